Source: an optimization exercise on an open RTL-to-GDS flow (aim: small area). Production flows keep margins and buffers that such runs may drop. In this exercise RTL edits were held to simulation tests only and were not proved equivalent to the original. The runs stand in the order in which they began. Some may have run side by side, so a run need not build on the results above it, and the first need not be the original design. Not every run is shown, and edits may drop behaviour that the tests do not exercise. Power figures rest on the tool's default switching activity, not on a simulated workload.

--- flow/config.mk ---
export PLATFORM = sky130hd
export DESIGN_NAME = cic_decimator
export DESIGN_NICKNAME = cic_decimator
export VERILOG_FILES = /design/flow/design.v
export SDC_FILE = /design/flow/constraint.sdc
export NUM_CORES = 8
export LEC_CHECK = 0
export CAP_MARGIN = 20
export CORE_MARGIN = 2
export CORE_UTILIZATION = 40
export SLEW_MARGIN = 20
--- flow/constraint.sdc ---
create_clock -name core_clock -period 7.5 [get_ports {i_clock}]
set_input_delay 1.5000 -clock core_clock [delete_from_list [all_inputs] [get_ports {i_clock}]]
set_output_delay 1.5000 -clock core_clock [all_outputs]
set_load 0.01 [all_outputs]
--- flow/design.v ---
`timescale 10ps / 10ps
`default_nettype none
module cic_decim_integrator #(
    parameter integer WIDTH = 16
) (
    input  wire logic [WIDTH-1:0] i_inph_data,
    input  wire logic [WIDTH-1:0] i_quad_data,
    input  wire logic             i_valid,
    output      logic [WIDTH-1:0] o_inph_data,
    output      logic [WIDTH-1:0] o_quad_data,
    output      logic             o_valid,
    input  wire logic             i_clock,
    input  wire logic             i_reset
);
logic [WIDTH-1:0] inph_accum;
logic [WIDTH-1:0] quad_accum;
always @(posedge i_clock) begin
    if (i_reset == 1'b1) begin
        inph_accum <= '0;
        quad_accum <= '0;
    end else if (i_valid == 1'b1) begin
        inph_accum <= inph_accum + i_inph_data;
        quad_accum <= quad_accum + i_quad_data;
    end
    o_valid <= i_valid;
end
assign o_inph_data = inph_accum;
assign o_quad_data = quad_accum;
endmodule
`default_nettype wire
`timescale 10ps / 10ps
`default_nettype none
module cic_decim_comb #(
    parameter integer WIDTH = 16,
    parameter integer DELAY = 2
) (
    input  wire logic [WIDTH-1:0] i_inph_data,
    input  wire logic [WIDTH-1:0] i_quad_data,
    input  wire logic             i_valid,
    output      logic [WIDTH-1:0] o_inph_data,
    output      logic [WIDTH-1:0] o_quad_data,
    output      logic             o_valid,
    input  wire logic             i_clock,
    input  wire logic             i_reset
);
logic [DELAY*WIDTH-1:0] inph_delays;
logic [DELAY*WIDTH-1:0] quad_delays;
generate
if (DELAY == 1) begin
    always @(posedge i_clock) begin
        if (i_reset == 1'b1) begin
            inph_delays <= { (DELAY*WIDTH){1'b0} };
            quad_delays <= { (DELAY*WIDTH){1'b0} };
            o_inph_data <= { (WIDTH){1'b0} };
            o_quad_data <= { (WIDTH){1'b0} };
        end else if (i_valid == 1'b1) begin
            inph_delays <= i_inph_data;
            quad_delays <= i_quad_data;
            o_inph_data <= i_inph_data - inph_delays;
            o_quad_data <= i_quad_data - quad_delays;
        end
        o_valid <= i_valid;
    end
end
if (DELAY > 1) begin
    always @(posedge i_clock) begin
        if (i_reset == 1'b1) begin
            inph_delays <= { (DELAY*WIDTH){1'b0} };
            quad_delays <= { (DELAY*WIDTH){1'b0} };
            o_inph_data <= { (WIDTH){1'b0} };
            o_quad_data <= { (WIDTH){1'b0} };
        end else if (i_valid == 1'b1) begin
            inph_delays[WIDTH-1:0] <= i_inph_data;
            quad_delays[WIDTH-1:0] <= i_quad_data;
            for (integer d = 1; d < DELAY; d++) begin
                inph_delays[(d+1)*WIDTH-1-:WIDTH] <= inph_delays[d*WIDTH-1-:WIDTH];
                quad_delays[(d+1)*WIDTH-1-:WIDTH] <= quad_delays[d*WIDTH-1-:WIDTH];
            end
            o_inph_data <= i_inph_data - inph_delays[DELAY*WIDTH-1-:WIDTH];
            o_quad_data <= i_quad_data - quad_delays[DELAY*WIDTH-1-:WIDTH];
        end
        o_valid <= i_valid;
    end
end
endgenerate
endmodule
`default_nettype wire
`timescale 10ps / 10ps
`default_nettype none
module cic_decim_stages #(
    parameter integer WIDTH = 16,
    parameter integer FACTOR = 313,
    parameter integer DELAY = 2,
    parameter integer STAGES = 5
) (
    input  wire logic [WIDTH-1:0] i_inph_data,
    input  wire logic [WIDTH-1:0] i_quad_data,
    input  wire logic             i_valid,
    output      logic [WIDTH-1:0] o_inph_data,
    output      logic [WIDTH-1:0] o_quad_data,
    output      logic             o_valid,
    input  wire logic             i_clock,
    input  wire logic             i_reset
);
wire [(STAGES+1)*WIDTH-1:0] inph_integ_data;
wire [(STAGES+1)*WIDTH-1:0] quad_integ_data;
wire [STAGES:0]             integ_valids;
logic [WIDTH-1:0] sample_inph;
logic [WIDTH-1:0] sample_quad;
logic             sample_valid;
genvar stage;
generate
assign inph_integ_data[WIDTH-1:0] = i_inph_data;
assign quad_integ_data[WIDTH-1:0] = i_quad_data;
assign integ_valids[0] = i_valid;
for(stage = 0; stage < STAGES; stage++) begin
    cic_decim_integrator #(
        .WIDTH(WIDTH))
    cic_integrator_inst (
        .i_inph_data(inph_integ_data[(stage+1)*WIDTH-1-:WIDTH]),
        .i_quad_data(quad_integ_data[(stage+1)*WIDTH-1-:WIDTH]),
        .i_valid    (integ_valids[stage]                      ),
        .o_inph_data(inph_integ_data[(stage+2)*WIDTH-1-:WIDTH]),
        .o_quad_data(quad_integ_data[(stage+2)*WIDTH-1-:WIDTH]),
        .o_valid    (integ_valids[stage+1]                    ),
        .i_clock    (i_clock                                  ),
        .i_reset    (i_reset                                  ));
end
endgenerate
logic [$clog2(FACTOR)-1:0] upsample_counter;
always_ff @(posedge i_clock) begin
    if(i_reset == 1'b1) begin
        upsample_counter <= '0;
        sample_inph <= '0;
        sample_quad <= '0;
        sample_valid <= 1'b0;
    end else begin
        if (integ_valids[STAGES] == 1'b1) begin
            if (upsample_counter == FACTOR-1) begin
                upsample_counter <= '0;
                sample_inph <= inph_integ_data[(STAGES+1)*WIDTH-1-:WIDTH];
                sample_quad <= quad_integ_data[(STAGES+1)*WIDTH-1-:WIDTH];
                sample_valid <= 1'b1;
            end else begin
                upsample_counter <= upsample_counter + 1;
                sample_valid <= 1'b0;
            end
        end else begin
            sample_valid <= 1'b0;
        end
    end
end
wire [(STAGES+1)*WIDTH-1:0] inph_comb_data;
wire [(STAGES+1)*WIDTH-1:0] quad_comb_data;
wire [STAGES:0]             comb_valids;
generate
assign inph_comb_data[WIDTH-1:0] = sample_inph;
assign quad_comb_data[WIDTH-1:0] = sample_quad;
assign comb_valids[0] = sample_valid;
for(stage = 0; stage < STAGES; stage++) begin
    cic_decim_comb #(
        .WIDTH(WIDTH),
        .DELAY(DELAY))
    cic_comb_inst (
        .i_inph_data(inph_comb_data[(stage+1)*WIDTH-1-:WIDTH]),
        .i_quad_data(quad_comb_data[(stage+1)*WIDTH-1-:WIDTH]),
        .i_valid    (comb_valids[stage]                    ),
        .o_inph_data(inph_comb_data[(stage+2)*WIDTH-1-:WIDTH]),
        .o_quad_data(quad_comb_data[(stage+2)*WIDTH-1-:WIDTH]),
        .o_valid    (comb_valids[stage+1]                    ),
        .i_clock    (i_clock                                 ),
        .i_reset    (i_reset                                 ));
end
endgenerate
assign o_inph_data = inph_comb_data[(STAGES+1)*WIDTH-1-:WIDTH];
assign o_quad_data = quad_comb_data[(STAGES+1)*WIDTH-1-:WIDTH];
assign o_valid = comb_valids[STAGES];
endmodule
`default_nettype wire
`timescale 10ps / 10ps
`default_nettype none
module cic_decim_compfir #(
    parameter integer WIDTH = 16
) (
    input  wire logic [WIDTH-1:0] i_inph,
    input  wire logic [WIDTH-1:0] i_quad,
    input  wire logic             i_valid,
    output      logic             o_ready,
    output      logic [WIDTH-1:0] o_inph,
    output      logic [WIDTH-1:0] o_quad,
    output      logic             o_inph_pos_oflow,
    output      logic             o_inph_neg_oflow,
    output      logic             o_quad_pos_oflow,
    output      logic             o_quad_neg_oflow,
    output      logic             o_valid,
    input  wire logic             i_clock,
    input  wire logic             i_reset
);
localparam integer F_HALF_ORDER = 16;
logic [$clog2(F_HALF_ORDER)-1:0] ready_count;
logic                                    accum_start;
logic                                    accum_finish;
always_ff @(posedge i_clock) begin
    if (i_reset == 1'b1) begin
        ready_count <= { $clog2(F_HALF_ORDER){ 1'b0 } };
        o_ready <= 1'b0;
        accum_start <= 1'b0;
        accum_finish <= 1'b0;
    end else if ((i_valid & o_ready) == 1'b1) begin
        ready_count <= F_HALF_ORDER-1;
        o_ready <= 1'b0;
        accum_start <= 1'b1;
        accum_finish <= 1'b0;
    end else if (ready_count > 0) begin
        ready_count <= ready_count - 1;
        o_ready <= ready_count == { { ($clog2(F_HALF_ORDER)-1){ 1'b0 } }, 1'b1 };
        accum_start <= 1'b0;
        accum_finish <= ready_count == { { ($clog2(F_HALF_ORDER)-1){ 1'b0 } }, 1'b1 };
    end else begin
        accum_finish <= 1'b0;
        o_ready <= ready_count == { { $clog2(F_HALF_ORDER){ 1'b0 } } };
    end
end
logic signed [17:0] inph_coeff_entry_reg0;
logic signed [17:0] quad_coeff_entry_reg0;
logic signed [17:0] coeff_entry_reg0;
logic               accum_start_reg0;
logic               accum_finish_reg0;
always_ff @ (posedge i_clock) begin
    case (ready_count)
    15: begin
        coeff_entry_reg0 <= 18'sb000000000010100011;
    end
    14: begin
        coeff_entry_reg0 <= 18'sb111111110110001011;
    end
    13: begin
        coeff_entry_reg0 <= 18'sb111111111100100001;
    end
    12: begin
        coeff_entry_reg0 <= 18'sb000000100110001111;
    end
    11: begin
        coeff_entry_reg0 <= 18'sb111111010111111100;
    end
    10: begin
        coeff_entry_reg0 <= 18'sb111111001101101010;
    end
    9: begin
        coeff_entry_reg0 <= 18'sb000010011001101100;
    end
    8: begin
        coeff_entry_reg0 <= 18'sb111110111110010111;
    end
    7: begin
        coeff_entry_reg0 <= 18'sb111100010001101010;
    end
    6: begin
        coeff_entry_reg0 <= 18'sb000101110110110110;
    end
    5: begin
        coeff_entry_reg0 <= 18'sb000000110101100011;
    end
    4: begin
        coeff_entry_reg0 <= 18'sb110101000011010110;
    end
    3: begin
        coeff_entry_reg0 <= 18'sb001000100100010111;
    end
    2: begin
        coeff_entry_reg0 <= 18'sb001010011011110000;
    end
    1: begin
        coeff_entry_reg0 <= 18'sb101010100011100100;
    end
    default: begin
        coeff_entry_reg0 <= 18'sb111110000001110101;
    end
    endcase
    accum_start_reg0 <= accum_start;
    accum_finish_reg0 <= accum_finish;
end
assign inph_coeff_entry_reg0 = coeff_entry_reg0;
assign quad_coeff_entry_reg0 = coeff_entry_reg0;
localparam integer F_LENGTH = 2 * F_HALF_ORDER + 1;
logic signed [F_LENGTH*WIDTH-1:0] inph_tdl;
logic signed [F_LENGTH*WIDTH-1:0] quad_tdl;
logic signed [WIDTH-1:0]          lhs_inph_reg0;
logic signed [WIDTH-1:0]          lhs_quad_reg0;
logic signed [WIDTH-1:0]          rhs_inph_reg0;
logic signed [WIDTH-1:0]          rhs_quad_reg0;
logic signed [WIDTH-1:0]          mid_inph_reg0;
logic signed [WIDTH-1:0]          mid_quad_reg0;
always_ff @(posedge i_clock) begin
    if (i_reset == 1'b1) begin
        inph_tdl <= { (F_LENGTH*WIDTH){ 1'b0 } };
        quad_tdl <= { (F_LENGTH*WIDTH){ 1'b0 } };
    end else if ((i_valid & o_ready) == 1'b1) begin
        inph_tdl[WIDTH-1-:WIDTH] <= i_inph;
        quad_tdl[WIDTH-1-:WIDTH] <= i_quad;
        for(integer TDL_IDX = 1; TDL_IDX < F_LENGTH; TDL_IDX++) begin
            inph_tdl[(TDL_IDX+1)*WIDTH-1-:WIDTH] <= inph_tdl[TDL_IDX*WIDTH-1-:WIDTH];
            quad_tdl[(TDL_IDX+1)*WIDTH-1-:WIDTH] <= quad_tdl[TDL_IDX*WIDTH-1-:WIDTH];
        end
        mid_inph_reg0 <= inph_tdl[(F_HALF_ORDER)*WIDTH-1-:WIDTH];
        mid_quad_reg0 <= quad_tdl[(F_HALF_ORDER)*WIDTH-1-:WIDTH];
    end
    case (ready_count)
    15: begin
        lhs_inph_reg0 <= inph_tdl[(0+1)*WIDTH-1-:WIDTH];
        lhs_quad_reg0 <= quad_tdl[(0+1)*WIDTH-1-:WIDTH];
        rhs_inph_reg0 <= inph_tdl[(32+1)*WIDTH-1-:WIDTH];
        rhs_quad_reg0 <= quad_tdl[(32+1)*WIDTH-1-:WIDTH];
    end
    14: begin
        lhs_inph_reg0 <= inph_tdl[(1+1)*WIDTH-1-:WIDTH];
        lhs_quad_reg0 <= quad_tdl[(1+1)*WIDTH-1-:WIDTH];
        rhs_inph_reg0 <= inph_tdl[(31+1)*WIDTH-1-:WIDTH];
        rhs_quad_reg0 <= quad_tdl[(31+1)*WIDTH-1-:WIDTH];
    end
    13: begin
        lhs_inph_reg0 <= inph_tdl[(2+1)*WIDTH-1-:WIDTH];
        lhs_quad_reg0 <= quad_tdl[(2+1)*WIDTH-1-:WIDTH];
        rhs_inph_reg0 <= inph_tdl[(30+1)*WIDTH-1-:WIDTH];
        rhs_quad_reg0 <= quad_tdl[(30+1)*WIDTH-1-:WIDTH];
    end
    12: begin
        lhs_inph_reg0 <= inph_tdl[(3+1)*WIDTH-1-:WIDTH];
        lhs_quad_reg0 <= quad_tdl[(3+1)*WIDTH-1-:WIDTH];
        rhs_inph_reg0 <= inph_tdl[(29+1)*WIDTH-1-:WIDTH];
        rhs_quad_reg0 <= quad_tdl[(29+1)*WIDTH-1-:WIDTH];
    end
    11: begin
        lhs_inph_reg0 <= inph_tdl[(4+1)*WIDTH-1-:WIDTH];
        lhs_quad_reg0 <= quad_tdl[(4+1)*WIDTH-1-:WIDTH];
        rhs_inph_reg0 <= inph_tdl[(28+1)*WIDTH-1-:WIDTH];
        rhs_quad_reg0 <= quad_tdl[(28+1)*WIDTH-1-:WIDTH];
    end
    10: begin
        lhs_inph_reg0 <= inph_tdl[(5+1)*WIDTH-1-:WIDTH];
        lhs_quad_reg0 <= quad_tdl[(5+1)*WIDTH-1-:WIDTH];
        rhs_inph_reg0 <= inph_tdl[(27+1)*WIDTH-1-:WIDTH];
        rhs_quad_reg0 <= quad_tdl[(27+1)*WIDTH-1-:WIDTH];
    end
    9: begin
        lhs_inph_reg0 <= inph_tdl[(6+1)*WIDTH-1-:WIDTH];
        lhs_quad_reg0 <= quad_tdl[(6+1)*WIDTH-1-:WIDTH];
        rhs_inph_reg0 <= inph_tdl[(26+1)*WIDTH-1-:WIDTH];
        rhs_quad_reg0 <= quad_tdl[(26+1)*WIDTH-1-:WIDTH];
    end
    8: begin
        lhs_inph_reg0 <= inph_tdl[(7+1)*WIDTH-1-:WIDTH];
        lhs_quad_reg0 <= quad_tdl[(7+1)*WIDTH-1-:WIDTH];
        rhs_inph_reg0 <= inph_tdl[(25+1)*WIDTH-1-:WIDTH];
        rhs_quad_reg0 <= quad_tdl[(25+1)*WIDTH-1-:WIDTH];
    end
    7: begin
        lhs_inph_reg0 <= inph_tdl[(8+1)*WIDTH-1-:WIDTH];
        lhs_quad_reg0 <= quad_tdl[(8+1)*WIDTH-1-:WIDTH];
        rhs_inph_reg0 <= inph_tdl[(24+1)*WIDTH-1-:WIDTH];
        rhs_quad_reg0 <= quad_tdl[(24+1)*WIDTH-1-:WIDTH];
    end
    6: begin
        lhs_inph_reg0 <= inph_tdl[(9+1)*WIDTH-1-:WIDTH];
        lhs_quad_reg0 <= quad_tdl[(9+1)*WIDTH-1-:WIDTH];
        rhs_inph_reg0 <= inph_tdl[(23+1)*WIDTH-1-:WIDTH];
        rhs_quad_reg0 <= quad_tdl[(23+1)*WIDTH-1-:WIDTH];
    end
    5: begin
        lhs_inph_reg0 <= inph_tdl[(10+1)*WIDTH-1-:WIDTH];
        lhs_quad_reg0 <= quad_tdl[(10+1)*WIDTH-1-:WIDTH];
        rhs_inph_reg0 <= inph_tdl[(22+1)*WIDTH-1-:WIDTH];
        rhs_quad_reg0 <= quad_tdl[(22+1)*WIDTH-1-:WIDTH];
    end
    4: begin
        lhs_inph_reg0 <= inph_tdl[(11+1)*WIDTH-1-:WIDTH];
        lhs_quad_reg0 <= quad_tdl[(11+1)*WIDTH-1-:WIDTH];
        rhs_inph_reg0 <= inph_tdl[(21+1)*WIDTH-1-:WIDTH];
        rhs_quad_reg0 <= quad_tdl[(21+1)*WIDTH-1-:WIDTH];
    end
    3: begin
        lhs_inph_reg0 <= inph_tdl[(12+1)*WIDTH-1-:WIDTH];
        lhs_quad_reg0 <= quad_tdl[(12+1)*WIDTH-1-:WIDTH];
        rhs_inph_reg0 <= inph_tdl[(20+1)*WIDTH-1-:WIDTH];
        rhs_quad_reg0 <= quad_tdl[(20+1)*WIDTH-1-:WIDTH];
    end
    2: begin
        lhs_inph_reg0 <= inph_tdl[(13+1)*WIDTH-1-:WIDTH];
        lhs_quad_reg0 <= quad_tdl[(13+1)*WIDTH-1-:WIDTH];
        rhs_inph_reg0 <= inph_tdl[(19+1)*WIDTH-1-:WIDTH];
        rhs_quad_reg0 <= quad_tdl[(19+1)*WIDTH-1-:WIDTH];
    end
    1: begin
        lhs_inph_reg0 <= inph_tdl[(14+1)*WIDTH-1-:WIDTH];
        lhs_quad_reg0 <= quad_tdl[(14+1)*WIDTH-1-:WIDTH];
        rhs_inph_reg0 <= inph_tdl[(18+1)*WIDTH-1-:WIDTH];
        rhs_quad_reg0 <= quad_tdl[(18+1)*WIDTH-1-:WIDTH];
    end
    0: begin
        lhs_inph_reg0 <= inph_tdl[(15+1)*WIDTH-1-:WIDTH];
        lhs_quad_reg0 <= quad_tdl[(15+1)*WIDTH-1-:WIDTH];
        rhs_inph_reg0 <= inph_tdl[(17+1)*WIDTH-1-:WIDTH];
        rhs_quad_reg0 <= quad_tdl[(17+1)*WIDTH-1-:WIDTH];
    end
    endcase
end
logic signed [WIDTH:0]   inph_preadder_reg1;
logic signed [WIDTH:0]   quad_preadder_reg1;
logic signed [17:0]      inph_coeff_entry_reg1;
logic signed [17:0]      quad_coeff_entry_reg1;
logic signed [WIDTH-1:0] mid_inph_reg1;
logic signed [WIDTH-1:0] mid_quad_reg1;
logic                    accum_start_reg1;
logic                    accum_finish_reg1;
always_ff @(posedge i_clock) begin
    inph_preadder_reg1 <= { lhs_inph_reg0[WIDTH-1], lhs_inph_reg0 } + { rhs_inph_reg0[WIDTH-1], rhs_inph_reg0 };
    quad_preadder_reg1 <= { lhs_quad_reg0[WIDTH-1], lhs_quad_reg0 } + { rhs_quad_reg0[WIDTH-1], rhs_quad_reg0 };
    inph_coeff_entry_reg1 <= inph_coeff_entry_reg0;
    quad_coeff_entry_reg1 <= quad_coeff_entry_reg0;
    accum_start_reg1 <= accum_start_reg0;
    accum_finish_reg1 <= accum_finish_reg0;
    if (accum_finish_reg0 == 1'b1) begin
        mid_inph_reg1 <= mid_inph_reg0;
        mid_quad_reg1 <= mid_quad_reg0;
    end
end
logic signed [WIDTH+18:0] inph_product_reg2;
logic signed [WIDTH+18:0] quad_product_reg2;
logic                     accum_start_reg2;
logic                     accum_finish_reg2;
always_ff @(posedge i_clock) begin
    inph_product_reg2 <= $signed(inph_preadder_reg1) * $signed(inph_coeff_entry_reg1);
    quad_product_reg2 <= $signed(quad_preadder_reg1) * $signed(quad_coeff_entry_reg1);
    accum_start_reg2 <= accum_start_reg1;
    accum_finish_reg2 <= accum_finish_reg1;
end
localparam integer MAX_FILTER_GAIN = 20;
logic signed [WIDTH+18+MAX_FILTER_GAIN:0] inph_accum_reg3;
logic signed [WIDTH+18+MAX_FILTER_GAIN:0] quad_accum_reg3;
logic                                     accum_finish_reg3;
always_ff @(posedge i_clock) begin
    if (accum_start_reg2 == 1'b1) begin
        inph_accum_reg3 <= inph_product_reg2;
        quad_accum_reg3 <= quad_product_reg2;
    end else begin
        inph_accum_reg3 <= inph_product_reg2 + inph_accum_reg3;
        quad_accum_reg3 <= quad_product_reg2 + quad_accum_reg3;
    end
    accum_finish_reg3 <= accum_finish_reg2;
end
logic signed [WIDTH+18+MAX_FILTER_GAIN:0] inph_result_reg4;
logic signed [WIDTH+18+MAX_FILTER_GAIN:0] quad_result_reg4;
logic                                     valid_reg4;
always_ff @(posedge i_clock) begin
    if (accum_finish_reg3 == 1'b1) begin
        inph_result_reg4 <= inph_accum_reg3 + {
            { (MAX_FILTER_GAIN + 3){ mid_inph_reg1[WIDTH-1] } },
            mid_inph_reg1,
            17'b0
        };
        quad_result_reg4 <= quad_accum_reg3 + {
            { (MAX_FILTER_GAIN + 3){ mid_quad_reg1[WIDTH-1] } },
            mid_quad_reg1,
            17'b0
        };
    end
    if (i_reset == 1'b1) begin
        valid_reg4 <= 1'b0;
    end else begin
        valid_reg4 <= accum_finish_reg3;
    end
end
localparam integer LOG2_DC_GAIN = 15;
logic signed [WIDTH+18+MAX_FILTER_GAIN-LOG2_DC_GAIN+1:0] inph_rounded_result_reg5;
logic signed [WIDTH+18+MAX_FILTER_GAIN-LOG2_DC_GAIN+1:0] quad_rounded_result_reg5;
logic                                                    valid_reg5;
always_ff @(posedge i_clock) begin
    if (inph_result_reg4[LOG2_DC_GAIN-1:0] == { 1'b1, { (LOG2_DC_GAIN-1){ 1'b0 } } }) begin
        if (inph_result_reg4[LOG2_DC_GAIN] == 1'b1) begin
            inph_rounded_result_reg5 <= {
                inph_result_reg4[WIDTH+18+MAX_FILTER_GAIN],
                inph_result_reg4[WIDTH+18+MAX_FILTER_GAIN:LOG2_DC_GAIN]
            };
        end else begin
            inph_rounded_result_reg5 <= {
                inph_result_reg4[WIDTH+18+MAX_FILTER_GAIN],
                inph_result_reg4[WIDTH+18+MAX_FILTER_GAIN:LOG2_DC_GAIN]
            } + 1'b1;
        end
    end else begin
        inph_rounded_result_reg5 <= {
            inph_result_reg4[WIDTH+18+MAX_FILTER_GAIN],
            inph_result_reg4[WIDTH+18+MAX_FILTER_GAIN:LOG2_DC_GAIN]
        } + inph_result_reg4[LOG2_DC_GAIN-1];
    end
    if (quad_result_reg4[LOG2_DC_GAIN-1:0] == { 1'b1, { (LOG2_DC_GAIN-1){ 1'b0 } } }) begin
        if (quad_result_reg4[LOG2_DC_GAIN] == 1'b1) begin
            quad_rounded_result_reg5 <= {
                quad_result_reg4[WIDTH+18+MAX_FILTER_GAIN],
                quad_result_reg4[WIDTH+18+MAX_FILTER_GAIN:LOG2_DC_GAIN]
            };
        end else begin
            quad_rounded_result_reg5 <= {
                quad_result_reg4[WIDTH+18+MAX_FILTER_GAIN],
                quad_result_reg4[WIDTH+18+MAX_FILTER_GAIN:LOG2_DC_GAIN]
            } + 1'b1;
        end
    end else begin
        quad_rounded_result_reg5 <= {
            quad_result_reg4[WIDTH+18+MAX_FILTER_GAIN],
            quad_result_reg4[WIDTH+18+MAX_FILTER_GAIN:LOG2_DC_GAIN]
        } + quad_result_reg4[LOG2_DC_GAIN-1];
    end
    if (i_reset == 1'b1) begin
        valid_reg5 <= 1'b0;
    end else begin
        valid_reg5 <= valid_reg4;
    end
end
always_ff @(posedge i_clock) begin
    if (i_reset == 1'b1) begin
        o_inph <= { WIDTH{1'b0} };
        o_quad <= { WIDTH{1'b0} };
        o_inph_pos_oflow <= 1'b0;
        o_inph_neg_oflow <= 1'b0;
        o_quad_pos_oflow <= 1'b0;
        o_quad_neg_oflow <= 1'b0;
        o_valid <= 1'b0;
    end else begin
        if (((&inph_rounded_result_reg5[WIDTH+18+MAX_FILTER_GAIN-16+1:WIDTH-1]) != 1'b1)
                && ((|inph_rounded_result_reg5[WIDTH+18+MAX_FILTER_GAIN-16+1:WIDTH-1]) != 1'b0)) begin
            if (inph_rounded_result_reg5[WIDTH+18+MAX_FILTER_GAIN-16+1] == 1'b0) begin
                o_inph_pos_oflow <= 1'b1;
                o_inph_neg_oflow <= 1'b0;
                o_inph <= { 1'b0, { (WIDTH-1){ 1'b1 } } };
            end else begin
                o_inph_pos_oflow <= 1'b0;
                o_inph_neg_oflow <= 1'b1;
                o_inph <= { 1'b1, { (WIDTH-1){ 1'b0 } } };
            end
        end else begin
            o_inph_pos_oflow <= 1'b0;
            o_inph_neg_oflow <= 1'b0;
            o_inph <= inph_rounded_result_reg5[WIDTH-1:0];
        end
        if (((&quad_rounded_result_reg5[WIDTH+18+MAX_FILTER_GAIN-16+1:WIDTH-1]) != 1'b1)
                && ((|quad_rounded_result_reg5[WIDTH+18+MAX_FILTER_GAIN-16+1:WIDTH-1]) != 1'b0)) begin
            if (quad_rounded_result_reg5[WIDTH+18+MAX_FILTER_GAIN-16+1] == 1'b0) begin
                o_quad_pos_oflow <= 1'b1;
                o_quad_neg_oflow <= 1'b0;
                o_quad <= { 1'b0, { (WIDTH-1){ 1'b1 } } };
            end else begin
                o_quad_pos_oflow <= 1'b0;
                o_quad_neg_oflow <= 1'b1;
                o_quad <= { 1'b1, { (WIDTH-1){ 1'b0 } } };
            end
        end else begin
            o_quad_pos_oflow <= 1'b0;
            o_quad_neg_oflow <= 1'b0;
            o_quad <= quad_rounded_result_reg5[WIDTH-1:0];
        end
        o_valid <= valid_reg5;
    end
end
endmodule
`default_nettype wire
`timescale 10ps / 10ps
`default_nettype none
module cic_decimator #(
    parameter integer WIDTH = 16
) (
    input  wire logic [WIDTH-1:0] i_inph,
    input  wire logic [WIDTH-1:0] i_quad,
    input  wire logic             i_valid,
    output      logic             o_ready,
    output      logic [WIDTH-1:0] o_inph,
    output      logic [WIDTH-1:0] o_quad,
    output      logic             o_valid,
    output      logic             o_inph_pos_oflow,
    output      logic             o_inph_neg_oflow,
    output      logic             o_quad_pos_oflow,
    output      logic             o_quad_neg_oflow,
    output      logic             o_cic_inph_pos_oflow,
    output      logic             o_cic_inph_neg_oflow,
    output      logic             o_cic_quad_pos_oflow,
    output      logic             o_cic_quad_neg_oflow,
    input  wire logic             i_clock,
    input  wire logic             i_reset
);
assign o_ready = 1'b1;
logic [50+WIDTH-1:0] cic_inph;
logic [50+WIDTH-1:0] cic_quad;
logic [50+WIDTH-1:0] comp_inph;
logic [50+WIDTH-1:0] comp_quad;
logic                comp_valid;
assign cic_inph = { { 50{ i_inph[WIDTH-1] } }, i_inph };
assign cic_quad = { { 50{ i_quad[WIDTH-1] } }, i_quad };
cic_decim_stages #(
    .FACTOR(       313),
    .DELAY (         2),
    .STAGES(         5),
    .WIDTH (WIDTH + 50))
cic_decim_stages_inst (
    .i_inph_data(cic_inph  ),
    .i_quad_data(cic_quad  ),
    .i_valid    (i_valid   ),
    .o_inph_data(comp_inph ),
    .o_quad_data(comp_quad ),
    .o_valid    (comp_valid),
    .i_clock    (i_clock   ),
    .i_reset    (i_reset   ));
logic [4+WIDTH-1:0] comp_rounded_inph;
logic [4+WIDTH-1:0] comp_rounded_quad;
logic               comp_rounded_valid;
always_ff @(posedge i_clock) begin
    if (i_reset == 1'b1) begin
        comp_rounded_valid <= 1'b0;
    end else begin
        comp_rounded_valid <= comp_valid;
    end
    comp_rounded_inph <= (comp_inph[WIDTH+50-1-:WIDTH+4+1] + 1'b1) >>> 1;
    comp_rounded_quad <= (comp_quad[WIDTH+50-1-:WIDTH+4+1] + 1'b1) >>> 1;
end
logic [WIDTH-1:0] comp_saturated_inph;
logic [WIDTH-1:0] comp_saturated_quad;
logic             comp_saturated_valid;
logic             comp_saturated_ready;
always_ff @(posedge i_clock) begin
    if (i_reset == 1'b1) begin
        comp_saturated_valid <= 1'b0;
    end else begin
        comp_saturated_valid <= comp_valid;
    end
    if (((&comp_rounded_inph[4+WIDTH-1:WIDTH-1]) != 1'b1)
            && ((|comp_rounded_inph[4+WIDTH-1:WIDTH-1]) != 1'b0)) begin
        if (comp_rounded_inph[4+WIDTH-1] == 1'b0) begin
            o_cic_inph_pos_oflow <= 1'b1;
            o_cic_inph_neg_oflow <= 1'b0;
            comp_saturated_inph <= { 1'b0, { (WIDTH-1){ 1'b1 } } };
        end else begin
            o_cic_inph_pos_oflow <= 1'b0;
            o_cic_inph_neg_oflow <= 1'b1;
            comp_saturated_inph <= { 1'b1, { (WIDTH-1){ 1'b0 } } };
        end
    end else begin
        o_cic_inph_pos_oflow <= 1'b0;
        o_cic_inph_neg_oflow <= 1'b0;
        comp_saturated_inph <= comp_rounded_inph[WIDTH-1:0];
    end
    if (((&comp_rounded_quad[4+WIDTH-1:WIDTH-1]) != 1'b1)
            && ((|comp_rounded_quad[4+WIDTH-1:WIDTH-1]) != 1'b0)) begin
        if (comp_rounded_quad[4+WIDTH-1] == 1'b0) begin
            o_cic_quad_pos_oflow <= 1'b1;
            o_cic_quad_neg_oflow <= 1'b0;
            comp_saturated_quad <= { 1'b0, { (WIDTH-1){ 1'b1 } } };
        end else begin
            o_cic_quad_pos_oflow <= 1'b0;
            o_cic_quad_neg_oflow <= 1'b1;
            comp_saturated_quad <= { 1'b1, { (WIDTH-1){ 1'b0 } } };
        end
    end else begin
        o_cic_quad_pos_oflow <= 1'b0;
        o_cic_quad_neg_oflow <= 1'b0;
        comp_saturated_quad <= comp_rounded_quad[WIDTH-1:0];
    end
end
cic_decim_compfir #(
    .WIDTH(WIDTH))
cic_decim_compfir_inst (
    .i_inph          (comp_saturated_inph ),
    .i_quad          (comp_saturated_quad ),
    .i_valid         (comp_saturated_valid),
    .o_ready         (comp_saturated_ready),
    .o_inph          (o_inph              ),
    .o_quad          (o_quad              ),
    .o_inph_pos_oflow(o_inph_pos_oflow    ),
    .o_inph_neg_oflow(o_inph_neg_oflow    ),
    .o_quad_pos_oflow(o_quad_pos_oflow    ),
    .o_quad_neg_oflow(o_quad_neg_oflow    ),
    .o_valid         (o_valid             ),
    .i_clock         (i_clock             ),
    .i_reset         (i_reset             ));
endmodule
`default_nettype wire
--- flow/run.sh ---
#!/bin/bash
# synth_recipe.tcl (not shown) runs the flow's synth.tcl, then flattens the netlist and writes it again
# the make line also repeats each setting of config.mk as NAME=value (left out here)
make -C /OpenROAD-flow-scripts/flow DESIGN_CONFIG=/design/flow/config.mk WORK_HOME=/design/flow/orfs CLKGATE_MAP_FILE= SYNTH_SCRIPT=/design/flow/synth_recipe.tcl finish
==> summary.txt, run 1 <==
Synthesis
  • Post-Syn Area: 0.258 sq mm
  • Number of synthesized flops with an enable pin: 174
  • Yosys cell types: 130
  • Register area share after synthesis: 35.2%
  • Syn Nets: 32899
  • Ys flop type: dfxtp_1
  • Yosys reg bits: 4456
  • Syn avg cell area: 8.47 sq um
  • Yosys synthesis warning count: 5
  • Syn Inst Count: 30516
  • Async SR Flop Fraction: 0%

STA
  • Setup_tns: 0 ns
  • Max_slew headroom: 10.5%
  • Setup Skew: 0.0640 ns
  • Fmax: 0.142 GHz
  • Period Utilization, post-route: 94.1%
  • Fin. Hold Viols: 0
  • Fin crit period: 7.05 ns
  • Least-Margin Pin Slew: 1.34 ns
  • RSZ-0062 raised after global routing: no
  • Final setup viols: 0
  • Pins Over Slew Limit: 0

Layout
  • Final-stage net count: 32043
  • Share of cells above drive strength 1: 4.45%
  • Filler instances: 63574
  • Area Growth Syn to Fin: 9.89%
  • Finished Cell Area: 0.284 sq mm
  • Biggest regs: cic_decim_stages_inst.genblk2.cic_comb_inst.inph_delays x660, cic_decim_stages_inst.genblk2.cic_comb_inst.quad_delays x660

Clock tree
  • CTS Buf Count: 522
  • Post-CTS Setup Repair Bufs: 0
  • CTS Root Cell: clkbuf_16
  • Clock Sinks: 4456
  • TritonCTS clock tree: yes
  • Clk latency of the worst-skew pair: 1.06 ns
  • Reg clk slew, reported paths: 0.06 ns
  • H-tree levels: 6
  • Clk buf depth: 4

Setup path
  • CP Launch Type: register
  • CP arrival: 8.04 ns
  • Crit path required time: 8.49 ns
  • CP endpoint kind: register
  • WS Path Type: register to register
  • Critical Path Fanout Max: 18

Route
  • Post-DRT Antenna Nets: 0
  • Post-route DRC: 0
  • DR pass1 iterations: 9
  • Drt initial violations: 14184
  • Vias/cell: 5.33
  • Wire per inst: 16.9 microns
  • Via count: 206358
  • Drt total wl: 654 mm

Global routing
  • First-pass GRT wire length: 1060 mm
  • Grt ovf: 0
  • Antenna violations before repair: 28
  • Largest net degree at the start of global routing: 240
  • Vias in the first global route: 196729
  • Gr usage total: 19.2%

Die
  • Die Area: 0.653 sq mm
  • Placeable Area: 0.644 sq mm
  • I/O pins: 77
  • Die width: 808 microns
  • Initial Utilization: 40.1%
  • Die Y: 808 microns
  • Num rows: 295

Place
  • DP Area: 0.266 sq mm
  • RePlAce Congestion: 0.869
  • Dpl hpwl: 466 mm
  • IO Port Bufs: 75

Outcome
  • Status: timing/DRC/antenna clean

Job
  • Max Cap Viol: 0

Hold path
  • HP Class: register to register
worst max-delay path, cell delays in order, from the launching register on:
cell      delay (ns)
dfxtp_1         0.90
nand2_1         0.20
fa_1            0.56
fa_1            0.49
fa_1            0.54
inv_1           0.05
fa_1            0.49
fa_1            0.49
inv_1           0.05
fa_1            0.51
inv_1           0.05
ha_1            0.35
a21o_1          0.20
a21o_1          0.16
a21oi_1         0.20
o31ai_1         0.08
a21oi_1         0.34
o311a_1         0.28
a21oi_1         0.13
o311ai_0        0.46
nand2b_1        0.11
a21oi_1         0.18
xnor2_1         0.13
per-stage QoR:
step                hold slack [ns]  cells  utilization, %  worst slack (ns)
global placement              0.311  37748            41.3             0.305
CTS                           0.324  38687            44.1             0.324
finish                        0.325  38699            44.1             0.445
global route                  0.327  38689            44.1            0.0104
detailed placement            0.312  37749            41.3             0.407
floorplan                     0.310  30516               -              1.08
placed cells by master, fill, tap and decap left out, drive strengths merged, types with 227 or more instances in the layout:
cell / synthesis / routed
a21o: 1079 / 1079
a21oi: 2883 / 2883
and2: 410 / 410
and3: 227 / 227
clkbuf: 1540 / 728
dfxtp: 4282 / 4282
fa: 646 / 646
ha: 1702 / 1702
inv: 1703 / 1742
mux2i: 2044 / 2044
nand2: 3975 / 3975
nand3: 444 / 444
nand4: 297 / 297
nor2: 3283 / 3283
nor2b: 231 / 231
nor3: 244 / 244
o21ai: 1070 / 1070
xnor2: 929 / 929
xor2: 527 / 527
worst paths after layout:
kind	startpoint	endpoint	slack, ns	depth (start not counted)
max	cic_decim_compfir_inst.inph_preadder_reg1[2]	cic_decim_compfir_inst.inph_product_reg2[31]	0.45	22
min	cic_decim_compfir_inst.coeff_entry_reg0[3]	cic_decim_compfir_inst.inph_coeff_entry_reg1[3]	0.32	0
max reg2reg	cic_decim_compfir_inst.inph_preadder_reg1[2]	cic_decim_compfir_inst.inph_product_reg2[31]	0.45	22
min reg2reg	cic_decim_compfir_inst.coeff_entry_reg0[3]	cic_decim_compfir_inst.inph_coeff_entry_reg1[3]	0.32	0
routing by layer:
layer	part of all wire, %	GRT usage, %
met1	47	26.2
met2	47	32.7
met3	4.1	2.02
met4	2.2	4.25
met5	0.0095	0
kinds of logic (layout without fill, tap and decap cells):
kind of cell,after synthesis,count (layout),share of synthesized area (%)
simple gates,9709,9709,16.3
compound gates,7104,7104,17.4
flops,4456,4456,35.2
buf+inv,3378,2936,4.92
fa+ha+maj,2348,2348,13.2
mux,2064,2064,8.00
xor+xnor,1456,1456,4.93
other cells,1,13,0.00145
final cells by class:
type / count / area, sq um / area share (%)
Sequential cell: 4456 / 91000 / 32.0
Multi-Input combinational cell: 22682 / 155000 / 54.5
Tap cell: 8613 / 10800 / 3.79
Timing Repair Buffer: 291 / 2830 / 0.997
Antenna cell: 12 / 30.0 / 0.0106
Clock buffer: 728 / 15000 / 5.27
Inverter: 1707 / 6410 / 2.26
Clock inverter: 210 / 3110 / 1.10
Yosys cell counts, types with 646 or more instances:
master    number  area (sq um)
nor2_1      3282         12300
inv_1       1700          6380
a21oi_1     2881         14400
o21ai_0      925          4630
dfxtp_1     4282         85700
mux2i_1     2044         20500
a21o_1      1079          8100
ha_1        1702         21300
xnor2_1      929          8140
nand2_1     3972         14900
fa_1         646         12900
clkbuf_1    1538          5770
timing repair:
action / CTS / global route
setup endpoints to repair: 0 / 4
hold buffers: 0 / 0
gates resized for setup: 0 / 1
endpoints found under the hold margin: 0 / 0
Power of run 1 is not shown: the default activity estimate is doubtful for this run.
==> run 2: changes to the inputs <==
==> flow/design.v (replaced) <==
`timescale 10ps / 10ps
`default_nettype none
module cic_decim_integrator #(
    parameter integer W  = 63,
    parameter integer NC = 4,
    parameter integer CW = 16
) (
    input  wire logic [W-1:0]  i_data,
    input  wire logic [NC-1:0] i_gate,
    output      logic [W-1:0]  o_data,
    input  wire logic          i_clock,
    input  wire logic          i_reset
);
logic [W-1:0]  acc;
logic [W-1:0]  opnd;
logic [W-1:0]  sum;
logic [W:0]    cy;
logic [NC-1:0] cout;
logic [NC-2:0] creg;
always_comb begin
    for (integer i = 0; i < W; i++) begin
        opnd[i] = i_data[i] & i_gate[(i / CW < NC) ? i / CW : NC - 1];
    end
    cy[0] = 1'b0;
    for (integer i = 0; i < W; i++) begin
        sum[i] = acc[i] ^ opnd[i] ^ cy[i];
        if (((i + 1) % CW == 0) && ((i + 1) / CW < NC)) begin
            cout[(i + 1) / CW - 1] = (acc[i] & opnd[i]) | (cy[i] & (acc[i] ^ opnd[i]));
            cy[i + 1] = creg[(i + 1) / CW - 1];
        end else begin
            cy[i + 1] = (acc[i] & opnd[i]) | (cy[i] & (acc[i] ^ opnd[i]));
        end
    end
    cout[NC-1] = cy[W];
end
always_ff @(posedge i_clock) begin
    if (i_reset == 1'b1) begin
        acc  <= '0;
        creg <= '0;
    end else begin
        acc  <= sum;
        creg <= cout[NC-2:0];
    end
end
assign o_data = acc;
endmodule
`default_nettype wire
`timescale 10ps / 10ps
`default_nettype none
module cic_decim_comb #(
    parameter integer W  = 63,
    parameter integer NC = 4,
    parameter integer CW = 16
) (
    input  wire logic [W-1:0]  i_data,     
    input  wire logic [NC-1:0] i_load,     
    input  wire logic          i_sload,    
    input  wire logic          i_clear,    
    input  wire logic          i_pass,     
    input  wire logic [5:0]    i_phase,
    output      logic [15:0]   o_data,
    output      logic          o_pos_oflow,
    output      logic          o_neg_oflow,
    input  wire logic          i_clock,
    input  wire logic          i_reset
);
localparam integer NR = 9;
logic [W-1:0]    x_reg;
logic [W-1:0]    q_reg;
logic [NR*W-1:0] ring;
always_ff @(posedge i_clock) begin
    for (integer i = 0; i < W; i++) begin
        if (i_reset == 1'b1)
            x_reg[i] <= 1'b0;
        else if (i_load[(i / CW < NC) ? i / CW : NC - 1] == 1'b1)
            x_reg[i] <= i_data[i];
    end
end
logic [W-1:0] nq;
logic [W:0]   yc;
logic [2:0]   yc_reg;
logic         yc3_reg;
logic [7:0]   ylo_reg;
logic [7:0]   ylo_nxt;
logic [8:0]   yhi;
logic         yc3_nxt;
logic [2:0]   yc_nxt;
assign nq = ~q_reg;
always_comb begin
    yc = '0;
    yc[0] = 1'b1;
    for (integer i = 0; i < 16; i++)
        yc[i+1] = (x_reg[i] & nq[i]) | (yc[i] & (x_reg[i] | nq[i]));
    yc_nxt[0] = yc[16];
    yc[16] = yc_reg[0];
    for (integer i = 16; i < 32; i++)
        yc[i+1] = (x_reg[i] & nq[i]) | (yc[i] & (x_reg[i] | nq[i]));
    yc_nxt[1] = yc[32];
    yc[32] = yc_reg[1];
    for (integer i = 32; i < 46; i++)
        yc[i+1] = (x_reg[i] & nq[i]) | (yc[i] & (x_reg[i] | nq[i]));
    yc_nxt[2] = yc[46];
    yc[46] = yc_reg[2];
    for (integer i = 46; i < 54; i++) begin
        ylo_nxt[i-46] = x_reg[i] ^ nq[i] ^ yc[i];
        yc[i+1] = (x_reg[i] & nq[i]) | (yc[i] & (x_reg[i] | nq[i]));
    end
    yc3_nxt = yc[54];
    yc[54] = yc3_reg;
    for (integer i = 54; i < 63; i++) begin
        yhi[i-54] = x_reg[i] ^ nq[i] ^ yc[i];
        yc[i+1] = (x_reg[i] & nq[i]) | (yc[i] & (x_reg[i] | nq[i]));
    end
end
always_ff @(posedge i_clock) begin
    yc_reg  <= yc_nxt;
    yc3_reg <= yc3_nxt;
    ylo_reg <= ylo_nxt;
end
logic [16:0] rnd;
logic        ovf;
assign rnd = { yhi, ylo_reg };
assign ovf = rnd[16] ^ rnd[15];
always_ff @(posedge i_clock) begin
    if (i_reset == 1'b1) begin
        o_data      <= '0;
        o_pos_oflow <= 1'b0;
        o_neg_oflow <= 1'b0;
    end else if (i_sload == 1'b1) begin
        o_data      <= ovf ? { rnd[16], { 15{ ~rnd[16] } } } : rnd[15:0];
        o_pos_oflow <= ovf & ~rnd[16];
        o_neg_oflow <= ovf & rnd[16];
    end
end
logic first;
logic early;
logic ba, bb, bc, bd, be;
logic u, v1, v, w, t, q;
logic cu_r, c1_r, c2_r, c3_r, c4_r, c5_r;
logic cu, c1, c2, c3, c4, c5;
logic u_r, vd1_r, vd2_r;
logic u2, v4, kbit;
assign first = (i_phase == 6'd0);
assign early = (i_phase[5:1] == 5'd0);
assign ba = ring[0*W];
assign bb = ring[2*W];
assign bc = ring[4*W];
assign bd = ring[6*W];
assign be = ring[8*W];
assign kbit = (i_phase >= 6'd45);
assign cu = first ? 1'b1 : cu_r;
assign u  = bc ^ ~bb ^ cu;
assign u2 = first ? 1'b0 : u_r;
assign c1 = first ? 1'b1 : c1_r;
assign v1 = ba ^ ~bd ^ c1;
assign c2 = first ? 1'b0 : c2_r;
assign v  = v1 ^ u2 ^ c2;
assign v4 = early ? 1'b0 : vd2_r;
assign c3 = first ? 1'b0 : c3_r;
assign w  = v ^ v4 ^ c3;
assign c4 = first ? 1'b0 : c4_r;
assign t  = be ^ w ^ c4;
assign c5 = first ? 1'b0 : c5_r;
assign q  = t ^ kbit ^ c5;
always_ff @(posedge i_clock) begin
    cu_r  <= (bc & ~bb) | (cu & (bc | ~bb));
    c1_r  <= (ba & ~bd) | (c1 & (ba | ~bd));
    c2_r  <= (v1 & u2) | (c2 & (v1 | u2));
    c3_r  <= (v & v4) | (c3 & (v | v4));
    c4_r  <= (be & w) | (c4 & (be | w));
    c5_r  <= (t & kbit) | (c5 & (t | kbit));
    u_r   <= u;
    vd1_r <= v;
    vd2_r <= vd1_r;
end
always_ff @(posedge i_clock) begin
    if (i_reset == 1'b1)
        q_reg <= { { (W-45){ 1'b1 } }, 45'b0 };    
    else if (i_pass == 1'b1)
        q_reg <= { q, q_reg[W-1:1] };
end
logic [NR-1:0] rin;
always_comb begin
    for (integer m = 0; m < NR; m++) begin
        if (i_clear == 1'b1)
            rin[m] = 1'b0;
        else if (i_pass == 1'b1)
            rin[m] = (m == 0) ? x_reg[i_phase] : ring[(m-1)*W];
        else
            rin[m] = ring[m*W];
    end
end
always_ff @(posedge i_clock) begin
    for (integer m = 0; m < NR; m++)
        ring[m*W +: W] <= { rin[m], ring[m*W+1 +: W-1] };
end
endmodule
`default_nettype wire
`timescale 10ps / 10ps
`default_nettype none
module cic_decim_stages #(
    parameter integer FACTOR = 313,
    parameter integer W      = 63,
    parameter integer NC     = 4,
    parameter integer CW     = 16
) (
    input  wire logic [15:0] i_inph,
    input  wire logic [15:0] i_quad,
    input  wire logic        i_valid,
    output      logic [15:0] o_inph,       
    output      logic [15:0] o_quad,
    output      logic        o_inph_pos_oflow,
    output      logic        o_inph_neg_oflow,
    output      logic        o_quad_pos_oflow,
    output      logic        o_quad_neg_oflow,
    output      logic        o_valid,      
    output      logic        o_new,        
    output      logic        o_clear,      
    input  wire logic        i_clock,
    input  wire logic        i_reset
);
logic [NC+3:0]               valids;
logic [$clog2(FACTOR)-1:0]   upsample_counter;
logic                        sample_valid;
logic [5:1]                  comb_valids;
logic                        trig;
assign trig = ~i_reset & valids[5] & (upsample_counter == FACTOR-1);
always_ff @(posedge i_clock) begin
    valids[NC+3:1] <= valids[NC+2:0];
    comb_valids <= { comb_valids[4:1], sample_valid };
end
assign valids[0] = i_valid;
always_ff @(posedge i_clock) begin
    if (i_reset == 1'b1) begin
        upsample_counter <= '0;
        sample_valid <= 1'b0;
        o_valid <= 1'b0;
    end else begin
        if (valids[5] == 1'b1) begin
            if (upsample_counter == FACTOR-1)
                upsample_counter <= '0;
            else
                upsample_counter <= upsample_counter + 1;
        end
        sample_valid <= trig;
        o_valid <= comb_valids[5];
    end
end
logic [7:1] trig_d;
always_ff @(posedge i_clock) begin
    if (i_reset == 1'b1)
        trig_d <= '0;
    else
        trig_d <= { trig_d[6:1], trig };
end
assign o_new = trig_d[7];
logic [5:0] phase;
logic       clear;
logic       pend;
logic       pass;
always_ff @(posedge i_clock) begin
    if (i_reset == 1'b1) begin
        phase <= 6'd0;
        clear <= 1'b1;
        pend <= 1'b0;
        pass <= 1'b0;
    end else begin
        phase <= (phase == 6'd62) ? 6'd0 : phase + 6'd1;
        if (phase == 6'd62)
            clear <= 1'b0;
        if (trig_d[7] == 1'b1)
            pend <= 1'b1;
        else if ((pend & ~clear) && (phase == 6'd62))
            pend <= 1'b0;
        if (phase == 6'd62)
            pass <= pend & ~clear;
    end
end
assign o_clear = clear;
logic [NC-1:1] inph_sign_d;
logic [NC-1:1] quad_sign_d;
always_ff @(posedge i_clock) begin
    inph_sign_d <= { inph_sign_d[NC-2:1], i_inph[15] & i_valid & ~i_reset };
    quad_sign_d <= { quad_sign_d[NC-2:1], i_quad[15] & i_valid & ~i_reset };
end
logic [W-1:0] inph_in;
logic [W-1:0] quad_in;
logic [NC-1:0] gate1;
always_comb begin
    for (integer i = 0; i < W; i++) begin
        if (i < 16) begin
            inph_in[i] = i_inph[i];
            quad_in[i] = i_quad[i];
        end else if (i < CW) begin
            inph_in[i] = i_inph[15];
            quad_in[i] = i_quad[15];
        end else begin
            inph_in[i] = inph_sign_d[(i / CW < NC) ? i / CW : NC - 1];
            quad_in[i] = quad_sign_d[(i / CW < NC) ? i / CW : NC - 1];
        end
    end
    gate1 = { { (NC-1){ 1'b1 } }, i_valid };
end
logic [W-1:0] inph_int [0:5];
logic [W-1:0] quad_int [0:5];
assign inph_int[0] = inph_in;
assign quad_int[0] = quad_in;
genvar st;
generate
for (st = 0; st < 5; st++) begin : g_int
    logic [NC-1:0] gate;
    assign gate = (st == 0) ? gate1 : valids[st+NC-1:st];
    cic_decim_integrator #(.W(W), .NC(NC), .CW(CW)) inph_inst (
        .i_data (inph_int[st]  ),
        .i_gate (gate          ),
        .o_data (inph_int[st+1]),
        .i_clock(i_clock       ),
        .i_reset(i_reset       ));
    cic_decim_integrator #(.W(W), .NC(NC), .CW(CW)) quad_inst (
        .i_data (quad_int[st]  ),
        .i_gate (gate          ),
        .o_data (quad_int[st+1]),
        .i_clock(i_clock       ),
        .i_reset(i_reset       ));
end
endgenerate
logic [NC-1:0] load;
assign load = { trig_d[NC-1:1], trig };
cic_decim_comb #(.W(W), .NC(NC), .CW(CW)) inph_comb (
    .i_data     (inph_int[5]     ),
    .i_load     (load            ),
    .i_sload    (trig_d[7]       ),
    .i_clear    (clear           ),
    .i_pass     (pass            ),
    .i_phase    (phase           ),
    .o_data     (o_inph          ),
    .o_pos_oflow(o_inph_pos_oflow),
    .o_neg_oflow(o_inph_neg_oflow),
    .i_clock    (i_clock         ),
    .i_reset    (i_reset         ));
cic_decim_comb #(.W(W), .NC(NC), .CW(CW)) quad_comb (
    .i_data     (quad_int[5]     ),
    .i_load     (load            ),
    .i_sload    (trig_d[7]       ),
    .i_clear    (clear           ),
    .i_pass     (pass            ),
    .i_phase    (phase           ),
    .o_data     (o_quad          ),
    .o_pos_oflow(o_quad_pos_oflow),
    .o_neg_oflow(o_quad_neg_oflow),
    .i_clock    (i_clock         ),
    .i_reset    (i_reset         ));
endmodule
`default_nettype wire
`timescale 10ps / 10ps
`default_nettype none
module cic_decim_compfir #(
    parameter integer WIDTH = 16
) (
    input  wire logic [WIDTH-1:0] i_inph,      
    input  wire logic [WIDTH-1:0] i_quad,
    input  wire logic             i_valid,     
    input  wire logic             i_new,       
    input  wire logic             i_clear,
    output      logic [WIDTH-1:0] o_inph,
    output      logic [WIDTH-1:0] o_quad,
    output      logic             o_inph_pos_oflow,
    output      logic             o_inph_neg_oflow,
    output      logic             o_quad_pos_oflow,
    output      logic             o_quad_neg_oflow,
    output      logic             o_valid,
    input  wire logic             i_clock,
    input  wire logic             i_reset
);
logic [3:0] ready_count;
logic       ready;
logic       accum_finish;
logic       accum_finish_reg0;
logic       accum_finish_reg1;
logic       accum_finish_reg2;
logic       accum_finish_reg3;
logic       valid_reg4;
logic       valid_reg5;
logic       start;
assign start = (i_valid & ready) & ~i_reset;
always_ff @(posedge i_clock) begin
    if (i_reset == 1'b1) begin
        ready_count <= 4'd0;
        ready <= 1'b0;
        accum_finish <= 1'b0;
    end else if ((i_valid & ready) == 1'b1) begin
        ready_count <= 4'd15;
        ready <= 1'b0;
        accum_finish <= 1'b0;
    end else if (ready_count > 0) begin
        ready_count <= ready_count - 1;
        ready <= ready_count == 4'd1;
        accum_finish <= ready_count == 4'd1;
    end else begin
        accum_finish <= 1'b0;
        ready <= ready_count == 4'd0;
    end
end
always_ff @(posedge i_clock) begin
    accum_finish_reg0 <= accum_finish;
    accum_finish_reg1 <= accum_finish_reg0;
    accum_finish_reg2 <= accum_finish_reg1;
    accum_finish_reg3 <= accum_finish_reg2;
    if (i_reset == 1'b1) begin
        valid_reg4 <= 1'b0;
        valid_reg5 <= 1'b0;
        o_valid <= 1'b0;
    end else begin
        valid_reg4 <= accum_finish_reg3;
        valid_reg5 <= valid_reg4;
        o_valid <= valid_reg5;
    end
end
logic [3:0] phase;
logic       pend;
logic       busy;
logic       ins;
logic [3:0] icnt;
logic [3:0] s;
logic [4:0] k;
logic       last_k;
logic       vd;
logic [4:0] kd;
logic       firstd;
logic       shiftd;
assign last_k = (s == 4'd15) ? (k == 5'd17) : (k == 5'd16);
always_ff @(posedge i_clock) begin
    if (i_reset == 1'b1) begin
        phase <= 4'd0;
        pend <= 1'b0;
        busy <= 1'b0;
        ins <= 1'b0;
        icnt <= 4'd0;
        s <= 4'd0;
        k <= 5'd0;
        vd <= 1'b0;
    end else begin
        phase <= phase + 4'd1;
        if (i_new == 1'b1)
            pend <= 1'b1;
        else if ((pend & ~busy & ~ins) && (phase == 4'd15))
            pend <= 1'b0;
        if ((pend & ~busy & ~ins) && (phase == 4'd15)) begin
            busy <= 1'b1;
            s <= 4'd0;
            k <= 5'd0;
        end else if (busy == 1'b1) begin
            if (last_k) begin
                k <= 5'd0;
                s <= s + 4'd1;
                if (s == 4'd15) begin
                    busy <= 1'b0;
                    ins <= 1'b1;
                    icnt <= 4'd0;
                end
            end else begin
                k <= k + 5'd1;
            end
        end else if (ins == 1'b1) begin
            icnt <= icnt + 4'd1;
            if (icnt == 4'd15)
                ins <= 1'b0;
        end
        vd <= busy;
    end
    kd <= k;
    firstd <= (s == 4'd0) && (k == 5'd0);
    shiftd <= (s != 4'd0) && (k == 5'd0);
end
cic_decim_fir_chan inph_fir (
    .i_data     (i_inph          ),
    .i_clear    (i_clear         ),
    .i_ins      (ins             ),
    .i_phase    (phase           ),
    .i_s        (s               ),
    .i_k        (k               ),
    .i_vd       (vd              ),
    .i_kd       (kd              ),
    .i_firstd   (firstd          ),
    .i_shiftd   (shiftd          ),
    .i_load     (start           ),
    .o_data     (o_inph          ),
    .o_pos_oflow(o_inph_pos_oflow),
    .o_neg_oflow(o_inph_neg_oflow),
    .i_clock    (i_clock         ),
    .i_reset    (i_reset         ));
cic_decim_fir_chan quad_fir (
    .i_data     (i_quad          ),
    .i_clear    (i_clear         ),
    .i_ins      (ins             ),
    .i_phase    (phase           ),
    .i_s        (s               ),
    .i_k        (k               ),
    .i_vd       (vd              ),
    .i_kd       (kd              ),
    .i_firstd   (firstd          ),
    .i_shiftd   (shiftd          ),
    .i_load     (start           ),
    .o_data     (o_quad          ),
    .o_pos_oflow(o_quad_pos_oflow),
    .o_neg_oflow(o_quad_neg_oflow),
    .i_clock    (i_clock         ),
    .i_reset    (i_reset         ));
endmodule
module cic_decim_fir_chan (
    input  wire logic [15:0] i_data,
    input  wire logic        i_clear,
    input  wire logic        i_ins,
    input  wire logic [3:0]  i_phase,
    input  wire logic [3:0]  i_s,
    input  wire logic [4:0]  i_k,
    input  wire logic        i_vd,
    input  wire logic [4:0]  i_kd,
    input  wire logic        i_firstd,
    input  wire logic        i_shiftd,
    input  wire logic        i_load,
    output      logic [15:0] o_data,
    output      logic        o_pos_oflow,
    output      logic        o_neg_oflow,
    input  wire logic        i_clock,
    input  wire logic        i_reset
);
localparam integer NR = 32;
localparam integer AW = 22;
logic [NR*16-1:0] ring;
logic [15:0]      din;
logic [NR-1:0]    rin;
assign din = { ~i_data[15], i_data[14:0] };
always_comb begin
    for (integer m = 0; m < NR; m++) begin
        if (i_clear == 1'b1)
            rin[m] = (i_phase == 4'd15);
        else if (i_ins == 1'b1)
            rin[m] = (m == 0) ? din[i_phase] : ring[(m-1)*16];
        else
            rin[m] = ring[m*16];
    end
end
always_ff @(posedge i_clock) begin
    for (integer m = 0; m < NR; m++)
        ring[m*16 +: 16] <= { rin[m], ring[m*16+1 +: 15] };
end
logic ta, tb;
always_comb begin
    ta = 1'b0;
    tb = 1'b0;
    if (i_k == 5'd0) begin
        ta = din[i_s];
        tb = ring[31*16];
    end else if (i_k == 5'd16) begin
        ta = ring[15*16];
    end else begin
        for (integer j = 1; j < 16; j++) begin
            if (i_k == j) begin
                ta = ring[(j-1)*16 + 16 - j];
                tb = ring[(31-j)*16 + 16 - j];
            end
        end
    end
end
logic a_r, b_r;
always_ff @(posedge i_clock) begin
    a_r <= ta;
    b_r <= tb;
end
logic signed [AW-1:0] g;
always_comb begin
    case (i_kd)
    5'd0:  g = 163;
    5'd1:  g = -629;
    5'd2:  g = -223;
    5'd3:  g = 2447;
    5'd4:  g = -2564;
    5'd5:  g = -3222;
    5'd6:  g = 9836;
    5'd7:  g = -4201;
    5'd8:  g = -15254;
    5'd9:  g = 23990;
    5'd10: g = 3427;
    5'd11: g = -44842;
    5'd12: g = 35095;
    5'd13: g = 42736;
    5'd14: g = -87836;
    5'd15: g = -8075;
    5'd16: g = 131072;
    default: g = -32768;
    endcase
end
logic signed [AW-1:0] inc;
always_comb begin
    if (i_kd == 5'd17)
        inc = g;
    else if ((a_r & b_r) == 1'b1)
        inc = g <<< 1;
    else if ((a_r ^ b_r) == 1'b1)
        inc = g;
    else
        inc = '0;
end
logic signed [AW-1:0] acc;
logic signed [AW-1:0] base;
logic                 tie;
always_comb begin
    if (i_firstd == 1'b1)
        base = 22'sd16383;
    else if (i_shiftd == 1'b1)
        base = acc >>> 1;
    else
        base = acc;
end
always_ff @(posedge i_clock) begin
    if (i_reset == 1'b1) begin
        acc <= '0;
        tie <= 1'b0;
    end else if (i_vd == 1'b1) begin
        acc <= base + inc;
        if (i_firstd == 1'b1)
            tie <= 1'b1;
        else if (i_shiftd == 1'b1)
            tie <= tie & acc[0];
    end
end
logic ovf;
assign ovf = ~((&acc[AW-1:15]) | ~(|acc[AW-1:15]));
always_ff @(posedge i_clock) begin
    if (i_load == 1'b1) begin
        o_data      <= ovf ? { acc[AW-1], { 15{ ~acc[AW-1] } } } : { acc[15:1], acc[0] | tie };
        o_pos_oflow <= ovf & ~acc[AW-1];
        o_neg_oflow <= ovf & acc[AW-1];
    end
end
endmodule
`default_nettype wire
`timescale 10ps / 10ps
`default_nettype none
module cic_decimator #(
    parameter integer WIDTH = 16
) (
    input  wire logic [WIDTH-1:0] i_inph,
    input  wire logic [WIDTH-1:0] i_quad,
    input  wire logic             i_valid,
    output      logic             o_ready,
    output      logic [WIDTH-1:0] o_inph,
    output      logic [WIDTH-1:0] o_quad,
    output      logic             o_valid,
    output      logic             o_inph_pos_oflow,
    output      logic             o_inph_neg_oflow,
    output      logic             o_quad_pos_oflow,
    output      logic             o_quad_neg_oflow,
    output      logic             o_cic_inph_pos_oflow,
    output      logic             o_cic_inph_neg_oflow,
    output      logic             o_cic_quad_pos_oflow,
    output      logic             o_cic_quad_neg_oflow,
    input  wire logic             i_clock,
    input  wire logic             i_reset
);
assign o_ready = 1'b1;
logic [WIDTH-1:0] comp_saturated_inph;
logic [WIDTH-1:0] comp_saturated_quad;
logic             comp_saturated_valid;
logic             comp_new;
logic             ring_clear;
cic_decim_stages #(
    .FACTOR(313))
cic_decim_stages_inst (
    .i_inph          (i_inph              ),
    .i_quad          (i_quad              ),
    .i_valid         (i_valid             ),
    .o_inph          (comp_saturated_inph ),
    .o_quad          (comp_saturated_quad ),
    .o_inph_pos_oflow(o_cic_inph_pos_oflow),
    .o_inph_neg_oflow(o_cic_inph_neg_oflow),
    .o_quad_pos_oflow(o_cic_quad_pos_oflow),
    .o_quad_neg_oflow(o_cic_quad_neg_oflow),
    .o_valid         (comp_saturated_valid),
    .o_new           (comp_new            ),
    .o_clear         (ring_clear          ),
    .i_clock         (i_clock             ),
    .i_reset         (i_reset             ));
cic_decim_compfir #(
    .WIDTH(WIDTH))
cic_decim_compfir_inst (
    .i_inph          (comp_saturated_inph ),
    .i_quad          (comp_saturated_quad ),
    .i_valid         (comp_saturated_valid),
    .i_new           (comp_new            ),
    .i_clear         (ring_clear          ),
    .o_inph          (o_inph              ),
    .o_quad          (o_quad              ),
    .o_inph_pos_oflow(o_inph_pos_oflow    ),
    .o_inph_neg_oflow(o_inph_neg_oflow    ),
    .o_quad_pos_oflow(o_quad_pos_oflow    ),
    .o_quad_neg_oflow(o_quad_neg_oflow    ),
    .o_valid         (o_valid             ),
    .i_clock         (i_clock             ),
    .i_reset         (i_reset             ));
endmodule
`default_nettype wire
==> summary.txt, run 2 <==
Outcome
  • Status: timing/DRC/antenna clean

Synthesis
  • Yosys cell types: 79
  • Number of synthesized flops with an enable pin: 36
  • Syn Nets: 8732
  • Synth top area cells: dfxtp_1 63%, fa_1 13%, nor2b_1 3.5%
  • Ys flop type: dfxtp_1
  • Register area share after synthesis: 64.4%
  • Commonest cells in the netlist: 3302 x dfxtp_1, 656 x fa_1, 588 x nor2b_1, 564 x nor2_1, 450 x and2_1
  • Syn avg cell area: 13.1 sq um
  • Yosys reg bits: 3338
  • Yosys top cell area share: 63.3%
  • Syn Inst Count: 7962
  • Most common cell in the netlist: dfxtp_1
  • Area leader, netlist: dfxtp_1
  • Yosys synthesis warning count: 11
  • Post-Syn Area: 0.104 sq mm
  • Async SR Flop Fraction: 0%

STA
  • Fmax: 0.138 GHz
  • Fin crit period: 7.24 ns
  • Final setup viols: 0
  • RSZ-0062 raised after global routing: no
  • Setup Skew: 0.0612 ns
  • Period Utilization, post-route: 96.5%
  • Max_slew headroom: 31.6%
  • Worst hold slack: 0.269 ns
  • Fin. Hold Viols: 0
  • Fin worst setup slack: 0.262 ns
  • Pins Over Slew Limit: 0
  • Least-Margin Pin Slew: 1.03 ns

Clock tree
  • CTS Root Cell: clkbuf_16
  • TritonCTS clock tree: yes
  • Post-CTS Setup Repair Bufs: 0
  • Clk buf depth: 4
  • Clock Sinks: 3338
  • Reg clk slew, reported paths: 0.07 ns
  • CTS Buf Count: 332
  • H-tree levels: 5
  • Clk latency of the worst-skew pair: 0.91 ns

Route
  • Via count: 51139
  • Post-DRT Antenna Nets: 0
  • Post-route DRC: 0
  • DR pass1 iterations: 5
  • Vias/cell: 4.35
  • Drt total wl: 160 mm
  • Drt initial violations: 2040
  • Wire per inst: 13.6 microns

Layout
  • Finished Cell Area: 0.120 sq mm
  • Commonest non-fill, non-tap cells in the layout: 3284 x dfxtp_1, 597 x fa_1, 588 x nor2b_1, 563 x nor2_1, 450 x and2_1
  • Share of cells above drive strength 1: 8.68%
  • Most common cell after layout, fill and taps aside: dfxtp_1
  • Util after Layout: 46.2%
  • Area Growth Syn to Fin: 14.8%
  • Filler instances: 22584
  • Final-stage net count: 8891
  • Biggest regs: cic_decim_stages_inst.inph_comb.ring x567, cic_decim_stages_inst.quad_comb.ring x567

Setup path
  • Critical Path, Cell by Cell: clkdlybuf4s50_1, and2_1, ha_1, inv_1, fa_1, inv_1, fa_2, fa_2, fa_2, fa_2, fa_2, fa_2, fa_2, fa_2, fa_2, fa_2, fa_2, fa_1, inv_1, fa_2, fa_1, nor2_1
  • Crit path required time: 8.33 ns
  • Critical Path Fanout Max: 4
  • CP endpoint kind: register
  • CP arrival: 8.07 ns
  • Most used cell, CP: fa_2
  • Slowest-stage cell, CP: clkdlybuf4s50_1
  • CP max stage delay: 0.51 ns
  • WP buf/inv: 4
  • WS Path Type: input port to register
  • CP Launch Type: input port
  • CP delay by family, top: adder cells

Die
  • I/O pins: 77
  • Die Y: 515 microns
  • Initial Utilization: 40.2%
  • Die Area: 0.265 sq mm
  • Die width: 515 microns
  • Num rows: 187
  • Placeable Area: 0.259 sq mm

Place
  • RePlAce Congestion: 0.769
  • DP Area: 0.109 sq mm
  • IO Port Bufs: 75
  • Setup WS pre-CTS: -0.693 ns
  • Dpl hpwl: 104 mm

Global routing
  • Antenna violations before repair: 3
  • Vias in the first global route: 52994
  • Gr usage total: 12.4%
  • First-pass GRT wire length: 271 mm
  • Grt ovf: 0
  • Largest net degree at the start of global routing: 188

Power
  • VDD IR max: 0.000304 V
  • Leakage: 47.7 nW
  • PD cells: 294 mW/mm^2
  • Design Power: 35.2 mW

Hold path
  • HP Class: register to register

Job
  • Max Cap Viol: 0
run 2: changes by cell type after synthesis, sizes merged, moves of 1271 or more:
cell and change:
nor2 -2719, nand2 -3672, clkbuf -1271, inv -1292, mux2i -1680, a21oi -2721
ha -1623
run 2: path summary, 6_finish.rpt:
| check | slack, ns | end | startpoint | cells after the start |
|---|---|---|---|---|
| worst min-delay path | 0.27 | cic_decim_compfir_inst.quad_fir.ring[196] | cic_decim_compfir_inst.quad_fir.ring[197] | 0 |
| worst max-delay path | 0.26 | cic_decim_stages_inst.g_int[0].quad_inst.acc[15] | i_valid | 22 |
| worst min register to register | 0.27 | cic_decim_compfir_inst.quad_fir.ring[196] | cic_decim_compfir_inst.quad_fir.ring[197] | 0 |
| worst max register to register | 0.29 | cic_decim_stages_inst.g_int[0].inph_inst.acc[47] | cic_decim_stages_inst.inph_sign_d[2] | 20 |
run 2: worst reg2reg max path: stages, from the launching register on:
cell and delay [ns]:
dfxtp_4 0.35, fa_2 0.39, fa_1 0.46, fa_2 0.42, fa_2 0.41, fa_1 0.46, fa_2 0.41, fa_2 0.40
fa_1 0.46, fa_2 0.42, fa_2 0.41, fa_2 0.41, fa_2 0.40, fa_1 0.41, inv_1 0.09, fa_1 0.17
inv_1 0.05, fa_1 0.41, inv_1 0.09, fa_1 0.39, nor2_1 0.10
run 2: cell families (layout without fill, tap and decap cells):
family	Yosys count	in the layout	synth area share, %
DFF	3338	3338	64.4
muxes	424	424	4.79
xor gates and xnor gates	78	78	0.655
adders and majority gates	751	751	13.7
other	1	2	0.00359
and+or+nand+nor	2109	2109	10.5
buffers and inverters	723	1115	2.60
AOI/OAI and AO/OA	538	538	3.35
run 2: stage by stage:
stage,cells,TNS (ns)
6_report,11757,0
3_5_place_dp,11188,-4.10
4_1_cts,11755,0
3_3_place_gp,11187,-4.22
2_1_floorplan,7962,0
5_1_grt,11757,0
run 2: area by class of cell:
class | instances | area, sq um | share of cell area [%]
flip-flops and latches | 3338 | 67200 | 56.1
multi-input cells | 3901 | 34600 | 28.9
clock buffers | 459 | 9520 | 7.95
well taps | 3402 | 4260 | 3.55
inverters | 411 | 1540 | 1.29
clock inverters | 108 | 1320 | 1.10
repair buffers | 137 | 1290 | 1.07
diodes | 1 | 2.50 | 0.00209
run 2: routing by layer:
metal,part of all wire [%],track usage (%)
met5,0,0
met4,3.0,4.48
met3,3.3,2.14
met2,45,19.8
met1,49,16.8
run 2: report_power, final:
| group | internal (mW) | switching, mW |
|---|---|---|
| combinational | 0.368 | 0.417 |
| sequential | 18.0 | 0.177 |
| clock | 9.74 | 6.50 |
run 2: timing repair:
item	CTS	global route
setup endpoints to repair	4	5
hold buffers	0	0
gates resized for setup	14	13
==> run 3: changes to the inputs <==
--- a/flow/design.v
+++ b/flow/design.v
@@ -65,71 +65,58 @@
     input  wire logic          i_reset
 );
 localparam integer NR = 9;
-logic [W-1:0]    x_reg;
-logic [W-1:0]    q_reg;
+logic [W-1:0]    xq;
 logic [NR*W-1:0] ring;
-always_ff @(posedge i_clock) begin
-    for (integer i = 0; i < W; i++) begin
-        if (i_reset == 1'b1)
-            x_reg[i] <= 1'b0;
-        else if (i_load[(i / CW < NC) ? i / CW : NC - 1] == 1'b1)
-            x_reg[i] <= i_data[i];
-    end
-end
 logic [W-1:0] nq;
 logic [W:0]   yc;
 logic [2:0]   yc_reg;
-logic         yc3_reg;
-logic [7:0]   ylo_reg;
-logic [7:0]   ylo_nxt;
-logic [8:0]   yhi;
-logic         yc3_nxt;
+logic [16:0]  ysum;
+logic [16:0]  ysum_nxt;
 logic [2:0]   yc_nxt;
-assign nq = ~q_reg;
+assign nq = ~xq;
 always_comb begin
     yc = '0;
     yc[0] = 1'b1;
     for (integer i = 0; i < 16; i++)
-        yc[i+1] = (x_reg[i] & nq[i]) | (yc[i] & (x_reg[i] | nq[i]));
+        yc[i+1] = (i_data[i] & nq[i]) | (yc[i] & (i_data[i] | nq[i]));
     yc_nxt[0] = yc[16];
     yc[16] = yc_reg[0];
     for (integer i = 16; i < 32; i++)
-        yc[i+1] = (x_reg[i] & nq[i]) | (yc[i] & (x_reg[i] | nq[i]));
+        yc[i+1] = (i_data[i] & nq[i]) | (yc[i] & (i_data[i] | nq[i]));
     yc_nxt[1] = yc[32];
     yc[32] = yc_reg[1];
-    for (integer i = 32; i < 46; i++)
-        yc[i+1] = (x_reg[i] & nq[i]) | (yc[i] & (x_reg[i] | nq[i]));
-    yc_nxt[2] = yc[46];
-    yc[46] = yc_reg[2];
-    for (integer i = 46; i < 54; i++) begin
-        ylo_nxt[i-46] = x_reg[i] ^ nq[i] ^ yc[i];
-        yc[i+1] = (x_reg[i] & nq[i]) | (yc[i] & (x_reg[i] | nq[i]));
-    end
-    yc3_nxt = yc[54];
-    yc[54] = yc3_reg;
-    for (integer i = 54; i < 63; i++) begin
-        yhi[i-54] = x_reg[i] ^ nq[i] ^ yc[i];
-        yc[i+1] = (x_reg[i] & nq[i]) | (yc[i] & (x_reg[i] | nq[i]));
-    end
+    for (integer i = 32; i < 48; i++)
+        yc[i+1] = (i_data[i] & nq[i]) | (yc[i] & (i_data[i] | nq[i]));
+    yc_nxt[2] = yc[48];
+    yc[48] = yc_reg[2];
+    for (integer i = 48; i < 63; i++)
+        yc[i+1] = (i_data[i] & nq[i]) | (yc[i] & (i_data[i] | nq[i]));
+    for (integer i = 46; i < 63; i++)
+        ysum_nxt[i-46] = i_data[i] ^ nq[i] ^ yc[i];
 end
 always_ff @(posedge i_clock) begin
-    yc_reg  <= yc_nxt;
-    yc3_reg <= yc3_nxt;
-    ylo_reg <= ylo_nxt;
+    if (i_load[0] == 1'b1)
+        yc_reg[0] <= yc_nxt[0];
+    if (i_load[1] == 1'b1)
+        yc_reg[1] <= yc_nxt[1];
+    if (i_load[2] == 1'b1) begin
+        yc_reg[2] <= yc_nxt[2];
+        ysum[1:0] <= ysum_nxt[1:0];
+    end
+    if (i_load[3] == 1'b1)
+        ysum[16:2] <= ysum_nxt[16:2];
 end
-logic [16:0] rnd;
 logic        ovf;
-assign rnd = { yhi, ylo_reg };
-assign ovf = rnd[16] ^ rnd[15];
+assign ovf = ysum[16] ^ ysum[15];
 always_ff @(posedge i_clock) begin
     if (i_reset == 1'b1) begin
         o_data      <= '0;
         o_pos_oflow <= 1'b0;
         o_neg_oflow <= 1'b0;
     end else if (i_sload == 1'b1) begin
-        o_data      <= ovf ? { rnd[16], { 15{ ~rnd[16] } } } : rnd[15:0];
-        o_pos_oflow <= ovf & ~rnd[16];
-        o_neg_oflow <= ovf & rnd[16];
+        o_data      <= ovf ? { ysum[16], { 15{ ~ysum[16] } } } : ysum[15:0];
+        o_pos_oflow <= ovf & ~ysum[16];
+        o_neg_oflow <= ovf & ysum[16];
     end
 end
 logic first;
@@ -174,10 +161,14 @@
     vd2_r <= vd1_r;
 end
 always_ff @(posedge i_clock) begin
-    if (i_reset == 1'b1)
-        q_reg <= { { (W-45){ 1'b1 } }, 45'b0 };    
-    else if (i_pass == 1'b1)
-        q_reg <= { q, q_reg[W-1:1] };
+    for (integer i = 0; i < W; i++) begin
+        if (i_reset == 1'b1)
+            xq[i] <= (i >= 45);                      
+        else if (i_pass == 1'b1)
+            xq[i] <= (i == W-1) ? q : xq[i+1];
+        else if (i_load[(i / CW < NC) ? i / CW : NC - 1] == 1'b1)
+            xq[i] <= i_data[i];
+    end
 end
 logic [NR-1:0] rin;
 always_comb begin
@@ -185,7 +176,7 @@
         if (i_clear == 1'b1)
             rin[m] = 1'b0;
         else if (i_pass == 1'b1)
-            rin[m] = (m == 0) ? x_reg[i_phase] : ring[(m-1)*W];
+            rin[m] = (m == 0) ? xq[0] : ring[(m-1)*W];
         else
             rin[m] = ring[m*W];
     end
==> summary.txt, run 3 <==
Route
  • Drt initial violations: 2114
  • DR pass1 iterations: 5
  • Drt total wl: 155 mm
  • Post-route DRC: 0
  • Post-DRT Antenna Nets: 0
  • Wire per inst: 13.5 microns
  • Vias/cell: 4.32
  • Via count: 49474

Die
  • Die Area: 0.257 sq mm
  • I/O pins: 77
  • Num rows: 184
  • Die width: 507 microns
  • Placeable Area: 0.251 sq mm
  • Initial Utilization: 40.2%
  • Die Y: 507 microns

Power
  • Comb power frac: 2.3%
  • Clock power share: 46.9%
  • Sw Pwr: 6.95 mW
  • Sw Share: 20.1%
  • Sequential Power Share: 50.8%
  • VDD IR max: 0.000267 V
  • PD cells: 298 mW/mm^2
  • Design Power: 34.7 mW
  • Leakage: 47.0 nW
  • Internal: 27.7 mW

STA
  • Fin crit period: 7.28 ns
  • Fin worst setup slack: 0.220 ns
  • Setup Skew: 0.0940 ns
  • Fin. Hold Viols: 0
  • Least-Margin Pin Slew: 1.15 ns
  • RSZ-0062 raised after global routing: no
  • Period Utilization, post-route: 97.1%
  • Fmax: 0.137 GHz
  • Max_slew headroom: 23.3%
  • Pins Over Slew Limit: 0
  • Final setup viols: 0

Clock tree
  • H-tree levels: 5
  • Clk buf depth: 4
  • Reg clk slew, reported paths: 0.06 ns
  • CTS Buf Count: 326
  • Clock Sinks: 3228
  • Post-CTS Setup Repair Bufs: 0
  • Clk latency of the worst-skew pair: 0.94 ns
  • TritonCTS clock tree: yes
  • Hold buffers post-CTS: 0
  • CTS Root Cell: clkbuf_16

Layout
  • Commonest non-fill, non-tap cells in the layout: 3134 x dfxtp_1, 613 x nor2b_1, 604 x fa_1, 513 x nor2_1, 449 x and2_1
  • Util after Layout: 46.4%
  • Most common cell after layout, fill and taps aside: dfxtp_1
  • Share of cells above drive strength 1: 8.36%
  • Final-stage net count: 8637
  • Filler instances: 21828
  • Area Growth Syn to Fin: 15.3%
  • Reg area: 0.0654 sq mm
  • Finished Cell Area: 0.116 sq mm
  • Biggest regs: cic_decim_stages_inst.inph_comb.ring x567, cic_decim_stages_inst.quad_comb.ring x567
  • Area of the multi-input gates: 0.0331 sq mm

Setup path
  • CP arrival: 8.13 ns
  • Crit path required time: 8.35 ns
  • CP endpoint kind: register
  • Critical Path Fanout Max: 29
  • Path depth of the worst reg2reg path: 20
  • CP Launch Type: input port
  • Reg2reg end: cic_decim_stages_inst.g_int[0].inph_inst.acc[31]
  • WS Path Type: input port to register
  • Reg2Reg Launch Point: cic_decim_stages_inst.inph_sign_d[1]
  • R2r setup slk: 0.27 ns

Hold path
  • Hold path endpoint: cic_decim_compfir_inst.inph_fir.ring[237]
  • HP Class: register to register
  • Hold depth: 0
  • Hold Startpoint: cic_decim_compfir_inst.inph_fir.ring[238]

Global routing
  • Gr usage total: 12.4%
  • First-pass GRT wire length: 263 mm
  • Vias in the first global route: 51038
  • Grt ovf: 0
  • Antenna violations before repair: 1
  • Largest net degree at the start of global routing: 227

Outcome
  • Status: timing/DRC/antenna clean

Synthesis
  • Syn avg cell area: 13.1 sq um
  • Most common cell in the netlist: dfxtp_1
  • Yosys cell types: 75
  • Area leader, netlist: dfxtp_1
  • Syn Nets: 8490
  • Syn Inst Count: 7718
  • Yosys reg bits: 3228
  • Synth top area cells: dfxtp_1 62%, fa_1 13%, nor2b_1 3.8%
  • Yosys synthesis warning count: 11
  • Ys flop type: dfxtp_1
  • Async SR Flop Fraction: 0%
  • Register area share after synthesis: 64.7%
  • Commonest cells in the netlist: 3152 x dfxtp_1, 656 x fa_1, 613 x nor2b_1, 515 x nor2_1, 449 x and2_1
  • Yosys top cell area share: 62.5%
  • Number of synthesized flops with an enable pin: 76
  • Post-Syn Area: 0.101 sq mm

Place
  • Setup WS pre-CTS: -0.775 ns
  • DP Area: 0.105 sq mm
  • IO Port Bufs: 75
  • Dpl hpwl: 99.1 mm
  • RePlAce Congestion: 0.778

Job
  • Max Cap Viol: 0
[run 3: changes by cell type after synthesis, sizes merged, moves of 12 or more]
cell,delta
nor2,-49
nand2,-89
edfxtp,+40
mux4,-40
dfxtp,-150
nand2b,+28
nor2b,+25
mux2i,-130
a31oi,-12
a21oi,+58
o211ai,-15
a211oi,+71
[run 3: cells by family after synthesis]
logic type / count (synthesis) / synth area share [%]
compound gates: 664 / 4.26
xor+xnor: 83 / 0.720
fa+ha+maj: 763 / 14.3
buf+inv: 719 / 2.68
flops: 3228 / 64.7
mux: 258 / 2.81
other cells: 1 / 0.00371
simple gates: 2002 / 10.5
[run 3: worst max-delay path by stage]
stage / from / endpoint / slack (ns) / cells past startpoint
6_report: i_valid / cic_decim_stages_inst.g_int[0].quad_inst.acc[15] / 0.22 / 23
5_1_grt: cic_decim_stages_inst.inph_sign_d[2] / cic_decim_stages_inst.g_int[0].inph_inst.acc[47] / 0.005 / 20
4_1_cts: cic_decim_stages_inst.quad_sign_d[1] / cic_decim_stages_inst.g_int[0].quad_inst.acc[31] / 0.001 / 20
3_5_place_dp: i_valid / cic_decim_stages_inst.g_int[0].quad_inst.acc[15] / -0.77 / 23
3_3_place_gp: i_valid / cic_decim_stages_inst.g_int[0].quad_inst.acc[15] / -0.77 / 23
2_1_floorplan: i_valid / cic_decim_stages_inst.g_int[0].quad_inst.acc[15] / -0.01 / 22
[run 3: area by class of cell]
| cell class | count | share of cell area (%) |
|---|---|---|
| flip-flops and latches | 3228 | 56.2 |
| multi-input cells | 3771 | 28.4 |
| clock buffers | 456 | 8.09 |
| well taps | 3348 | 3.60 |
| inverters | 417 | 1.34 |
| clock inverters | 121 | 1.32 |
| repair buffers | 121 | 1.04 |
| diodes | 2 | 0.00430 |
[run 3: layer usage]
metal | part of all wire [%] | global-route usage (%)
met3 | 4.2 | 2.69
met5 | 0 | 0
met2 | 45 | 19.4
met4 | 2.7 | 4.16
met1 | 49 | 17.0
[run 3: per-stage QoR]
stage | hold WS [ns] | instances | setup TNS, ns
finish | 0.279 | 11464 | 0
global route | 0.292 | 11463 | 0
detailed placement | 0.312 | 10885 | -4.15
CTS | 0.281 | 11462 | 0
floorplan | 0.310 | 7718 | -0.0145
global placement | 0.310 | 10884 | -4.02
[run 3: power groups by stage]
stage	Sequential, mW	Clock (mW)	Combinational (mW)
2_1_floorplan	18.0	0	0.615
3_3_place_gp	18.0	0	0.764
3_5_place_dp	18.0	0	0.812
4_1_cts	17.6	16.7	0.818
5_1_grt	17.7	17.4	0.937
6_report	17.6	16.3	0.786
[run 3: critical path: stages]
cell and delay, ns:
clkdlybuf4s50_1 0.44, buf_12 0.17, and2_1 0.14, ha_1 0.19
inv_1 0.07, fa_1 0.16, inv_1 0.06, fa_1 0.42
fa_2 0.38, fa_2 0.38, fa_2 0.38, fa_2 0.37
fa_2 0.37, fa_2 0.37, fa_2 0.37, fa_2 0.37
fa_2 0.38, fa_2 0.37, fa_1 0.40, inv_1 0.09
fa_1 0.21, fa_1 0.42, nor2_1 0.09
[run 3: repair_timing]
item                                    in CTS  in global routing
endpoints found under the setup margin       4                  5
resized for setup                           10                 12
pin swaps                                    0                  0
==> run 4: changes to the inputs <==
--- a/flow/design.v
+++ b/flow/design.v
@@ -70,9 +70,12 @@
 logic [W-1:0] nq;
 logic [W:0]   yc;
 logic [2:0]   yc_reg;
-logic [16:0]  ysum;
-logic [16:0]  ysum_nxt;
 logic [2:0]   yc_nxt;
+logic [1:0]   ymid;
+logic [16:0]  rnd;
+logic         ovf;
+logic         pos_d;
+logic         neg_d;
 assign nq = ~xq;
 always_comb begin
     yc = '0;
@@ -91,9 +94,11 @@
     yc[48] = yc_reg[2];
     for (integer i = 48; i < 63; i++)
         yc[i+1] = (i_data[i] & nq[i]) | (yc[i] & (i_data[i] | nq[i]));
-    for (integer i = 46; i < 63; i++)
-        ysum_nxt[i-46] = i_data[i] ^ nq[i] ^ yc[i];
+    for (integer i = 48; i < 63; i++)
+        rnd[i-46] = i_data[i] ^ nq[i] ^ yc[i];
+    rnd[1:0] = ymid;
 end
+assign ovf = rnd[16] ^ rnd[15];
 always_ff @(posedge i_clock) begin
     if (i_load[0] == 1'b1)
         yc_reg[0] <= yc_nxt[0];
@@ -101,22 +106,25 @@
         yc_reg[1] <= yc_nxt[1];
     if (i_load[2] == 1'b1) begin
         yc_reg[2] <= yc_nxt[2];
-        ysum[1:0] <= ysum_nxt[1:0];
+        ymid <= { i_data[47] ^ nq[47] ^ yc[47], i_data[46] ^ nq[46] ^ yc[46] };
+    end
+    if (i_load[3] == 1'b1) begin
+        pos_d <= ovf & ~rnd[16];
+        neg_d <= ovf & rnd[16];
     end
-    if (i_load[3] == 1'b1)
-        ysum[16:2] <= ysum_nxt[16:2];
 end
-logic        ovf;
-assign ovf = ysum[16] ^ ysum[15];
 always_ff @(posedge i_clock) begin
     if (i_reset == 1'b1) begin
         o_data      <= '0;
         o_pos_oflow <= 1'b0;
         o_neg_oflow <= 1'b0;
-    end else if (i_sload == 1'b1) begin
-        o_data      <= ovf ? { ysum[16], { 15{ ~ysum[16] } } } : ysum[15:0];
-        o_pos_oflow <= ovf & ~ysum[16];
-        o_neg_oflow <= ovf & ysum[16];
+    end else begin
+        if (i_load[3] == 1'b1)
+            o_data <= ovf ? { rnd[16], { 15{ ~rnd[16] } } } : rnd[15:0];
+        if (i_sload == 1'b1) begin
+            o_pos_oflow <= pos_d;
+            o_neg_oflow <= neg_d;
+        end
     end
 end
 logic first;
--- a/flow/config.mk
+++ b/flow/config.mk
@@ -7,5 +7,8 @@
 export LEC_CHECK = 0
 export CAP_MARGIN = 20
 export CORE_MARGIN = 2
-export CORE_UTILIZATION = 40
+export CORE_UTILIZATION = 65
+export CTS_BUF_LIST = sky130_fd_sc_hd__clkbuf_8
+export CTS_CLUSTER_DIAMETER = 50
+export CTS_CLUSTER_SIZE = 20
 export SLEW_MARGIN = 20
==> summary.txt, run 4 <==
Outcome
  • Status: timing/DRC/antenna clean

Global routing
  • First-pass GRT wire length: 250 mm
  • Largest net degree at the start of global routing: 217
  • Grt ovf: 0
  • Antenna violations before repair: 2
  • Gr usage total: 19.4%
  • Vias in the first global route: 49686

Layout
  • Finished Layout Cells: 9905
  • Final-stage net count: 8512
  • Biggest regs: cic_decim_stages_inst.inph_comb.ring x567, cic_decim_stages_inst.quad_comb.ring x567
  • Reg area: 0.0646 sq mm
  • Filler instances: 10985
  • Share of cells above drive strength 1: 6.73%
  • Finished Cell Area: 0.107 sq mm
  • Area Growth Syn to Fin: 7.28%
  • Area of the multi-input gates: 0.0330 sq mm
  • Commonest non-fill, non-tap cells in the layout: 3134 x dfxtp_1, 590 x nor2_1, 577 x fa_1, 561 x nor2b_1, 448 x and2_1
  • Most common cell after layout, fill and taps aside: dfxtp_1

Setup path
  • CP delay by family, top: adder cells
  • CP max stage delay: 0.47 ns
  • Reg2reg end: cic_decim_stages_inst.g_int[0].inph_inst.acc[31]
  • WP buf/inv: 3
  • Critical Path Fanout Max: 2
  • Most used cell, CP: fa_1
  • Reg2Reg Launch Point: cic_decim_stages_inst.inph_sign_d[1]
  • Path depth of the worst reg2reg path: 20
  • WS Path Type: register to register
  • Slowest-stage cell, CP: fa_1
  • Critical Path, Cell by Cell: fa_2, fa_2, fa_2, fa_2, fa_2, fa_1, fa_1, fa_1, fa_1, fa_1, fa_2, fa_2, fa_1, inv_1, fa_1, inv_1, fa_1, inv_1, fa_1, nor2_1
  • CP arrival: 8.10 ns
  • CP Launch Type: register
  • CP endpoint kind: register
  • Crit path required time: 8.36 ns
  • R2r setup slk: 0.26 ns

Route
  • Post-DRT Antenna Nets: 0
  • Routed wl met2: 66.8 mm
  • Vias/cell: 4.89
  • Drt total wl: 147 mm
  • Via count: 48425
  • Met3 Wirelength: 4.46 mm
  • M1 wire length: 72.2 mm
  • Post-route DRC: 0
  • Wire per inst: 14.8 microns
  • Top sig layer: met4
  • Drt initial violations: 2123
  • DR pass1 iterations: 5

Die
  • Die Y: 396 microns
  • Num rows: 144
  • Die Area: 0.157 sq mm
  • Initial Utilization: 65.2%
  • Die width: 396 microns
  • I/O pins: 77
  • Placeable Area: 0.154 sq mm

Synthesis
  • Number of synthesized flops with an enable pin: 50
  • Most common cell in the netlist: dfxtp_1
  • Ys flop type: dfxtp_1
  • Register area share after synthesis: 64.5%
  • Area leader, netlist: dfxtp_1
  • Synth top area cells: dfxtp_1 63%, fa_1 13%, nor2b_1 3.5%
  • Syn Nets: 8458
  • Commonest cells in the netlist: 3152 x dfxtp_1, 656 x fa_1, 595 x nor2_1, 561 x nor2b_1, 448 x and2_1
  • Yosys synthesis warning count: 11
  • Syn Inst Count: 7688
  • Async SR Flop Fraction: 0%
  • Yosys top cell area share: 63.0%
  • Yosys reg bits: 3202
  • Post-Syn Area: 0.100 sq mm
  • Yosys cell types: 74
  • Syn avg cell area: 13.0 sq um

STA
  • Fin crit period: 7.24 ns
  • Fin. Hold Viols: 0
  • Least-Margin Pin Slew: 1.21 ns
  • Period Utilization, post-route: 96.6%
  • RSZ-0062 raised after global routing: no
  • Setup_tns: 0 ns
  • Fin worst setup slack: 0.256 ns
  • Max_slew headroom: 19.5%
  • Setup Skew: 0.0604 ns
  • Fmax: 0.138 GHz
  • Final setup viols: 0
  • Pins Over Slew Limit: 0

Clock tree
  • Hold buffers post-CTS: 0
  • TritonCTS clock tree: yes
  • Clock Sinks: 3202
  • CTS Buf Count: 213
  • Clk buf depth: 3
  • CTS Root Cell: clkbuf_8
  • H-tree levels: 4
  • Reg clk slew, reported paths: 0.11 ns
  • Clk latency of the worst-skew pair: 0.94 ns

Place
  • Setup WS pre-CTS: -0.650 ns
  • IO Port Bufs: 75
  • Cells after DPL: 9567
  • DP Area: 0.103 sq mm
  • Dpl hpwl: 97.4 mm
  • RePlAce Congestion: 0.807

Hold path
  • Hold depth: 0
  • HP Class: register to register
  • Hold Startpoint: cic_decim_stages_inst.inph_comb.ring[471]
  • Hold path endpoint: cic_decim_stages_inst.inph_comb.ring[470]

Job
  • Max Cap Viol: 0

Power
  • VDD IR max: 0.000228 V
  • PD cells: 250 mW/mm^2
  • Leakage: 43.4 nW
[run 4: cell count changes after synthesis, sizes merged, moves of 30 or more]
cell	delta
a211o	-30
a211oi	-37
mux2i	+58
nand2b	-50
nor2	+80
nor2b	-52
[run 4: cell type report]
| class | count | share of cell area (%) |
|---|---|---|
| antenna | 2 | 0.00466 |
| clock buffer | 219 | 2.81 |
| clock inverter | 113 | 1.16 |
| inverter | 402 | 1.47 |
| multi-input combinational | 3782 | 30.7 |
| sequential | 3202 | 60.2 |
| tap | 2044 | 2.38 |
| timing repair buffer | 141 | 1.25 |
[run 4: routing by layer]
layer / GRT usage [%] / vias to the layer above
li1: - / 24339
met2: 30.9 / 545
met3: 2.96 / 238
met5: 0 / -
met4: 4.94 / 0
met1: 28.0 / 23303
[run 4: how the worst max path moves through the flow]
stage | endpoint | startpoint | cells past startpoint
2_1_floorplan | cic_decim_stages_inst.g_int[0].inph_inst.acc[15] | i_valid | 22
3_3_place_gp | cic_decim_stages_inst.g_int[0].quad_inst.acc[15] | i_valid | 22
3_5_place_dp | cic_decim_stages_inst.g_int[0].quad_inst.acc[15] | i_valid | 22
4_1_cts | cic_decim_stages_inst.quad_comb.o_data[5] | cic_decim_stages_inst.g_int[4].quad_inst.acc[48] | 23
5_1_grt | cic_decim_stages_inst.g_int[0].quad_inst.acc[47] | cic_decim_stages_inst.quad_sign_d[2] | 20
6_report | cic_decim_stages_inst.g_int[0].inph_inst.acc[31] | cic_decim_stages_inst.inph_sign_d[1] | 20
[run 4: kinds of logic after synthesis]
| group | Yosys count | synth area share (%) |
|---|---|---|
| buffers and inverters | 704 | 2.72 |
| XOR/XNOR | 80 | 0.700 |
| flip-flops | 3202 | 64.5 |
| AO/OA/AOI/OAI | 635 | 3.97 |
| multiplexers | 315 | 3.40 |
| adder cells (fa/ha/maj) | 760 | 14.4 |
| other | 1 | 0.00375 |
| AND/OR/NAND/NOR | 1991 | 10.3 |
[run 4: worst register-to-register path, cell delays in order, from the launching register on]
cell,delay [ns]
dfxtp_4,0.36
fa_2,0.39
fa_2,0.41
fa_2,0.42
fa_2,0.41
fa_2,0.40
fa_1,0.45
fa_1,0.46
fa_1,0.46
fa_1,0.46
fa_1,0.47
fa_2,0.41
fa_2,0.40
fa_1,0.41
inv_1,0.09
fa_1,0.17
inv_1,0.05
fa_1,0.41
inv_1,0.08
fa_1,0.38
nor2_1,0.09
[run 4: through the flow]
stage	hold slack, ns	utilization (%)	power, mW
final	0.307	70.0	26.9
after global routing	0.318	70.0	28.0
after CTS	0.306	69.9	27.2
after detailed placement	0.312	67.1	18.7
after global placement	0.310	67.1	18.6
after floorplan	0.310	-	18.4
[run 4: power by group]
group / switching [mW] / internal [mW]
Combinational: 0.413 / 0.382
Sequential: 0.184 / 17.3
Clock: 5.35 / 3.27
[run 4: timing repair]
item,in CTS,in global routing
endpoints found under the hold margin,0,0
cloned,0,0
buffers inserted,4,0
gates resized for setup,14,23
pin swaps,6,6
setup endpoints to repair,35,35
==> run 5: changes to the inputs <==
--- a/flow/design.v
+++ b/flow/design.v
@@ -114,17 +114,14 @@
     end
 end
 always_ff @(posedge i_clock) begin
+    if (i_load[3] == 1'b1)
+        o_data <= ovf ? { rnd[16], { 15{ ~rnd[16] } } } : rnd[15:0];
     if (i_reset == 1'b1) begin
-        o_data      <= '0;
         o_pos_oflow <= 1'b0;
         o_neg_oflow <= 1'b0;
-    end else begin
-        if (i_load[3] == 1'b1)
-            o_data <= ovf ? { rnd[16], { 15{ ~rnd[16] } } } : rnd[15:0];
-        if (i_sload == 1'b1) begin
-            o_pos_oflow <= pos_d;
-            o_neg_oflow <= neg_d;
-        end
+    end else if (i_sload == 1'b1) begin
+        o_pos_oflow <= pos_d;
+        o_neg_oflow <= neg_d;
     end
 end
 logic first;
@@ -170,9 +167,7 @@
 end
 always_ff @(posedge i_clock) begin
     for (integer i = 0; i < W; i++) begin
-        if (i_reset == 1'b1)
-            xq[i] <= (i >= 45);                      
-        else if (i_pass == 1'b1)
+        if (i_pass == 1'b1)
             xq[i] <= (i == W-1) ? q : xq[i+1];
         else if (i_load[(i / CW < NC) ? i / CW : NC - 1] == 1'b1)
             xq[i] <= i_data[i];
@@ -254,19 +249,22 @@
 end
 assign o_new = trig_d[7];
 logic [5:0] phase;
+logic [1:0] init;
 logic       clear;
 logic       pend;
 logic       pass;
+logic       cpass;
+assign clear = (init != 2'd0);
 always_ff @(posedge i_clock) begin
     if (i_reset == 1'b1) begin
         phase <= 6'd0;
-        clear <= 1'b1;
+        init <= 2'd2;
         pend <= 1'b0;
         pass <= 1'b0;
     end else begin
         phase <= (phase == 6'd62) ? 6'd0 : phase + 6'd1;
-        if (phase == 6'd62)
-            clear <= 1'b0;
+        if ((phase == 6'd62) && clear)
+            init <= init - 2'd1;
         if (trig_d[7] == 1'b1)
             pend <= 1'b1;
         else if ((pend & ~clear) && (phase == 6'd62))
@@ -275,6 +273,7 @@
             pass <= pend & ~clear;
     end
 end
+assign cpass = pass | (init == 2'd1);
 assign o_clear = clear;
 logic [NC-1:1] inph_sign_d;
 logic [NC-1:1] quad_sign_d;
@@ -330,7 +329,7 @@
     .i_load     (load            ),
     .i_sload    (trig_d[7]       ),
     .i_clear    (clear           ),
-    .i_pass     (pass            ),
+    .i_pass     (cpass           ),
     .i_phase    (phase           ),
     .o_data     (o_inph          ),
     .o_pos_oflow(o_inph_pos_oflow),
@@ -342,7 +341,7 @@
     .i_load     (load            ),
     .i_sload    (trig_d[7]       ),
     .i_clear    (clear           ),
-    .i_pass     (pass            ),
+    .i_pass     (cpass           ),
     .i_phase    (phase           ),
     .o_data     (o_quad          ),
     .o_pos_oflow(o_quad_pos_oflow),
@@ -419,7 +418,6 @@
 logic       pend;
 logic       busy;
 logic       ins;
-logic [3:0] icnt;
 logic [3:0] s;
 logic [4:0] k;
 logic       last_k;
@@ -434,7 +432,6 @@
         pend <= 1'b0;
         busy <= 1'b0;
         ins <= 1'b0;
-        icnt <= 4'd0;
         s <= 4'd0;
         k <= 5'd0;
         vd <= 1'b0;
@@ -455,15 +452,12 @@
                 if (s == 4'd15) begin
                     busy <= 1'b0;
                     ins <= 1'b1;
-                    icnt <= 4'd0;
                 end
             end else begin
                 k <= k + 5'd1;
             end
-        end else if (ins == 1'b1) begin
-            icnt <= icnt + 4'd1;
-            if (icnt == 4'd15)
-                ins <= 1'b0;
+        end else if ((ins == 1'b1) && (phase == 4'd0)) begin
+            ins <= 1'b0;
         end
         vd <= busy;
     end
@@ -549,7 +543,7 @@
     ta = 1'b0;
     tb = 1'b0;
     if (i_k == 5'd0) begin
-        ta = din[i_s];
+        ta = din[i_phase];       
         tb = ring[31*16];
     end else if (i_k == 5'd16) begin
         ta = ring[15*16];
==> summary.txt, run 5 <==
Outcome
  • Status: timing/DRC/antenna clean

STA
  • Fmax: 0.137 GHz
  • Worst hold slack: 0.301 ns
  • Max_slew headroom: 33.1%
  • Least-Margin Pin Slew: 0.997 ns
  • Setup Skew: 0.0583 ns
  • Fin. Hold Viols: 0
  • Period Utilization, post-route: 97.1%
  • Final setup viols: 0
  • Setup_tns: 0 ns
  • RSZ-0062 raised after global routing: no
  • Pins Over Slew Limit: 0
  • Fin crit period: 7.28 ns

Clock tree
  • Reg clk slew, reported paths: 0.11 ns
  • Hold buffers post-CTS: 0
  • H-tree levels: 4
  • CTS Root Cell: clkbuf_8
  • Clk latency of the worst-skew pair: 0.95 ns
  • Clk buf depth: 3
  • TritonCTS clock tree: yes
  • CTS Buf Count: 215
  • Clock Sinks: 3199

Place
  • RePlAce Congestion: 0.792
  • Dpl hpwl: 96.4 mm
  • IO Port Bufs: 75
  • Cells after DPL: 9266

Route
  • Vias/cell: 4.83
  • Via count: 46371
  • DR pass1 iterations: 5
  • Wire per inst: 14.7 microns
  • Drt total wl: 142 mm
  • Post-DRT Antenna Nets: 0
  • Post-route DRC: 0
  • Drt initial violations: 1926

Die
  • Num rows: 143
  • Die Y: 395 microns
  • I/O pins: 77
  • Die width: 395 microns
  • Initial Utilization: 65.4%
  • Placeable Area: 0.152 sq mm
  • Die Area: 0.156 sq mm

Global routing
  • Largest net degree at the start of global routing: 172
  • Grt met2 use: 29.2%
  • GRT Max-Usage Layer: met2
  • Met1 GRT Util: 28.1%
  • First-pass GRT wire length: 240 mm
  • Vias in the first global route: 47095
  • Grt ovf: 0
  • Grt met3 use: 2.97%
  • Antenna violations before repair: 2
  • Gr usage total: 18.9%

Synthesis
  • Number of synthesized flops with an enable pin: 208
  • Largest family of logic cells by synthesized area: adder cells
  • Yosys reg bits: 3199
  • Area leader, netlist: dfxtp_1
  • Post-Synth XOR/XNOR Area: 0.680%
  • Multiplexer share of the synthesized area: 1.55%
  • Post-synthesis simple-gate area fraction: 10.5%
  • Most common cell in the netlist: dfxtp_1
  • Post-Syn Area: 0.0992 sq mm
  • Yosys synthesis warning count: 11
  • Commonest cells in the netlist: 2991 x dfxtp_1, 656 x fa_1, 585 x nor2b_1, 448 x and2_1, 420 x nand2_1
  • Ys flop type: dfxtp_1
  • Syn Inst Count: 7360
  • Async SR Flop Fraction: 0%
  • Synth top area cells: dfxtp_1 60%, fa_1 13%, edfxtp_1 6.3%
  • Syn avg cell area: 13.5 sq um
  • Yosys top cell area share: 60.4%
  • Synth Area in Compound Gates: 3.63%
  • Syn Nets: 8132
  • Post-synthesis adder-cell area fraction: 14.6%
  • Yosys cell types: 74
  • Register area share after synthesis: 66.7%

Power
  • PD cells: 255 mW/mm^2
  • Leakage: 42.9 nW
  • VDD IR max: 0.000152 V

Layout
  • Finished Layout Cells: 9602
  • Commonest non-fill, non-tap cells in the layout: 2981 x dfxtp_1, 585 x nor2b_1, 582 x fa_1, 448 x and2_1, 420 x nand2_1
  • Area Growth Syn to Fin: 7.61%
  • Share of cells above drive strength 1: 6.74%
  • Biggest regs: cic_decim_stages_inst.inph_comb.ring x567, cic_decim_stages_inst.quad_comb.ring x567
  • Final-stage net count: 8229
  • Filler instances: 10722
  • Most common cell after layout, fill and taps aside: dfxtp_1

Job
  • Max Cap Viol: 0

Setup path
  • Crit path launch: cic_decim_stages_inst.inph_comb.xq[48]
  • CP endpoint: cic_decim_stages_inst.inph_comb.o_data[1]
  • CP endpoint kind: register
  • Path depth of the worst reg2reg path: 20
  • Reg2Reg Launch Point: cic_decim_stages_inst.inph_comb.xq[48]
  • Critical Path Fanout Max: 15
  • Reg2reg end: cic_decim_stages_inst.inph_comb.o_data[1]
  • CP arrival: 7.97 ns
  • Crit path required time: 8.19 ns
  • CP Launch Type: register
  • WS Path Type: register to register
  • R2r setup slk: 0.22 ns

Hold path
  • HP Class: register to register
## run 5: changes by cell type in the layout (fill, tap and decap cells not counted), moves of 21 or more
cell,change
nor2b_1,+24
a21oi_1,-129
a211oi_1,-21
dfxtp_1,-153
o21ai_0,+102
a211o_1,+28
edfxtp_1,+158
nor2_1,-244
mux2i_1,-165
nand2_1,+186
## run 5: cell families (layout without fill, tap and decap cells)
family	count (synthesis)	count (layout)
AOI/OAI and AO/OA	567	567
xor gates and xnor gates	77	77
other	1	4
adders and majority gates	765	765
and+or+nand+nor	1966	1966
DFF	3199	3199
buffers and inverters	644	853
muxes	141	141
## run 5: routing by layer
metal | part of all wire, % | wire length, microns
met1 | 50 | 71400
met2 | 44 | 62900
met3 | 3.1 | 4380
met4 | 2.1 | 2900
met5 | 0 | 0
## run 5: power by group
group,internal (mW),switching [mW]
sequential,17.4,0.185
clock,3.40,5.31
combinational,0.431,0.468
total,21.2,5.97
## run 5: final cells by class
class                      count  area, sq um  area share [%]
antenna                        3         7.51         0.00703
multi-input combinational   3517        30900            29.0
clock buffer                 223         3070            2.88
inverter                     385         1450            1.35
timing repair buffer         139         1320            1.24
tap                         2030         2540            2.38
clock inverter               106         1270            1.19
sequential                  3199        66100            62.0
## run 5: critical path, cell delays in order (launching register included)
cell      delay, ns
edfxtp_1       0.44
fa_2           0.39
fa_2           0.40
fa_2           0.40
fa_2           0.40
fa_2           0.40
fa_2           0.41
fa_2           0.40
fa_2           0.40
fa_2           0.41
fa_2           0.41
fa_2           0.41
fa_2           0.40
fa_2           0.40
fa_2           0.41
xnor2_4        0.16
xnor2_2        0.23
ha_4           0.25
nor2_4         0.12
buf_12         0.14
a21oi_1        0.04
## run 5: repair_timing
action / 4_1_cts / 5_1_grt
resized for setup: 14 / 22
setup endpoints to repair: 34 / 35
setup buffers: 2 / 1
endpoints found under the hold margin: 0 / 0
pin swaps: 4 / 3
## run 5: worst min path at each step
stage	depth (start not counted)	startpoint	endpoint	slack, ns
floorplan	0	cic_decim_compfir_inst.accum_finish	cic_decim_compfir_inst.accum_finish_reg0	0.31
global placement	0	cic_decim_compfir_inst.inph_fir.ring[29]	cic_decim_compfir_inst.inph_fir.ring[28]	0.31
detailed placement	0	cic_decim_compfir_inst.quad_fir.ring[159]	cic_decim_compfir_inst.quad_fir.ring[158]	0.31
CTS	0	cic_decim_stages_inst.quad_comb.ring[317]	cic_decim_stages_inst.quad_comb.ring[316]	0.31
global route	0	cic_decim_compfir_inst.quad_fir.ring[100]	cic_decim_compfir_inst.quad_fir.ring[99]	0.32
finish	0	cic_decim_stages_inst.quad_comb.ring[409]	cic_decim_stages_inst.quad_comb.ring[408]	0.30
## run 5: stage by stage
step           total power, mW  cell area [sq um]  setup slack, ns  util, %
2_1_floorplan             18.6              99300           0.0134        -
5_1_grt                   28.3             107000           0.0159     70.3
6_report                  27.2             107000            0.216     70.3
3_3_place_gp              18.8             102000           -0.640     67.3
3_5_place_dp              18.9             102000           -0.643     67.3
4_1_cts                   27.5             107000          0.00616     70.3
==> run 6: changes to the inputs <==
==> flow/flow/run.sh (new file) <==
#!/bin/bash
# The standard layout (standard.sh: ORFS synthesis to final layout, the
# standard synthesis unchanged) with two differences:
#  - the port buffers are the smallest buffer cell (buf_1) instead of the
#    clkdlybuf4s50_1 that buffer_ports picks by default;
#  - clock tree synthesis inserts no dummy loads.
# The clock tree settings are otherwise those of config.mk.
set -euo pipefail
export BUFFER_PORTS_ARGS="-buffer_cell sky130_fd_sc_hd__buf_1"
export CTS_ARGS="-sink_clustering_enable -repair_clock_nets -sink_clustering_size 20 -sink_clustering_max_diameter 50 -buf_list sky130_fd_sc_hd__clkbuf_8 -dont_use_dummy_load"
bash standard.sh > standard.log 2>&1
==> flow/standard.sh (new file) <==
#!/bin/bash
# synth_recipe.tcl (not shown) runs the flow's synth.tcl, then flattens the netlist and writes it again
# the make line also repeats each setting of config.mk as NAME=value (left out here)
make -C /OpenROAD-flow-scripts/flow DESIGN_CONFIG=/design/flow/config.mk WORK_HOME=/design/flow/orfs CLKGATE_MAP_FILE= SYNTH_SCRIPT=/design/flow/synth_recipe.tcl "${@:-finish}"
removed: flow/run.sh
==> summary.txt, run 6 <==
Synthesis
  • Yosys top cell area share: 60.4%
  • Most common cell in the netlist: dfxtp_1
  • Yosys reg bits: 3199
  • Synth top area cells: dfxtp_1 60%, fa_1 13%, edfxtp_1 6.3%
  • Register area share after synthesis: 66.7%
  • Area leader, netlist: dfxtp_1
  • Syn Nets: 8132
  • Commonest cells in the netlist: 2991 x dfxtp_1, 656 x fa_1, 585 x nor2b_1, 448 x and2_1, 420 x nand2_1
  • Async SR Flop Fraction: 0%
  • Syn avg cell area: 13.5 sq um
  • Number of synthesized flops with an enable pin: 208
  • Yosys cell types: 74
  • Syn Inst Count: 7360
  • Post-Syn Area: 0.0992 sq mm
  • Yosys synthesis warning count: 11
  • Ys flop type: dfxtp_1

Clock tree
  • CTS Root Cell: clkbuf_8
  • TritonCTS clock tree: yes
  • Hold buffers post-CTS: 0
  • Clk buf depth: 3
  • Clock Sinks: 3199
  • Reg clk slew, reported paths: 0.11 ns
  • H-tree levels: 4
  • Clk latency of the worst-skew pair: 0.93 ns
  • CTS Buf Count: 212

Global routing
  • Largest net degree at the start of global routing: 173
  • Grt ovf: 0
  • Vias in the first global route: 46395
  • First-pass GRT wire length: 237 mm
  • Gr usage total: 18.6%
  • Antenna violations before repair: 1

STA
  • Period Utilization, post-route: 97.1%
  • Fin. Hold Viols: 0
  • Pins Over Slew Limit: 0
  • Final setup viols: 0
  • Least-Margin Pin Slew: 1.09 ns
  • Fin crit period: 7.28 ns
  • Setup Skew: 0.0923 ns
  • Max_slew headroom: 27.1%
  • Fmax: 0.137 GHz
  • Worst hold slack: 0.253 ns

Die
  • Die Area: 0.156 sq mm
  • Die width: 395 microns
  • Die Y: 395 microns
  • Num rows: 143
  • I/O pins: 77
  • Placeable Area: 0.152 sq mm
  • Initial Utilization: 65.4%

Route
  • Via count: 46083
  • Post-route DRC: 0
  • Drt initial violations: 2025
  • Wire per inst: 14.7 microns
  • Post-DRT Antenna Nets: 0
  • Drt total wl: 139 mm
  • DR pass1 iterations: 5
  • Vias/cell: 4.86

Hold path
  • HP Class: register to register

Layout
  • Biggest regs: cic_decim_stages_inst.inph_comb.ring x567, cic_decim_stages_inst.quad_comb.ring x567
  • Share of cells above drive strength 1: 5.44%
  • Area Growth Syn to Fin: 5.67%
  • Final-stage net count: 8219
  • Commonest non-fill, non-tap cells in the layout: 2980 x dfxtp_1, 585 x nor2b_1, 580 x fa_1, 448 x and2_1, 420 x nand2_1
  • Filler instances: 10934
  • Most common cell after layout, fill and taps aside: dfxtp_1

Setup path
  • WS Path Type: register to register
  • Critical Path Fanout Max: 15
  • Crit path required time: 8.10 ns
  • CP Launch Type: register
  • CP arrival: 7.88 ns
  • CP endpoint kind: register

Power
  • VDD IR max: 0.000168 V
  • Leakage: 42.0 nW
  • Design Power: 25.7 mW
  • PD cells: 245 mW/mm^2

Place
  • IO Port Bufs: 75
  • RePlAce Congestion: 0.818
  • Dpl hpwl: 94.7 mm

Outcome
  • Status: timing/DRC/antenna clean

Job
  • Max Cap Viol: 0
==> run 6: cell counts after synthesis <==
Identical to the previous run, type by type.
==> run 6: power breakdown <==
group          total [mW]  leakage (nW)  internal [mW]  switching [mW]
Clock                7.22          1.52           2.53            4.70
Sequential           17.6          26.0           17.4           0.183
Combinational       0.873          14.4          0.416           0.458
Total                25.7          42.0           20.3            5.34
==> run 6: final cells by class <==
| type | instances | area [sq um] | share of cell area (%) |
|---|---|---|---|
| Antenna cell | 3 | 7.51 | 0.00716 |
| Clock buffer | 212 | 2920 | 2.78 |
| Inverter | 385 | 1450 | 1.38 |
| Multi-Input combinational cell | 3517 | 30900 | 29.5 |
| Sequential cell | 3199 | 66100 | 63.1 |
| Tap cell | 2030 | 2540 | 2.42 |
| Timing Repair Buffer | 132 | 826 | 0.788 |
==> run 6: worst max-delay path, stage by stage, from the launching register on <==
cell,delay (ns)
edfxtp_1,0.43
fa_2,0.39
fa_2,0.40
fa_2,0.40
fa_2,0.40
fa_2,0.40
fa_2,0.40
fa_2,0.40
fa_2,0.40
fa_2,0.41
fa_2,0.41
fa_2,0.40
fa_2,0.40
fa_2,0.40
fa_2,0.39
xnor2_4,0.16
xnor2_2,0.15
ha_1,0.36
nor2_4,0.14
buf_12,0.14
a21oi_1,0.05
==> run 6: path summary, 6_finish.rpt <==
kind	start	endpoint	slack [ns]	depth (start not counted)
worst max register to register	cic_decim_stages_inst.inph_comb.xq[48]	cic_decim_stages_inst.inph_comb.o_data[0]	0.22	20
worst min-delay path	cic_decim_stages_inst.inph_comb.ring[497]	cic_decim_stages_inst.inph_comb.ring[496]	0.25	0
worst max-delay path	cic_decim_stages_inst.inph_comb.xq[48]	cic_decim_stages_inst.inph_comb.o_data[0]	0.22	20
worst min register to register	cic_decim_stages_inst.inph_comb.ring[497]	cic_decim_stages_inst.inph_comb.ring[496]	0.25	0
==> run 6: per-stage QoR <==
stage / utilization, % / std cells / setup WS [ns] / TNS [ns] / area (sq um)
floorplan: - / 7360 / 0.0134 / 0 / 99300
global placement: 67.0 / 9259 / -0.277 / -1.06 / 102000
detailed placement: 67.0 / 9259 / -0.301 / -2.19 / 102000
CTS: 69.0 / 9474 / 0.00738 / 0 / 105000
global route: 69.1 / 9476 / -0.00795 / -0.0121 / 105000
finish: 69.1 / 9478 / 0.220 / 0 / 105000
==> run 6: per-layer routing <==
layer / track usage, % / routed length, microns / share of wire [%] / vias up
met5: 0 / 0 / 0 / -
met4: 5.12 / 3400 / 2.4 / 0
met3: 2.82 / 4550 / 3.3 / 236
met2: 27.9 / 60100 / 43 / 554
met1: 28.4 / 71100 / 51 / 22083
li1: - / - / - / 23210
==> run 6: cell families (layout without fill, tap and decap cells) <==
family	count (synthesis)	count (layout)	synth area share (%)
AO/OA/AOI/OAI	567	567	3.63
other	1	4	0.00378
flip-flops	3199	3199	66.7
multiplexers	141	141	1.55
XOR/XNOR	77	77	0.680
buffers and inverters	644	729	2.44
adder cells (fa/ha/maj)	765	765	14.6
AND/OR/NAND/NOR	1966	1966	10.5
==> run 6: what timing repair did <==
item	4_1_cts	5_1_grt
endpoints found under the setup margin	34	36
buffers inserted	3	0
pin swaps	5	3
gates resized for setup	11	25
==> run 7: changes to the inputs <==
--- a/flow/design.v
+++ b/flow/design.v
@@ -240,14 +240,6 @@
         o_valid <= comb_valids[5];
     end
 end
-logic [7:1] trig_d;
-always_ff @(posedge i_clock) begin
-    if (i_reset == 1'b1)
-        trig_d <= '0;
-    else
-        trig_d <= { trig_d[6:1], trig };
-end
-assign o_new = trig_d[7];
 logic [5:0] phase;
 logic [1:0] init;
 logic       clear;
@@ -255,6 +247,9 @@
 logic       pass;
 logic       cpass;
 assign clear = (init != 2'd0);
+logic sample_new;
+assign sample_new = o_valid & ~clear;
+assign o_new = sample_new;
 always_ff @(posedge i_clock) begin
     if (i_reset == 1'b1) begin
         phase <= 6'd0;
@@ -265,7 +260,7 @@
         phase <= (phase == 6'd62) ? 6'd0 : phase + 6'd1;
         if ((phase == 6'd62) && clear)
             init <= init - 2'd1;
-        if (trig_d[7] == 1'b1)
+        if (sample_new == 1'b1)
             pend <= 1'b1;
         else if ((pend & ~clear) && (phase == 6'd62))
             pend <= 1'b0;
@@ -323,11 +318,11 @@
 end
 endgenerate
 logic [NC-1:0] load;
-assign load = { trig_d[NC-1:1], trig };
+assign load = { comb_valids[NC-2:1], sample_valid, trig };
 cic_decim_comb #(.W(W), .NC(NC), .CW(CW)) inph_comb (
     .i_data     (inph_int[5]     ),
     .i_load     (load            ),
-    .i_sload    (trig_d[7]       ),
+    .i_sload    (sample_new      ),
     .i_clear    (clear           ),
     .i_pass     (cpass           ),
     .i_phase    (phase           ),
@@ -339,7 +334,7 @@
 cic_decim_comb #(.W(W), .NC(NC), .CW(CW)) quad_comb (
     .i_data     (quad_int[5]     ),
     .i_load     (load            ),
-    .i_sload    (trig_d[7]       ),
+    .i_sload    (sample_new      ),
     .i_clear    (clear           ),
     .i_pass     (cpass           ),
     .i_phase    (phase           ),
@@ -434,7 +429,6 @@
         ins <= 1'b0;
         s <= 4'd0;
         k <= 5'd0;
-        vd <= 1'b0;
     end else begin
         phase <= phase + 4'd1;
         if (i_new == 1'b1)
@@ -459,12 +453,12 @@
         end else if ((ins == 1'b1) && (phase == 4'd0)) begin
             ins <= 1'b0;
         end
-        vd <= busy;
     end
-    kd <= k;
-    firstd <= (s == 4'd0) && (k == 5'd0);
-    shiftd <= (s != 4'd0) && (k == 5'd0);
 end
+assign vd = busy;
+assign kd = k;
+assign firstd = (s == 4'd0) && (k == 5'd0);
+assign shiftd = (s != 4'd0) && (k == 5'd0);
 cic_decim_fir_chan inph_fir (
     .i_data     (i_inph          ),
     .i_clear    (i_clear         ),
@@ -519,7 +513,7 @@
     input  wire logic        i_reset
 );
 localparam integer NR = 32;
-localparam integer AW = 22;
+localparam integer AW = 21;
 logic [NR*16-1:0] ring;
 logic [15:0]      din;
 logic [NR-1:0]    rin;
@@ -557,10 +551,8 @@
     end
 end
 logic a_r, b_r;
-always_ff @(posedge i_clock) begin
-    a_r <= ta;
-    b_r <= tb;
-end
+assign a_r = ta;
+assign b_r = tb;
 logic signed [AW-1:0] g;
 always_comb begin
     case (i_kd)
@@ -600,7 +592,7 @@
 logic                 tie;
 always_comb begin
     if (i_firstd == 1'b1)
-        base = 22'sd16383;
+        base = 21'sd16383;
     else if (i_shiftd == 1'b1)
         base = acc >>> 1;
     else
==> summary.txt, run 7 <==
Outcome
  • Status: timing/DRC/antenna clean

Die
  • Initial Utilization: 65.7%
  • Die Area: 0.155 sq mm
  • Die Y: 393 microns
  • Die width: 393 microns
  • Num rows: 142
  • Placeable Area: 0.150 sq mm
  • I/O pins: 77

Place
  • IO Port Bufs: 75
  • DP Area: 0.101 sq mm
  • Dpl hpwl: 94.9 mm
  • RePlAce Congestion: 0.822

Synthesis
  • Yosys cell types: 83
  • Area leader, netlist: dfxtp_1
  • Ys flop type: dfxtp_1
  • Register area share after synthesis: 66.7%
  • Post-Syn Area: 0.0986 sq mm
  • Async SR Flop Fraction: 0%
  • Post-synthesis adder-cell area fraction: 14.6%
  • Number of synthesized flops with an enable pin: 208
  • Synth top area cells: dfxtp_1 60%, fa_1 13%, edfxtp_1 6.3%
  • Syn Nets: 8123
  • Yosys synthesis warning count: 11
  • Largest family of logic cells by synthesized area: adder cells
  • Yosys reg bits: 3179
  • Synth Area in Compound Gates: 4.06%
  • Most common cell in the netlist: dfxtp_1
  • Commonest cells in the netlist: 2971 x dfxtp_1, 656 x fa_1, 554 x nor2b_1, 445 x and2_1, 427 x nand2_1
  • Syn Inst Count: 7349
  • Post-Synth XOR/XNOR Area: 0.649%
  • Multiplexer share of the synthesized area: 1.12%
  • Yosys top cell area share: 60.3%
  • Syn avg cell area: 13.4 sq um
  • Post-synthesis simple-gate area fraction: 10.4%

Global routing
  • Antenna violations before repair: 2
  • First-pass GRT wire length: 238 mm
  • Met1 GRT Util: 27.4%
  • Grt met3 use: 2.91%
  • GRT Max-Usage Layer: met2
  • Gr usage total: 18.8%
  • Grt met2 use: 29.6%
  • Grt ovf: 0
  • Vias in the first global route: 46902
  • Largest net degree at the start of global routing: 185

Layout
  • Biggest regs: cic_decim_stages_inst.inph_comb.ring x567, cic_decim_stages_inst.quad_comb.ring x567
  • Final-stage net count: 8245
  • Util after Layout: 69.5%
  • Share of cells above drive strength 1: 5.42%
  • Commonest non-fill, non-tap cells in the layout: 2962 x dfxtp_1, 595 x fa_1, 554 x nor2b_1, 445 x and2_1, 427 x nand2_1
  • Most common cell after layout, fill and taps aside: dfxtp_1
  • Area Growth Syn to Fin: 5.83%
  • Finished Cell Area: 0.104 sq mm

Route
  • Drt total wl: 141 mm
  • Drt initial violations: 1833
  • Wire per inst: 14.8 microns
  • DR pass1 iterations: 7
  • Vias/cell: 4.91
  • Post-route DRC: 0
  • Post-DRT Antenna Nets: 0
  • Via count: 46570

Power
  • Leakage: 41.9 nW
  • VDD IR max: 0.000153 V
  • Design Power: 25.6 mW
  • Sw Pwr: 5.34 mW
  • Sw Share: 20.9%
  • PD cells: 246 mW/mm^2
  • Comb power frac: 3.6%
  • Internal: 20.3 mW
  • Clock power share: 28.3%
  • Sequential Power Share: 68.1%

Setup path
  • Critical Path Fanout Max: 15
  • CP arrival: 7.86 ns
  • WS Path Type: register to register
  • Crit path required time: 8.09 ns
  • CP endpoint kind: register
  • CP Launch Type: register

STA
  • Setup_tns: 0 ns
  • Period Utilization, post-route: 96.9%
  • Max_slew headroom: 30.3%
  • RSZ-0062 raised after global routing: no
  • Worst hold slack: 0.261 ns
  • Fmax: 0.138 GHz
  • Pins Over Slew Limit: 0
  • Least-Margin Pin Slew: 1.04 ns
  • Fin. Hold Viols: 0
  • Fin crit period: 7.27 ns
  • Final setup viols: 0
  • Setup Skew: 0.0952 ns

Clock tree
  • CTS Root Cell: clkbuf_8
  • Clock Sinks: 3179
  • TritonCTS clock tree: yes
  • CTS Buf Count: 216
  • Clk latency of the worst-skew pair: 0.93 ns
  • H-tree levels: 4
  • Reg clk slew, reported paths: 0.11 ns
  • Clk buf depth: 3

Hold path
  • HP Class: register to register

Job
  • Max Cap Viol: 0
[run 7: cell types whose count changed after synthesis, sizes merged, moves of 8 or more]
cell / delta
nor2b: -31
o22a: +28
a221oi: +9
nor2: -8
a21oi: +14
dfxtp: -20
a211o: -24
nor3: +18
o21ai: +9
maj3: -8
inv: +34
nand2: +8
mux2i: -39
a22o: +10
[run 7: logic make-up after synthesis]
logic type | Yosys count
adders and majority gates | 759
DFF | 3179
AOI/OAI and AO/OA | 621
muxes | 98
xor gates and xnor gates | 73
other | 1
buffers and inverters | 669
and+or+nand+nor | 1949
[run 7: what timing repair did]
| action | 4_1_cts | 5_1_grt |
|---|---|---|
| endpoints found under the setup margin | 35 | 35 |
| gates resized for setup | 13 | 22 |
| buffers inserted | 1 | 0 |
| hold buffers | 0 | 0 |
| pin swaps | 0 | 1 |
[run 7: metrics by stage]
stage	worst slack, ns	cells
3_3_place_gp	-0.234	9268
2_1_floorplan	-0.0145	7349
5_1_grt	0.00489	9486
6_report	0.230	9487
3_5_place_dp	-0.251	9268
4_1_cts	0.00743	9485
[run 7: per-layer routing]
metal / wire, microns / share of wire (%) / vias to the layer above
met4: 3360 / 2.4 / 0
li1: - / - / 23245
met3: 4290 / 3.1 / 260
met1: 69600 / 50 / 22547
met2: 63300 / 45 / 518
met5: 0 / 0 / -
[run 7: area by class of cell]
class / count / area, sq um
diodes: 2 / 5.00
clock buffers: 216 / 2970
fillers: 10727 / 45800
inverters: 420 / 1580
multi-input cells: 3501 / 30500
flip-flops and latches: 3179 / 65700
well taps: 2016 / 2520
repair buffers: 153 / 962
[run 7: path summary, 6_finish.rpt]
path	startpoint	end	slack, ns	depth (start not counted)
setup / recovery	cic_decim_stages_inst.quad_comb.xq[48]	cic_decim_stages_inst.quad_comb.o_data[9]	0.23	19
hold reg to reg	cic_decim_stages_inst.quad_comb.ring[500]	cic_decim_stages_inst.quad_comb.ring[499]	0.26	0
hold / removal	cic_decim_stages_inst.quad_comb.ring[500]	cic_decim_stages_inst.quad_comb.ring[499]	0.26	0
setup reg to reg	cic_decim_stages_inst.quad_comb.xq[48]	cic_decim_stages_inst.quad_comb.o_data[9]	0.23	19
[run 7: power groups by stage]
stage	combinational [mW]	sequential [mW]	clock, mW
floorplan	0.721	17.8	0
global placement	0.890	17.8	0
detailed placement	0.936	17.8	0
CTS	0.944	17.5	7.56
global route	1.09	17.5	8.15
finish	0.916	17.4	7.26
[run 7: worst max-delay path: stages, from the launching register on]
cell      delay [ns]
edfxtp_1        0.42
fa_1            0.44
fa_2            0.38
fa_2            0.37
fa_1            0.42
fa_1            0.42
fa_1            0.42
fa_1            0.42
fa_1            0.42
fa_1            0.42
fa_1            0.43
fa_1            0.43
fa_2            0.39
fa_2            0.38
fa_2            0.41
xnor2_2         0.15
ha_1            0.33
nor2_2          0.14
buf_12          0.15
a21oi_1         0.05
==> run 8: changes to the inputs <==
--- a/flow/design.v
+++ b/flow/design.v
@@ -374,8 +374,6 @@
 logic       accum_finish_reg3;
 logic       valid_reg4;
 logic       valid_reg5;
-logic       start;
-assign start = (i_valid & ready) & ~i_reset;
 always_ff @(posedge i_clock) begin
     if (i_reset == 1'b1) begin
         ready_count <= 4'd0;
@@ -410,32 +408,40 @@
     end
 end
 logic [3:0] phase;
-logic       pend;
-logic       busy;
+logic       ipend;
 logic       ins;
+logic       cpend;
+logic       busy;
 logic [3:0] s;
 logic [4:0] k;
 logic       last_k;
-logic       vd;
-logic [4:0] kd;
 logic       firstd;
 logic       shiftd;
+logic       done;
 assign last_k = (s == 4'd15) ? (k == 5'd17) : (k == 5'd16);
+assign done = busy & last_k & (s == 4'd15);
 always_ff @(posedge i_clock) begin
     if (i_reset == 1'b1) begin
         phase <= 4'd0;
-        pend <= 1'b0;
-        busy <= 1'b0;
+        ipend <= 1'b0;
         ins <= 1'b0;
+        cpend <= 1'b0;
+        busy <= 1'b0;
         s <= 4'd0;
         k <= 5'd0;
     end else begin
         phase <= phase + 4'd1;
         if (i_new == 1'b1)
-            pend <= 1'b1;
-        else if ((pend & ~busy & ~ins) && (phase == 4'd15))
-            pend <= 1'b0;
-        if ((pend & ~busy & ~ins) && (phase == 4'd15)) begin
+            ipend <= 1'b1;
+        else if (phase == 4'd15)
+            ipend <= 1'b0;
+        if (phase == 4'd15)
+            ins <= ipend;
+        if ((o_valid & ~i_clear) == 1'b1)
+            cpend <= 1'b1;
+        else if (phase == 4'd15)
+            cpend <= 1'b0;
+        if ((cpend == 1'b1) && (phase == 4'd15)) begin
             busy <= 1'b1;
             s <= 4'd0;
             k <= 5'd0;
@@ -443,76 +449,68 @@
             if (last_k) begin
                 k <= 5'd0;
                 s <= s + 4'd1;
-                if (s == 4'd15) begin
+                if (s == 4'd15)
                     busy <= 1'b0;
-                    ins <= 1'b1;
-                end
             end else begin
                 k <= k + 5'd1;
             end
-        end else if ((ins == 1'b1) && (phase == 4'd0)) begin
-            ins <= 1'b0;
         end
     end
 end
-assign vd = busy;
-assign kd = k;
 assign firstd = (s == 4'd0) && (k == 5'd0);
 assign shiftd = (s != 4'd0) && (k == 5'd0);
+logic acc_valid;
+always_ff @(posedge i_clock) begin
+    if ((i_clear == 1'b1) && (phase == 4'd10))
+        acc_valid <= 1'b0;
+    else if (done == 1'b1)
+        acc_valid <= 1'b1;
+end
 cic_decim_fir_chan inph_fir (
     .i_data     (i_inph          ),
     .i_clear    (i_clear         ),
     .i_ins      (ins             ),
     .i_phase    (phase           ),
-    .i_s        (s               ),
     .i_k        (k               ),
-    .i_vd       (vd              ),
-    .i_kd       (kd              ),
+    .i_busy     (busy            ),
     .i_firstd   (firstd          ),
     .i_shiftd   (shiftd          ),
-    .i_load     (start           ),
+    .i_valid    (acc_valid       ),
     .o_data     (o_inph          ),
     .o_pos_oflow(o_inph_pos_oflow),
     .o_neg_oflow(o_inph_neg_oflow),
-    .i_clock    (i_clock         ),
-    .i_reset    (i_reset         ));
+    .i_clock    (i_clock         ));
 cic_decim_fir_chan quad_fir (
     .i_data     (i_quad          ),
     .i_clear    (i_clear         ),
     .i_ins      (ins             ),
     .i_phase    (phase           ),
-    .i_s        (s               ),
     .i_k        (k               ),
-    .i_vd       (vd              ),
-    .i_kd       (kd              ),
+    .i_busy     (busy            ),
     .i_firstd   (firstd          ),
     .i_shiftd   (shiftd          ),
-    .i_load     (start           ),
+    .i_valid    (acc_valid       ),
     .o_data     (o_quad          ),
     .o_pos_oflow(o_quad_pos_oflow),
     .o_neg_oflow(o_quad_neg_oflow),
-    .i_clock    (i_clock         ),
-    .i_reset    (i_reset         ));
+    .i_clock    (i_clock         ));
 endmodule
 module cic_decim_fir_chan (
     input  wire logic [15:0] i_data,
     input  wire logic        i_clear,
     input  wire logic        i_ins,
     input  wire logic [3:0]  i_phase,
-    input  wire logic [3:0]  i_s,
     input  wire logic [4:0]  i_k,
-    input  wire logic        i_vd,
-    input  wire logic [4:0]  i_kd,
+    input  wire logic        i_busy,
     input  wire logic        i_firstd,
     input  wire logic        i_shiftd,
-    input  wire logic        i_load,
+    input  wire logic        i_valid,
     output      logic [15:0] o_data,
     output      logic        o_pos_oflow,
     output      logic        o_neg_oflow,
-    input  wire logic        i_clock,
-    input  wire logic        i_reset
+    input  wire logic        i_clock
 );
-localparam integer NR = 32;
+localparam integer NR = 33;
 localparam integer AW = 21;
 logic [NR*16-1:0] ring;
 logic [15:0]      din;
@@ -537,25 +535,22 @@
     ta = 1'b0;
     tb = 1'b0;
     if (i_k == 5'd0) begin
-        ta = din[i_phase];       
-        tb = ring[31*16];
+        ta = ring[0];
+        tb = ring[32*16];
     end else if (i_k == 5'd16) begin
-        ta = ring[15*16];
+        ta = ring[16*16];
     end else begin
         for (integer j = 1; j < 16; j++) begin
             if (i_k == j) begin
-                ta = ring[(j-1)*16 + 16 - j];
-                tb = ring[(31-j)*16 + 16 - j];
+                ta = ring[j*16 + 16 - j];
+                tb = ring[(32-j)*16 + 16 - j];
             end
         end
     end
 end
-logic a_r, b_r;
-assign a_r = ta;
-assign b_r = tb;
 logic signed [AW-1:0] g;
 always_comb begin
-    case (i_kd)
+    case (i_k)
     5'd0:  g = 163;
     5'd1:  g = -629;
     5'd2:  g = -223;
@@ -578,11 +573,11 @@
 end
 logic signed [AW-1:0] inc;
 always_comb begin
-    if (i_kd == 5'd17)
+    if (i_k == 5'd17)
         inc = g;
-    else if ((a_r & b_r) == 1'b1)
+    else if ((ta & tb) == 1'b1)
         inc = g <<< 1;
-    else if ((a_r ^ b_r) == 1'b1)
+    else if ((ta ^ tb) == 1'b1)
         inc = g;
     else
         inc = '0;
@@ -599,10 +594,7 @@
         base = acc;
 end
 always_ff @(posedge i_clock) begin
-    if (i_reset == 1'b1) begin
-        acc <= '0;
-        tie <= 1'b0;
-    end else if (i_vd == 1'b1) begin
+    if (i_busy == 1'b1) begin
         acc <= base + inc;
         if (i_firstd == 1'b1)
             tie <= 1'b1;
@@ -612,11 +604,15 @@
 end
 logic ovf;
 assign ovf = ~((&acc[AW-1:15]) | ~(|acc[AW-1:15]));
-always_ff @(posedge i_clock) begin
-    if (i_load == 1'b1) begin
-        o_data      <= ovf ? { acc[AW-1], { 15{ ~acc[AW-1] } } } : { acc[15:1], acc[0] | tie };
-        o_pos_oflow <= ovf & ~acc[AW-1];
-        o_neg_oflow <= ovf & acc[AW-1];
+always_comb begin
+    if (i_valid == 1'b0) begin
+        o_data      = '0;
+        o_pos_oflow = 1'b0;
+        o_neg_oflow = 1'b0;
+    end else begin
+        o_data      = ovf ? { acc[AW-1], { 15{ ~acc[AW-1] } } } : { acc[15:1], acc[0] | tie };
+        o_pos_oflow = ovf & ~acc[AW-1];
+        o_neg_oflow = ovf & acc[AW-1];
     end
 end
 endmodule
==> summary.txt, run 8 <==
Setup path
  • Most used cell, CP: fa_1
  • CP Launch Type: register
  • Critical Path Fanout Max: 9
  • WS Path Type: register to register
  • R2r setup slk: 0.21 ns
  • Path depth of the worst reg2reg path: 19
  • CP max stage delay: 0.45 ns
  • WP buf/inv: 1
  • CP delay by family, top: adder cells
  • CP endpoint kind: register
  • Crit path required time: 8.14 ns
  • Reg2reg end: cic_decim_stages_inst.quad_comb.o_data[9]
  • Slowest-stage cell, CP: fa_1
  • Critical Path, Cell by Cell: fa_2, fa_1, fa_1, fa_1, fa_1, fa_1, fa_1, fa_1, fa_1, fa_2, fa_2, fa_2, fa_2, fa_2, xnor2_2, ha_1, nor2_2, buf_4, a21oi_1
  • Reg2Reg Launch Point: cic_decim_stages_inst.quad_comb.xq[48]
  • CP arrival: 7.92 ns

Synthesis
  • Yosys top cell area share: 60.4%
  • Synth top area cells: dfxtp_1 60%, fa_1 13%, edfxtp_1 6.6%
  • Yosys cell types: 78
  • Post-Syn Area: 0.0981 sq mm
  • Async SR Flop Fraction: 0%
  • Number of synthesized flops with an enable pin: 216
  • Syn avg cell area: 13.4 sq um
  • Most common cell in the netlist: dfxtp_1
  • Yosys reg bits: 3177
  • Ys flop type: dfxtp_1
  • Yosys synthesis warning count: 11
  • Area leader, netlist: dfxtp_1
  • Commonest cells in the netlist: 2961 x dfxtp_1, 656 x fa_1, 554 x nor2b_1, 510 x nand2_1, 452 x and2_1
  • Syn Inst Count: 7298
  • Syn Nets: 8072
  • Register area share after synthesis: 67.0%

Die
  • Die Area: 0.154 sq mm
  • Num rows: 142
  • Placeable Area: 0.150 sq mm
  • I/O pins: 77
  • Die Y: 393 microns
  • Die width: 393 microns
  • Initial Utilization: 65.5%

Global routing
  • Gr usage total: 19.2%
  • Grt ovf: 0
  • Vias in the first global route: 46990
  • Antenna violations before repair: 2
  • Largest net degree at the start of global routing: 231
  • First-pass GRT wire length: 238 mm

Hold path
  • Hold depth: 0
  • Hold Startpoint: cic_decim_stages_inst.inph_comb.ring[234]
  • HP Class: register to register
  • Hold path endpoint: cic_decim_stages_inst.inph_comb.ring[233]

Power
  • VDD IR max: 0.000218 V
  • PD cells: 244 mW/mm^2
  • Leakage: 41.8 nW

Route
  • Post-route DRC: 0
  • Drt initial violations: 1978
  • Vias/cell: 4.91
  • DR pass1 iterations: 6
  • Wire per inst: 14.9 microns
  • Drt total wl: 141 mm
  • Post-DRT Antenna Nets: 0
  • Via count: 46339

STA
  • Fmax: 0.137 GHz
  • Final setup viols: 0
  • Least-Margin Pin Slew: 1.10 ns
  • Pins Over Slew Limit: 0
  • Worst hold slack: 0.231 ns
  • Fin. Hold Viols: 0
  • Setup Skew: 0.132 ns
  • Fin worst setup slack: 0.214 ns
  • Max_slew headroom: 26.6%
  • Period Utilization, post-route: 97.1%
  • Fin crit period: 7.29 ns

Clock tree
  • CTS Root Cell: clkbuf_8
  • CTS Buf Count: 210
  • Clock Sinks: 3177
  • Clk buf depth: 3
  • Clk latency of the worst-skew pair: 0.94 ns
  • H-tree levels: 4
  • Reg clk slew, reported paths: 0.10 ns
  • Hold buffers post-CTS: 0
  • TritonCTS clock tree: yes

Layout
  • Commonest non-fill, non-tap cells in the layout: 2952 x dfxtp_1, 590 x fa_1, 554 x nor2b_1, 510 x nand2_1, 452 x and2_1
  • Area Growth Syn to Fin: 5.83%
  • Final-stage net count: 8197
  • Share of cells above drive strength 1: 5.52%
  • Biggest regs: cic_decim_stages_inst.inph_comb.ring x567, cic_decim_stages_inst.quad_comb.ring x567
  • Most common cell after layout, fill and taps aside: dfxtp_1

Place
  • Dpl hpwl: 95.3 mm
  • IO Port Bufs: 75
  • RePlAce Congestion: 0.837
  • Setup WS pre-CTS: -0.312 ns

Job
  • Max Cap Viol: 0

Outcome
  • Status: timing/DRC/antenna clean
==> run 8: cell count changes after synthesis, moves of 18 or more <==
cell and change:
nor3_1 -20, a21boi_0 +18, o21ai_0 -28, nor2_1 -68
o22a_1 -27, nand2_1 +83, a21oi_1 +74
==> run 8: final cells by class <==
class / instances / area (sq um)
sequential: 3177 / 65800
fill: 10672 / 45900
multi-input combinational: 3466 / 30100
clock buffer: 210 / 2890
tap: 2016 / 2520
inverter: 409 / 1540
timing repair buffer: 159 / 978
antenna: 4 / 10.0
==> run 8: report_power, final <==
part	total (mW)	internal [mW]	switching, mW
logic	0.772	0.373	0.400
clock network	7.17	2.50	4.67
registers	17.4	17.3	0.172
==> run 8: metal layers <==
layer	track usage [%]	share of wire [%]
met5	0	0
met4	4.63	2.2
met3	3.19	3.8
met2	31.2	46
met1	27.2	48
==> run 8: worst max-delay path by stage <==
stage	startpoint	endpoint	slack, ns	cells after the start
2_1_floorplan	i_valid	cic_decim_stages_inst.g_int[0].quad_inst.acc[15]	-0.01	22
3_3_place_gp	i_valid	cic_decim_stages_inst.g_int[0].quad_inst.acc[15]	-0.34	22
3_5_place_dp	i_valid	cic_decim_stages_inst.g_int[0].quad_inst.acc[15]	-0.31	22
4_1_cts	cic_decim_stages_inst.g_int[0].quad_inst.acc[16]	cic_decim_stages_inst.g_int[0].quad_inst.acc[31]	0.003	18
5_1_grt	cic_decim_stages_inst.quad_comb.xq[48]	cic_decim_stages_inst.quad_comb.o_data[1]	-0.02	19
6_report	cic_decim_stages_inst.quad_comb.xq[48]	cic_decim_stages_inst.quad_comb.o_data[9]	0.21	19
==> run 8: repair_timing <==
item / 4_1_cts / 5_1_grt
endpoints found under the setup margin: 29 / 40
gates resized for setup: 14 / 28
pin swaps: 2 / 2
endpoints found under the hold margin: 0 / 0
setup buffers: 1 / 0
==> run 8: per-stage QoR <==
step / util (%) / cell area (sq um) / power (mW) / instances / TNS [ns]
floorplan: - / 98200 / 18.4 / 7298 / -0.0145
global placement: 67.3 / 101000 / 18.6 / 9226 / -1.52
detailed placement: 67.3 / 101000 / 18.6 / 9226 / -3.99
CTS: 69.3 / 104000 / 25.7 / 9437 / 0
global route: 69.3 / 104000 / 26.5 / 9438 / -0.0446
finish: 69.3 / 104000 / 25.4 / 9441 / 0
==> run 8: cells by family after synthesis <==
| family | Yosys count | synth area share (%) |
|---|---|---|
| adder cells (fa/ha/maj) | 770 | 14.8 |
| other | 1 | 0.00382 |
| AND/OR/NAND/NOR | 1932 | 10.3 |
| AO/OA/AOI/OAI | 599 | 3.71 |
| XOR/XNOR | 80 | 0.714 |
| buffers and inverters | 655 | 2.51 |
| flip-flops | 3177 | 67.0 |
| multiplexers | 84 | 0.986 |

==> afterwards: timing with drivers on the ports <==
How much do the figures lean on ideal ports? The routed layouts below were timed once more, with nothing changed but the port constraints. Step 1 assumes that a clkbuf_16 drives the clock port and a buf_2 every other input. Step 2 times the ports against the registers' clock, not the clock port: input delays grow and output delays shrink by t, the midpoint of the rising clock arrivals with the driver on. Slacks: no drivers / after step 1 / after step 2; pairs: no drivers / after step 1.
| run | t (ns) | setup WS [ns] | slew at the worst register clock pin (ns) |
|---|---|---|---|
| run 1 | 1.168 | 0.445 / 0.445 / 0.445 | 0.07 / 0.07 |
| run 2 | 1.004 | 0.262 / 0.291 / -0.657 | 0.07 / 0.07 |
| run 3 | 0.983 | 0.220 / 0.271 / -0.696 | 0.07 / 0.07 |
| run 4 | 0.984 | 0.256 / 0.256 / -0.579 | 0.12 / 0.12 |
| run 5 | 0.991 | 0.216 / 0.216 / -0.626 | 0.12 / 0.12 |
| run 6 | 0.947 | 0.220 / 0.220 / -0.278 | 0.12 / 0.12 |
| run 7 | 0.948 | 0.230 / 0.230 / -0.254 | 0.12 / 0.12 |
| run 8 | 0.938 | 0.214 / 0.214 / -0.306 | 0.12 / 0.12 |
Met with ideal ports but missed after step 2: setup timing in 7 of these runs. For run 2, which loses most, drivers alone change the setup slack by +0.029 ns; drivers and shift together by -0.919 ns.
